Source: an optimization exercise on an open RTL-to-GDS flow (aim: small area). Production flows keep margins and buffers that such runs may drop. At most, simulation tests tie the RTL to the original design; equivalence was not proved. Runs are listed by start time; runs that overlapped did not see each other's results, and the first one shown may already differ from the original design. Not every run is shown, and edits may drop behaviour that the tests do not exercise. For runs 5 and 6, only the layout was checked, not whether the RTL still works. The clock port is modelled as an ideal driver; clocking choices that lean on that would not hold on a real chip. Power figures rest on the tool's default switching activity, not on a simulated workload.

--- flow/design.v ---
module uart_top #(parameter clk_freq=1000000, baudrate=9600)
				(input clk,
				input reset,
				input newd,
				input [8-1:0] din,
				input rx,
				output tx,
				output done_tx,
				output done_rx,
				output [8-1:0] dout);
	uart_tx #(clk_freq, baudrate) DUT_TX (.clk(clk), .reset(reset), .newd(newd), .din(din), .tx(tx), .done_tx(done_tx));
	uart_rx #(clk_freq, baudrate) DUT_RX (.clk(clk), .reset(reset), .rx(rx), .done_rx(done_rx), .dout(dout));
endmodule
module uart_tx #(parameter clk_freq = 1000000, baudrate = 9600)
				(input clk, reset,
				input newd,
                input [8-1:0] din,
				output reg tx,	 
				output reg done_tx);
	localparam clk_count = (clk_freq/baudrate);	 
  	enum bit {idle=1'b0, send=1'b1} state;	 
	int count, countbit;
	reg [8-1:0] temp;
	reg uclk;	 
	wire utick = !(count < clk_count/2) && !uclk;
	always@(posedge clk) begin
		if(!reset) begin
			count <= 0;
			uclk  <= 1'b0;
		end
		else if(count < clk_count/2) begin
			count <= count+1;
		end
		else begin
			count <= 0;
			uclk <= !uclk;
		end	
	end
	always@(posedge clk) begin
		if(!reset) begin
			state 	<= idle;
			tx 		<= 1'b1;
			done_tx <= 1'b0;
		end
		else if(utick) begin
			case(state)
				idle: begin
					countbit <= 1'b0;
					tx 		 <= 1'b1;
					done_tx  <= 1'b0;
					if(newd) begin
						state 	<= send;
						tx 		<= 1'b0;	 
						temp	<= din;		 
					end
					else begin
						state 	<= idle;
						tx 		<= 1'b1;
						done_tx <= 1'b0;
					end
				end
				send: begin
					if(countbit<=8-1) begin
						tx 		 <= temp[countbit];
						done_tx  <= 1'b0; 	 
                      	state 	 <= send;	 
						countbit <= countbit + 1;
					end
					else begin
						tx		 <= 1'b1;	 
						done_tx  <= 1'b1;
						state	 <= idle;
						countbit <= 0;
					end
				end
				default: begin
					state 	 <= idle;
					tx 		 <= 1'b1;
					done_tx	 <= 1'b0;
					countbit <= 0;
				end
			endcase
		end
	end
endmodule
module uart_rx #(parameter clk_freq=1000000, baudrate=9600)
	(input clk, reset,
	input rx,
	output reg done_rx,
	output reg [8-1:0] dout);
	localparam clk_count = clk_freq/baudrate;
	integer count;
	integer countbit;	 
	reg uclk;
	wire utick = !(count < clk_count/2) && !uclk;
	enum bit {idle = 1'b0, receive = 1'b1} state;
	always@(posedge clk) begin
		if(!reset) begin
			count <= 0;
			uclk  <= 1'b0;
		end
        else if (count < clk_count/2) begin
			count <= count+1;
		end
		else begin
			count <= 0;
			uclk  <= !uclk;
		end
	end
	always@(posedge clk) begin
		if(!reset) begin
			state	 <= idle;
			done_rx  <= 1'b0;
			countbit <= 0;
			dout	 <= 0;
		end
		else if(utick) begin
			case(state)
				idle: begin
					countbit <= 0;
					dout	 <= 0;
					done_rx  <= 1'b0;
					if(rx==1'b0)	 
						state <= receive;
					else
						state <= idle;
				end
				receive: begin
					if (countbit <= 8-1) begin
						dout 	 <= {rx,dout[7:1]};			 
						 done_rx  <= 1'b0;
						 countbit <= countbit+1;
                      	 state	  <= receive;
					end
					else begin
						state  	 <= idle;
						done_rx  <= 1'b1;
						countbit <= 0;
					end
				end
				default: begin
					state 	 <= idle;
					done_rx  <= 1'b0;
					countbit <= 0;
					dout 	 <= 'b0;
				end
			 endcase
		end
	end
endmodule
--- flow/run.sh ---
#!/bin/bash
# synth_recipe.tcl (not shown) runs the flow's synth.tcl, then flattens the netlist and writes it again
# the make line also repeats each setting of config.mk as NAME=value (left out here)
make -C /OpenROAD-flow-scripts/flow DESIGN_CONFIG=/design/flow/config.mk WORK_HOME=/design/flow/orfs CLKGATE_MAP_FILE= SYNTH_SCRIPT=/design/flow/synth_recipe.tcl finish
--- flow/config.mk ---
export PLATFORM = sky130hd
export DESIGN_NAME = uart_top
export DESIGN_NICKNAME = uart_top
export VERILOG_FILES = /design/flow/design.v
export SDC_FILE = /design/flow/constraint.sdc
export NUM_CORES = 4
export LEC_CHECK = 0
export CAP_MARGIN = 20
export CORE_MARGIN = 2
export CORE_UTILIZATION = 40
export SLEW_MARGIN = 20
--- flow/constraint.sdc ---
create_clock -name core_clock -period 10.0 [get_ports {clk}]
set_input_delay 2.0000 -clock core_clock [delete_from_list [all_inputs] [get_ports {clk}]]
set_output_delay 2.0000 -clock core_clock [all_outputs]
set_load 0.01 [all_outputs]
==> results of run 1 <==
## per-stage QoR
stage	total power [mW]	instance area (um2)	utilization [%]	hold WS, ns	setup slack [ns]
floorplan	0.653	7510	-	0.430	4.83
global placement	0.661	7890	42.5	0.448	6.04
detailed placement	0.661	7890	42.5	0.458	6.00
CTS	1.36	8530	45.9	0.472	6.46
global route	1.39	8530	45.9	0.495	6.26
finish	1.34	8530	45.9	0.465	6.49
## routing by layer
metal  up-vias  part of all wire (%)
li1       3111                     -
met1      2881                    51
met2       102                    44
met3        19                   3.4
met4         0                   1.1
met5         -                     0
## state kept, by name, summed over array words and instances, names as in the netlist, 8 cells and up
name             cells
DUT_TX.count        32
DUT_TX.temp          8
DUT_RX.count        32
DUT_TX.countbit     32
DUT_RX.dout          8
DUT_RX.countbit     32
## critical path, stage by stage
cell	delay, ns
clkdlybuf4s50_1	0.46
buf_4	0.39
nand2_1	0.70
nor2_1	0.28
## power by group
part / switching (mW) / total, mW / internal [mW] / leakage, nW
sequential: 0.00227 / 0.629 / 0.626 / 1.26
combinational: 0.0118 / 0.0189 / 0.00709 / 1.15
clock: 0.255 / 0.694 / 0.439 / 0.314
total: 0.269 / 1.34 / 1.07 / 2.72
## cell families after synthesis
group	Yosys count	share of synthesized area (%)
AOI/OAI and AO/OA	90	7.58
xor gates and xnor gates	89	10.4
adders and majority gates	4	0.666
buffers and inverters	54	3.63
DFF	151	45.6
muxes	3	0.733
and+or+nand+nor	459	31.5
## final cells by class
| type | count | share of cell area [%] |
|---|---|---|
| Clock buffer | 21 | 5.53 |
| Sequential cell | 151 | 40.2 |
| Tap cell | 234 | 3.43 |
| Inverter | 16 | 0.704 |
| Timing Repair Buffer | 30 | 3.29 |
| Multi-Input combinational cell | 645 | 45.0 |
| Clock inverter | 11 | 1.94 |
## placed cells by master (no fill, tap or decap), types with 6 or more instances in the layout
master and count:
o21ai_0 8, xor2_1 36, clkbuf_16 18, nor4_1 38
clkdlybuf4s50_1 22, o22ai_1 17, nand4_1 47, and4_1 13
or4_1 6, nand2_1 77, or3_1 16, and3_1 22
edfxtp_1 40, a31oi_1 13, and2_1 7, inv_1 16
a21oi_1 29, nor3_1 21, dfxtp_1 111, nor2_1 124
buf_4 8, xnor2_1 53, nand3_1 61
## worst min-delay path by stage
stage | slack (ns) | from | end | cells after the start
2_1_floorplan | 0.43 | DUT_TX.count[0] | DUT_TX.count[0] | 1
3_3_place_gp | 0.45 | DUT_TX.count[0] | DUT_TX.count[0] | 1
4_1_cts | 0.47 | DUT_TX.count[0] | DUT_TX.count[0] | 1
3_5_place_dp | 0.46 | DUT_TX.count[0] | DUT_TX.count[0] | 1
5_1_grt | 0.50 | DUT_TX.count[31] | DUT_TX.count[31] | 1
6_report | 0.46 | DUT_TX.count[0] | DUT_TX.count[0] | 1
==> qor.csv, run 1 <==
stage;metric;value;unit
status;run status;timing/DRC/antenna clean;
clock_network;Hold Buf Count CTS;0;
power_and_ir_drop;power density over the cells;157;nW/um2
route;drt initial violations;431;
power_and_ir_drop;peak supply drop;0.0000790;V
sta;Final Slew Violations;0;
synth;most frequent cell after synthesis;nor2_1;
layout;register area;3420;um2
critical_path;CP endpoint kind;flip-flop;
sta;Fin Setup TNS;0;ns
critical_path;Startpoint Class;input pin;
floorplanning;Core Area;18600;um2
grt;largest net degree at the start of global routing;44;
clock_network;worst-skew pair later-pin latency;0.43;ns
floorplanning;Top Ports;23;
min_path;worst hold path type;flip-flop to flip-flop;
critical_path;Worst R2R Path Depth;5;
critical_path;Setup crit end;DUT_TX.count[26];
sta;Final period util;35.1;%
critical_path;Setup Crit Path Kind;input pin to flip-flop;
placed_design;dpl hpwl;10300;um
synth;register area share after synthesis;45.6;%
floorplanning;Die Span X;141;um
synth;syn_nets;866;
placed_design;placed insts;1076;
route;routed wire length;16300;um
synth;Synth top area share;29.6;%
sta;setup violators final;0;
run;maxcap violations;0;
synth;Yosys warning count;2;
floorplanning;Initial Utilization;40.4;%
route;Residual DRC;0;
clock_network;H-tree depth;4;
clock_network;total CTS buffers;17;
route;post-DR vias/cell;5.52;
sta;clk_skew;0.0106;ns
synth;number of synthesized flops with an enable pin;40;
grt;most used routing layer;met2;
floorplanning;row count;50;
clock_network;post-CTS sizing;0;
layout;fillcell total;1803;
clock_network;Reg clk slew, reported paths;0.06;ns
grt;first-pass GRT wire length;27500;um
sta;crit path time final;3.51;ns
synth;Top FF cell, synth;dfxtp_1;
critical_path;Critical Path Fanout Max;41;
sta;Slew HR;33.6;%
grt;Global Route Usage Sum;16.8;%
critical_path;r2r endpoint;DUT_TX.count[26];
grt;met3 Usage GRT;4.25;%
placed_design;Port Buf Inserts;22;
clock_network;clock sink total;151;
layout;final std cells w/o fill;1108;
clock_network;CTS max path bufs;2;
clock_network;CTS root buffer;clkbuf_16;
synth;Avg Inst Size Synth;8.84;um2
synth;Yosys reg bits;151;
grt;vias in the first global route;5700;
critical_path;FF-to-FF setup slack;7.21;ns
layout;# nets final;877;
sta;Worst Tran Pin Value;0.994;ns
grt;M2 GR Usage;26.6;%
route;drt wl/cell;14.7;um
synth;largest cells by area after synthesis;dfxtp_1 30%, edfxtp_1 16%, nor2_1 6.2%;
sta;Final Hold Fails;0;
layout;area of the multi-input gates;3830;um2
floorplanning;die area;19900;um2
layout;share of cells above drive strength 1;6.52;%
floorplanning;Die Y;141;um
grt;GR Overflow Total;0;
grt;met1 usage;22.8;%
clock_network;CTS tree;yes;
clock_network;post-CTS setup buffers;0;
synth;Synth area leader;dfxtp_1;
power_and_ir_drop;leak pwr;2.72;nW
critical_path;Worst EP arrival;3.86;ns
route;TritonRoute pass-1 iters;5;
layout;diodes inserted;0;
layout;Layout area overhead;13.5;%
critical_path;worst endpoint required time;10.35;ns
placed_design;routability cong.;0.754;
synth;synthesized area;7510;um2
synth;Post-Syn Instances;850;
critical_path;worst flop-to-flop path startpoint;DUT_TX.count[23];
synth;most frequent cells after synthesis;124 x nor2_1, 111 x dfxtp_1, 77 x nand2_1;
synth;Cell variety after synth;58;
route;Final ANT Viol Nets;0;
sta;fmax;0.285;GHz
sta;RSZ-0062 raised after global routing;no;
grt;initial antenna violation count;0;
route;DR vias;6113;
synth;ys async rst share;0;%
critical_path;crit path launch;reset;
==> inputs of run 2 (changes only) <==
==> flow/design.v (replaced) <==
module uart_top #(parameter clk_freq=1000000, baudrate=9600)
				(input clk,
				input reset,
				input newd,
				input [7:0] din,
				input rx,
				output tx,
				output done_tx,
				output done_rx,
				output [7:0] dout);
	localparam HALF = (clk_freq/baudrate)/2;	 
	localparam PER  = 2*(HALF+1);			 
	reg [5:0] c; reg u;
	wire tick = (c == 6'd52) && !u;
	always @(posedge clk)
		if (!reset) begin c <= 0; u <= 0; end
		else if (c == 6'd52) begin c <= 0; u <= !u; end
		else c <= c + 1'b1;
	reg [3:0] t;
	reg [7:0] temp;
	wire t_rdy = !t[3] && !t[0];
	always @(posedge clk) begin
		if (!reset) t <= 4'd6;
		else if (tick) begin
			if (t_rdy) t <= newd ? 4'd7 : 4'd6;
			else t <= t + 1'b1;
		end
		if (tick && t_rdy && newd) temp <= din;
	end
	assign tx = t[3] ? temp[t[2:0]] : !t[0];
	assign done_tx = !t[3] && !t[1];
	reg [3:0] r;
	reg [7:0] d;
	wire r_rdy = !r[3] && r[0];
	always @(posedge clk) begin
		if (!reset) begin
			r <= 4'd3;
			d <= 8'd0;
		end else if (tick) begin
			if (r_rdy) r <= rx ? 4'd3 : 4'd8;
			else r <= r + 1'b1;
			if (r_rdy) d <= 8'd0;
			else if (r[3]) d <= {rx, d[7:1]};
		end
	end
	assign dout = d;
	assign done_rx = !r[3] && r[0] && !r[1];
endmodule
==> run 2 against run 1 <==
  * Synthesized cell count decreased by 85%
  * Area after synthesis down 83%
  * Clock power fell by 87%
  * Worst setup slack worse by 0.53 ns
  * Via count shrank 83%
  * Sequential share of layout area grew 2.9 points
  * Hold slack improved by 0.010 ns
  * Final area down 81%
  * Die area down 81%
  * Sequential cell count is 120 lower
  * Critical path type is now flip-flop to output pin
  * Largest cell class is now sequential cells
==> qor.csv, run 2 <==
stage;metric;value;unit
status;run status;timing/DRC/antenna clean;
layout;biggest regs;d x8, temp x8, c x6;
clock_network;clock sink total;31;
critical_path;critical path's slowest cell;mux4_2;
placed_design;routability cong.;0.724;
synth;register area share after synthesis;54.1;%
sta;fmax;0.247;GHz
clock_network;Reg clk slew, reported paths;0.09;ns
floorplanning;Top Ports;23;
route;Residual DRC;0;
layout;final std cells w/o fill;199;
route;DR vias;1020;
synth;Yosys reg bits;31;
power_and_ir_drop;leak pwr;0.564;nW
critical_path;CP endpoint kind;output pin;
synth;most frequent cell after synthesis;dfxtp_1;
synth;Top FF cell, synth;dfxtp_1;
sta;RSZ-0062 raised after global routing;no;
clock_network;Hold Buf Count CTS;0;
critical_path;Setup Crit Path Kind;flip-flop to output pin;
sta;Slew HR;55.5;%
critical_path;CP bufs+invs;1;
layout;register area;701;um2
placed_design;placed insts;191;
sta;Worst Tran Pin Value;0.664;ns
placed_design;Port Buf Inserts;22;
power_and_ir_drop;power density over the cells;143;nW/um2
power_and_ir_drop;peak supply drop;0.000104;V
layout;share of cells above drive strength 1;6.45;%
layout;area of the multi-input gates;553;um2
layout;Layout area overhead;25.6;%
floorplanning;Initial Utilization;42.1;%
critical_path;worst endpoint required time;8.00;ns
synth;Cell variety after synth;34;
clock_network;CTS root buffer;clkbuf_4;
critical_path;crit path cell chain;mux4_2, nor3b_1, a21oi_1, clkdlybuf4s50_1;
sta;Final period util;40.5;%
placed_design;dpl hpwl;1780;um
sta;Final Slew Violations;0;
synth;most frequent cells after synthesis;23 x dfxtp_1, 15 x nand2_1, 11 x nor2_1;
synth;Yosys warning count;1;
clock_network;post-CTS setup buffers;0;
synth;mux cell area share after synthesis;3.47;%
layout;# nets final;170;
sta;Fin Setup TNS;0;ns
grt;first-pass GRT wire length;4230;um
route;drt initial violations;55;
grt;Global Route Usage Sum;15.4;%
floorplanning;Core Area;3080;um2
min_path;worst hold path type;flip-flop to flip-flop;
grt;initial antenna violation count;0;
grt;GR Overflow Total;0;
sta;clk_skew;0.00308;ns
clock_network;CTS max path bufs;2;
grt;vias in the first global route;951;
critical_path;Critical Path Fanout Max;6;
synth;Avg Inst Size Synth;10.1;um2
route;post-DR vias/cell;5.13;
layout;diodes inserted;0;
synth;syn_nets;144;
synth;Synth Area in XOR/XNOR;2.03;%
critical_path;max incr delay on CP;0.53;ns
synth;largest cells by area after synthesis;dfxtp_1 36%, edfxtp_1 19%, nand2_1 4.3%;
synth;Simple-Gate Fraction of Synth Area;19.3;%
layout;commonest cells after routing, fill and taps aside;23 x dfxtp_1, 22 x clkdlybuf4s50_1, 15 x nand2_1;
floorplanning;row count;20;
synth;synthesized area;1300;um2
critical_path;CP top delay family;multiplexers;
sta;crit path time final;4.05;ns
synth;ys async rst share;0;%
run;maxcap violations;0;
layout;commonest non-fill, non-tap cell in the layout;dfxtp_1;
critical_path;Startpoint Class;flip-flop;
clock_network;CTS tree;yes;
sta;setup violators final;0;
clock_network;worst-skew pair later-pin latency;0.32;ns
synth;Synth area leader;dfxtp_1;
synth;Synth top area share;35.5;%
layout;fillcell total;288;
synth;Post-Synth Adder-Cell Area;3.86;%
sta;Final Hold Fails;0;
synth;number of synthesized flops with an enable pin;8;
clock_network;post-CTS sizing;0;
route;TritonRoute pass-1 iters;4;
clock_network;total CTS buffers;5;
floorplanning;Die Y;60.9;um
clock_network;H-tree depth;2;
synth;Post-Syn Instances;128;
floorplanning;Die Span X;60.9;um
route;Final ANT Viol Nets;0;
synth;largest family of logic cells by synthesized area;simple AND/OR/NAND/NOR gates;
route;routed wire length;2430;um
synth;Compound-Gate Fraction of Synth Area;14.0;%
critical_path;Worst EP arrival;2.05;ns
route;drt wl/cell;12.2;um
floorplanning;die area;3710;um2
grt;largest net degree at the start of global routing;17;
==> run 2: changes by cell type in the layout (fill, tap and decap cells not counted), moves of 20 or more <==
cell      change
xnor2_1      -52
nand2_1      -62
edfxtp_1     -32
dfxtp_1      -88
nor3_1       -20
nand3_1      -56
xor2_1       -34
nor2_1      -113
and3_1       -22
nand4_1      -47
nor4_1       -36
==> run 2: worst reg2reg max path, cell delays in order (launching register included) <==
cell and delay (ns):
dfxtp_1 0.35, inv_1 0.06, ha_1 0.16, and4b_1 0.29, nand2_1 0.16, nor2_1 0.55
==> run 2: cells by family after synthesis <==
family	after synthesis
multiplexers	2
adder cells (fa/ha/maj)	4
XOR/XNOR	3
buffers and inverters	9
AO/OA/AOI/OAI	31
flip-flops	31
AND/OR/NAND/NOR	48
==> run 2: routing by layer <==
metal | vias up | track usage (%) | part of all wire (%)
met5 | - | 0 | 0
met4 | 0 | 7.45 | 1.6
met3 | 4 | 4.48 | 3.0
met2 | 12 | 21.4 | 44
met1 | 480 | 22.0 | 51
li1 | 524 | - | -
==> run 2: power breakdown <==
group          switching (mW)  internal, mW  leakage, nW
logic                 0.00382       0.00532        0.264
registers             0.00100         0.129        0.258
clock network          0.0417        0.0514       0.0426
==> run 2: layout make-up <==
type	instances	area share, %
Inverter	6	1.38
Multi-Input combinational cell	88	34.0
Tap cell	44	3.38
Sequential cell	31	43.0
Clock buffer	5	2.31
Clock inverter	3	2.38
Timing Repair Buffer	22	13.5
==> run 2: worst paths after layout <==
| path | from | endpoint | slack (ns) | depth (start not counted) |
|---|---|---|---|---|
| hold reg to reg | c[0] | c[0] | 0.48 | 1 |
| setup / recovery | t[1] | tx | 5.95 | 4 |
| setup reg to reg | c[0] | temp[6] | 8.07 | 5 |
| hold / removal | c[0] | c[0] | 0.48 | 1 |
==> run 2: through the flow <==
step / cell area, um2 / power [mW] / hold WS [ns] / util [%] / worst slack (ns)
after floorplan: 1300 / 0.137 / 0.430 / - / 6.81
after global placement: 1550 / 0.142 / 0.442 / 50.4 / 6.32
after detailed placement: 1550 / 0.142 / 0.459 / 50.4 / 6.30
after CTS: 1630 / 0.235 / 0.483 / 52.9 / 5.92
after global routing: 1630 / 0.244 / 0.520 / 52.9 / 5.72
final: 1630 / 0.233 / 0.475 / 52.9 / 5.95
==> inputs of run 3 (changes only) <==
==> flow/flow/run.sh (new file) <==
#!/bin/bash
set -euo pipefail
here=$(pwd)
export BUFFER_PORTS_ARGS="-buffer_cell sky130_fd_sc_hd__buf_1"
export PRE_CTS_TCL=$here/flow/clkbuf.tcl
export CTS_ARGS="-clk_nets clk"
export CLKBUF_CELL=${CLKBUF_CELL:-sky130_fd_sc_hd__clkbuf_4}
export CLKBUF_N=${CLKBUF_N:-3}
bash standard.sh > standard.log 2>&1
==> flow/flow/clkbuf.tcl (new file) <==
# PRE_CTS_TCL hook: replaces the TritonCTS tree (CTS_ARGS limits TritonCTS to the
# clk port net, which then has too few sinks to build anything).
# Drive the register clock pins through NBUF clock buffers fed by the clk port.
# Sinks are split into NBUF groups of nearby registers (sorted by x, then y).
set block [ord::get_db_block]
set master [[ord::get_db] findMaster $::env(CLKBUF_CELL)]
set nbuf $::env(CLKBUF_N)
set clknet [$block findNet clk]
set sinks {}
foreach it [$clknet getITerms] {
  set loc [[$it getInst] getLocation]
  lappend sinks [list [lindex $loc 0] [lindex $loc 1] $it]
}
set sinks [lsort -integer -index 0 $sinks]
set n [llength $sinks]
for {set b 0} {$b < $nbuf} {incr b} {
  set lo [expr {($b * $n) / $nbuf}]
  set hi [expr {(($b + 1) * $n) / $nbuf - 1}]
  set grp [lrange $sinks $lo $hi]
  set net [odb::dbNet_create $block clknet_$b]
  $net setSigType CLOCK
  set inst [odb::dbInst_create $block $master clkbuf_$b]
  set sx 0; set sy 0
  foreach s $grp {
    set sx [expr {$sx + [lindex $s 0]}]; set sy [expr {$sy + [lindex $s 1]}]
    set it [lindex $s 2]
    $it disconnect
    $it connect $net
  }
  [$inst findITerm A] connect $clknet
  [$inst findITerm X] connect $net
  $inst setLocation [expr {$sx / [llength $grp]}] [expr {$sy / [llength $grp]}]
  $inst setPlacementStatus PLACED
  puts "clock buffer clkbuf_$b ([$master getName]) drives [llength $grp] sinks"
}
==> flow/standard.sh (new file) <==
#!/bin/bash
# synth_recipe.tcl (not shown) runs the flow's synth.tcl, then flattens the netlist and writes it again
# the make line also repeats each setting of config.mk as NAME=value (left out here)
make -C /OpenROAD-flow-scripts/flow DESIGN_CONFIG=/design/flow/config.mk WORK_HOME=/design/flow/orfs CLKGATE_MAP_FILE= SYNTH_SCRIPT=/design/flow/synth_recipe.tcl "${@:-finish}"
--- a/flow/config.mk
+++ b/flow/config.mk
@@ -7,5 +7,6 @@
 export LEC_CHECK = 0
 export CAP_MARGIN = 20
 export CORE_MARGIN = 2
-export CORE_UTILIZATION = 40
+export CORE_UTILIZATION = 70
+export PLACE_DENSITY = 0.85
 export SLEW_MARGIN = 20
removed: flow/run.sh
==> run 3 against run 2 <==
  * Sequential share of layout area increased by 5.5 points
  * Via count increased by 4.8%
  * Sequential power about the same
  * Largest power group unchanged
  * Combinational power decreased by 31%
  * Critical path type unchanged
  * Worst setup slack improved by 0.24 ns
  * Critical path depth unchanged
  * Final cell count decreased by 10%
==> qor.csv, run 3 <==
stage;metric;value;unit
synth;Post-Syn Instances;128;
critical_path;worst flop-to-flop path startpoint;c[0];
synth;register area share after synthesis;54.1;%
sta;Final Hold Fails;0;
floorplanning;die area;2210;um2
synth;ys async rst share;0;%
synth;synthesized area;1300;um2
route;drt wl/cell;13.9;um
layout;Layout area overhead;11.3;%
route;DR vias;1069;
clock_network;post-CTS sizing;0;
sta;RSZ-0062 raised after global routing;no;
clock_network;Reg clk slew, reported paths;0.11;ns
sta;setup violators final;0;
sta;Worst Tran Pin Value;0.654;ns
layout;commonest cells after routing, fill and taps aside;23 x dfxtp_1, 22 x buf_1, 15 x nand2_1;
critical_path;r2r endpoint;d[2];
critical_path;CP endpoint kind;output pin;
sta;Hold WS;0.467;ns
critical_path;Worst R2R Path Depth;5;
synth;most frequent cell after synthesis;dfxtp_1;
route;routed wire length;2490;um
grt;Global Route Usage Sum;25.7;%
grt;vias in the first global route;960;
placed_design;Port Buf Inserts;22;
clock_network;post-CTS setup buffers;0;
layout;share of cells above drive strength 1;6.49;%
synth;most frequent cells after synthesis;23 x dfxtp_1, 15 x nand2_1, 11 x nor2_1;
layout;diodes inserted;0;
placed_design;routability cong.;0.735;
synth;syn_nets;144;
critical_path;FF-to-FF setup slack;8.04;ns
sta;Slew HR;56.2;%
layout;# nets final;171;
power_and_ir_drop;final total power;206;uW
synth;number of synthesized flops with an enable pin;8;
route;Final ANT Viol Nets;0;
route;post-DR vias/cell;5.97;
layout;commonest non-fill, non-tap cell in the layout;dfxtp_1;
status;run status;timing/DRC/antenna clean;
clock_network;total CTS buffers;3;
floorplanning;Die Span X;47.0;um
min_path;hold wc startpoint;c[0];
sta;crit path time final;3.81;ns
synth;Yosys reg bits;31;
critical_path;Critical Path Fanout Max;6;
floorplanning;Initial Utilization;75.1;%
critical_path;CP top delay family;multiplexers;
floorplanning;Core Area;1730;um2
grt;GR Overflow Total;0;
critical_path;worst endpoint required time;8.00;ns
critical_path;Setup Crit Path Kind;flip-flop to output pin;
critical_path;Startpoint Class;flip-flop;
sta;Final Slew Violations;0;
synth;largest cells by area after synthesis;dfxtp_1 36%, edfxtp_1 19%, nand2_1 4.3%;
grt;first-pass GRT wire length;3990;um
route;drt initial violations;6;
synth;Yosys warning count;1;
power_and_ir_drop;leak pwr;0.499;nW
synth;Synth area leader;dfxtp_1;
synth;Avg Inst Size Synth;10.1;um2
min_path;worst hold path type;flip-flop to flip-flop;
route;Residual DRC;0;
clock_network;worst-skew pair later-pin latency;0.43;ns
placed_design;dpl hpwl;1800;um
sta;fmax;0.262;GHz
critical_path;CP bufs+invs;1;
grt;initial antenna violation count;0;
sta;Fin Setup TNS;0;ns
layout;biggest regs;d x8, temp x8, c x6;
sta;Final period util;38.1;%
floorplanning;Top Ports;23;
synth;Cell variety after synth;34;
clock_network;Hold Buf Count CTS;0;
critical_path;crit path cell chain;mux4_2, nor3b_1, a21oi_1, buf_1;
floorplanning;row count;15;
run;maxcap violations;0;
sta;clk_skew;0.0201;ns
power_and_ir_drop;peak supply drop;0.000121;V
synth;Top FF cell, synth;dfxtp_1;
route;TritonRoute pass-1 iters;4;
min_path;hold path depth;1;
min_path;Hold EP;c[0];
critical_path;max incr delay on CP;0.53;ns
synth;Synth top area share;35.5;%
grt;largest net degree at the start of global routing;17;
critical_path;critical path's slowest cell;mux4_2;
power_and_ir_drop;power density over the cells;143;nW/um2
floorplanning;Die Y;47.0;um
critical_path;Worst EP arrival;1.81;ns
clock_network;CTS tree;yes;
run 3: cell count changes in the layout (fill, tap and decap cells not counted), sizes merged:
| cell | change |
|---|---|
| clkbuf | +2 |
| clkdlybuf4s50 | -22 |
| bufinv | -1 |
| buf | +22 |
| clkinv | -2 |
run 3: final cells by class, without the clock buffers:
| type | count | area (um2) |
|---|---|---|
| buffer | 3 | 22.5 |
| fill | 112 | 284 |
| inverter | 6 | 22.5 |
| multi-input combinational | 88 | 553 |
| sequential | 31 | 701 |
| tap | 25 | 31.3 |
| timing repair buffer | 22 | 82.6 |
run 3: per-stage QoR:
stage | instances | worst slack [ns] | util (%) | instance area (um2)
detailed placement | 172 | 6.66 | 80.5 | 1390
floorplan | 128 | 6.81 | - | 1300
global placement | 172 | 6.68 | 80.5 | 1390
CTS | 179 | 6.17 | 83.6 | 1440
finish | 179 | 6.19 | 83.6 | 1440
global route | 179 | 6.06 | 83.6 | 1440
run 3: how the worst max path moves through the flow:
stage               startpoint  endpoint  slack [ns]  depth (start not counted)
CTS                       t[1]        tx        6.17                          4
floorplan                 t[1]        tx        6.81                          3
finish                    t[1]        tx        6.19                          4
global route              t[1]        tx        6.06                          4
detailed placement        t[1]        tx        6.66                          4
global placement          t[1]        tx        6.68                          4
run 3: report_power, final:
part	switching, mW	internal, mW
combinational	0.00377	0.00254
sequential	0.000995	0.129
clock	0.0376	0.0320
run 3: cells by family (layout without fill, tap and decap cells):
kind of cell / Yosys count / after routing / share of synthesized area, %
adder cells (fa/ha/maj): 4 / 4 / 3.86
flip-flops: 31 / 31 / 54.1
XOR/XNOR: 3 / 3 / 2.03
multiplexers: 2 / 2 / 3.47
AO/OA/AOI/OAI: 31 / 31 / 14.0
buffers and inverters: 9 / 35 / 3.28
AND/OR/NAND/NOR: 48 / 48 / 19.3
run 3: worst reg2reg max path, cell delays in order (launching register included):
cell and delay, ns:
dfxtp_1 0.34, inv_1 0.06, ha_1 0.15, nand4b_1 0.50, nor3_2 0.64, o22ai_1 0.14
run 3: routing by layer:
layer / GRT usage [%] / vias to the layer above / part of all wire (%)
li1: - / 526 / -
met1: 30.6 / 521 / 42
met2: 46.0 / 18 / 53
met3: 7.31 / 4 / 3.7
met4: 6.11 / 0 / 1.0
met5: 0 / - / 0
==> inputs of run 4 (changes only) <==
==> flow/flow/run.sh (replaced) <==
#!/bin/bash
set -euo pipefail
here=$(pwd)
export BUFFER_PORTS_ARGS="-buffer_cell sky130_fd_sc_hd__buf_1"
export PRE_CTS_TCL=$here/flow/clkbuf.tcl
export CTS_ARGS="-clk_nets clk"
export CLKBUF_CELL=${CLKBUF_CELL:-sky130_fd_sc_hd__clkbuf_8}
export CLKBUF_N=${CLKBUF_N:-2}
bash standard.sh > standard.log 2>&1
--- a/flow/config.mk
+++ b/flow/config.mk
@@ -7,6 +7,5 @@
 export LEC_CHECK = 0
 export CAP_MARGIN = 20
 export CORE_MARGIN = 2
-export CORE_UTILIZATION = 70
-export PLACE_DENSITY = 0.85
+export CORE_UTILIZATION = 40
 export SLEW_MARGIN = 20
==> run 4 against run 3 <==
  * Still clean on timing, DRC and antenna
  * Final area up 1.5%
  * Sequential power about the same
  * Via count down 3.2%
  * Critical path depth unchanged
  * First-iteration DRC count rose to 11 times the previous value
  * Sequential share of layout area down 0.71 points
  * Maximum frequency up 0.17%
  * Critical path type unchanged
  * Largest cell class unchanged
  * Largest power group unchanged
==> qor.csv, run 4 <==
stage;metric;value;unit
status;run status;timing/DRC/antenna clean;
clock_network;Hold Buf Count CTS;0;
placed_design;pre-CTS WS;6.61;ns
sta;crit path time final;3.80;ns
clock_network;CTS tree;yes;
critical_path;max incr delay on CP;0.53;ns
sta;RSZ-0062 raised after global routing;no;
grt;initial antenna violation count;0;
synth;number of synthesized flops with an enable pin;8;
critical_path;Startpoint Class;flip-flop;
floorplanning;Core Area;3080;um2
critical_path;CP endpoint kind;output pin;
power_and_ir_drop;power density over the cells;141;nW/um2
sta;Final Hold Fails;0;
route;DR vias;1035;
sta;Final Slew Violations;0;
synth;register area share after synthesis;54.1;%
route;top sig layer;met4;
layout;# nets final;170;
run;maxcap violations;0;
critical_path;Setup Crit Path Kind;flip-flop to output pin;
grt;Global Route Usage Sum;15.2;%
placed_design;Port Buf Inserts;22;
grt;first-pass GRT wire length;4190;um
clock_network;post-CTS sizing;0;
clock_network;total CTS buffers;3;
sta;clk_skew;0.00998;ns
critical_path;Critical Path Fanout Max;6;
critical_path;Worst EP arrival;1.80;ns
route;routed wl met2;1210;um
sta;fmax;0.263;GHz
synth;synthesized area;1300;um2
synth;Cell variety after synth;34;
route;TritonRoute pass-1 iters;5;
route;drt wl/cell;12.5;um
sta;setup violators final;0;
critical_path;worst endpoint required time;8.00;ns
floorplanning;Top Ports;23;
grt;largest net degree at the start of global routing;17;
synth;Avg Inst Size Synth;10.1;um2
route;Residual DRC;0;
synth;syn_nets;144;
layout;Layout area overhead;12.9;%
synth;Post-Syn Instances;128;
layout;fillcell total;318;
synth;Synth area leader;dfxtp_1;
critical_path;critical path's slowest cell;mux4_2;
layout;diodes inserted;0;
min_path;worst hold path type;flip-flop to flip-flop;
synth;Yosys warning count;1;
sta;final setup margin;6.20;ns
route;Final ANT Viol Nets;0;
grt;GR Overflow Total;0;
layout;commonest non-fill, non-tap cell in the layout;dfxtp_1;
power_and_ir_drop;peak supply drop;0.0000835;V
grt;vias in the first global route;959;
route;M1 WL;1120;um
route;met3 routed wirelength;80;um
route;drt initial violations;63;
synth;Top FF cell, synth;dfxtp_1;
sta;Slew HR;56.2;%
synth;most frequent cells after synthesis;23 x dfxtp_1, 15 x nand2_1, 11 x nor2_1;
synth;largest cells by area after synthesis;dfxtp_1 36%, edfxtp_1 19%, nand2_1 4.3%;
placed_design;routability cong.;0.771;
floorplanning;row count;20;
route;routed wire length;2450;um
sta;Worst Tran Pin Value;0.655;ns
critical_path;crit path cell chain;mux4_2, nor3b_1, a21oi_1, buf_1;
sta;Fin Setup TNS;0;ns
layout;Post-Route Utilization;47.6;%
layout;share of cells above drive strength 1;5.26;%
layout;register area;701;um2
floorplanning;Die Y;60.9;um
sta;Final period util;38.0;%
synth;Yosys reg bits;31;
clock_network;worst-skew pair later-pin latency;0.41;ns
floorplanning;Die Span X;60.9;um
critical_path;CP bufs+invs;1;
synth;Synth top area share;35.5;%
clock_network;post-CTS setup buffers;0;
floorplanning;die area;3710;um2
layout;commonest cells after routing, fill and taps aside;23 x dfxtp_1, 22 x buf_1, 15 x nand2_1;
clock_network;Reg clk slew, reported paths;0.10;ns
layout;area of the multi-input gates;553;um2
critical_path;CP top delay family;multiplexers;
synth;most frequent cell after synthesis;dfxtp_1;
placed_design;dpl hpwl;1790;um
route;post-DR vias/cell;5.28;
layout;biggest regs;d x8, temp x8, c x6;
synth;ys async rst share;0;%
power_and_ir_drop;leak pwr;0.495;nW
floorplanning;Initial Utilization;42.1;%
run 4: worst register-to-register path, stage by stage, from the launching register on:
cell and delay (ns):
dfxtp_1 0.34, inv_1 0.06, ha_1 0.16, and4b_1 0.30, nand2_1 0.17, nor2_1 0.55
run 4: power breakdown:
| group | internal (mW) | switching (mW) |
|---|---|---|
| Clock | 0.0318 | 0.0377 |
| Sequential | 0.129 | 0.00100 |
| Combinational | 0.00261 | 0.00387 |
| Total | 0.164 | 0.0425 |
run 4: through the flow:
stage / area (um2) / total power [mW] / hold slack, ns / instances
final: 1460 / 0.206 / 0.473 / 196
after detailed placement: 1410 / 0.140 / 0.457 / 191
after CTS: 1460 / 0.211 / 0.478 / 196
after global placement: 1410 / 0.139 / 0.443 / 191
after global routing: 1460 / 0.216 / 0.504 / 196
after floorplan: 1300 / 0.137 / 0.430 / 128
run 4: cells by family after synthesis:
| group | Yosys count | synth area share [%] |
|---|---|---|
| adders and majority gates | 4 | 3.86 |
| and+or+nand+nor | 48 | 19.3 |
| buffers and inverters | 9 | 3.28 |
| AOI/OAI and AO/OA | 31 | 14.0 |
| xor gates and xnor gates | 3 | 2.03 |
| DFF | 31 | 54.1 |
| muxes | 2 | 3.47 |
run 4: final timing paths:
path                            startpoint      end  slack, ns  depth (start not counted)
worst max-delay path                  t[1]       tx       6.20                          4
worst min-delay path                  c[0]     c[0]       0.47                          1
worst max register to register        c[0]  temp[5]       8.05                          5
worst min register to register        c[0]     c[0]       0.47                          1
run 4: layer usage:
metal  vias to the layer above  track usage (%)
met5                         -                0
met4                         0             7.76
met3                         4             4.05
met2                        16             24.4
met1                       494             18.7
li1                        521                -
run 4: cell type report, without the clock buffers:
cell class	count	share of cell area (%)
tap	44	3.76
sequential	31	47.9
multi-input combinational	88	37.8
timing repair buffer	22	5.64
buffer	2	1.88
inverter	6	1.54
==> inputs of run 5 (changes only) <==
==> flow/design.v (replaced) <==
module uart_top #(parameter clk_freq=1000000, baudrate=9600)
				(input clk,
				input reset,
				input newd,
				input [7:0] din,
				input rx,
				output tx,
				output done_tx,
				output done_rx,
				output [7:0] dout);
	reg [6:0] s;
	wire fb = s[6] ^ (s[4] ? !(s[2] | s[0]) : (s[2] | !s[0]));
	wire tick = (s == 7'h50);
	always @(posedge clk)
		if (!reset) s <= 7'h40;
		else s <= {s[5:0], fb};
	reg [3:0] t;
	reg [7:0] temp;
	wire t_rdy = !t[3] && !t[0];
	wire [3:0] t_nx;
	assign t_nx[0] = t_rdy ? newd : !t[0];
	assign t_nx[1] = t_rdy | (t[1] ^ t[0]);
	assign t_nx[2] = t_rdy | (t[2] ^ (t[1] & t[0]));
	assign t_nx[3] = !(t_rdy | (t[3] & t[2] & t[1] & t[0]));
	always @(posedge clk) begin
		if (!reset) t <= 4'd6;
		else if (tick) begin
			t <= t_nx;
		end
		if (t_rdy) temp <= din;
	end
	assign tx = t[3] ? temp[t[2:0]] : !t[0];
	assign done_tx = !t[3] && !t[1];
	reg [3:0] r;
	reg [7:0] d;
	wire r_rdy = !r[3] && r[0];
	wire [3:0] r_nx;
	assign r_nx[0] = r_rdy ? rx : !r[0];
	assign r_nx[1] = r_rdy ? rx : r[1] ^ r[0];
	assign r_nx[2] = !r_rdy & (r[2] ^ (r[1] & r[0]));
	assign r_nx[3] = r_rdy ? !rx : r[3] & !(r[2] & r[1] & r[0]);
	always @(posedge clk) begin
		if (!reset) begin
			r <= 4'd3;
			d <= 8'd0;
		end else if (tick) begin
			r <= r_nx;
			if (r_rdy) d <= 8'd0;
			else if (r[3]) d <= {rx, d[7:1]};
		end
	end
	assign dout = d;
	assign done_rx = !r[3] && r[0] && !r[1];
endmodule
==> flow/flow/run.sh (replaced) <==
#!/bin/bash
set -euo pipefail
here=$(pwd)
export BUFFER_PORTS_ARGS="-buffer_cell sky130_fd_sc_hd__buf_1"
export PRE_CTS_TCL=$here/flow/pre_cts.tcl
export CTS_ARGS="-clk_nets clk"
export CLKBUF_CELL=${CLKBUF_CELL:-sky130_fd_sc_hd__clkbuf_16}
export CLKBUF_N=${CLKBUF_N:-1}
bash standard.sh > standard.log 2>&1
--- a/flow/flow/clkbuf.tcl
+++ b/flow/flow/clkbuf.tcl
@@ -1,5 +1,5 @@
-# PRE_CTS_TCL hook: replaces the TritonCTS tree (CTS_ARGS limits TritonCTS to the
-# clk port net, which then has too few sinks to build anything).
+# Clock tree: CTS_ARGS limits TritonCTS to the clk port net, which then
+# has too few sinks to build anything, so this is the whole tree.
 # Drive the register clock pins through NBUF clock buffers fed by the clk port.
 # Sinks are split into NBUF groups of nearby registers (sorted by x, then y).
 set block [ord::get_db_block]
==> flow/flow/downsize.tcl (new file) <==
set db [ord::get_db]
set block [ord::get_db_block]
set lib_masters {}
foreach lib [$db getLibs] {
  foreach m [$lib getMasters] { lappend lib_masters $m }
}
proc cell_area {m} { expr {[$m getWidth] * [$m getHeight]} }
set dont_use [split $::env(DONT_USE_CELLS)]
set saved 0
foreach inst [$block getInsts] {
  set m [$inst getMaster]
  set name [$m getName]
  if {![regexp {^(sky130_fd_sc_hd__[a-z0-9]+)_([0-9]+)$} $name -> base drive]} { continue }
  if {[regexp {df|edf|sdf|dl|clk|buf|tap|fill|decap|conb|ha$|fa$} $base]} { continue }
  set best $m
  foreach c $lib_masters {
    set cn [$c getName]
    if {![regexp "^${base}_\[0-9\]+\$" $cn]} { continue }
    if {[lsearch -exact $dont_use $cn] >= 0} { continue }
    if {[cell_area $c] < [cell_area $best]} { set best $c }
  }
  if {$best ne $m} {
    puts "downsize [$inst getName]: $name -> [$best getName]"
    replace_cell [$inst getName] [$best getName]
  }
}
==> flow/flow/pre_cts.tcl (new file) <==
# PRE_CTS hook: downsize logic, then build the clock tree by hand.
source [file dirname [info script]]/downsize.tcl
source [file dirname [info script]]/clkbuf.tcl
--- a/flow/config.mk
+++ b/flow/config.mk
@@ -7,5 +7,6 @@
 export LEC_CHECK = 0
 export CAP_MARGIN = 20
 export CORE_MARGIN = 2
-export CORE_UTILIZATION = 40
+export CORE_UTILIZATION = 70
+export PLACE_DENSITY = 0.85
 export SLEW_MARGIN = 20
==> run 5 against run 4 <==
  * Still clean
  * Utilization increased by 31 points
  * Routed wire length decreased by 8.5%
  * Clock skew decreased by 0.0069 ns
  * First-iteration DRC count decreased by 71%
  * Synthesized cell count decreased by 13%
  * Sequential share of layout area increased by 4.9 points
  * Area after synthesis decreased by 5.6%
  * Final area decreased by 9.2%
  * Sequential cell count unchanged
  * Clock power decreased by 31%
  * Power decreased by 7.1%
  * Via count decreased by 11%
  * Critical path type unchanged
  * Critical endpoint unchanged
==> qor.csv, run 5 <==
stage;metric;value;unit
critical_path;Worst EP arrival;1.48;ns
sta;Fin Setup TNS;0;ns
layout;share of cells above drive strength 1;3.08;%
sta;RSZ-0062 raised after global routing;no;
floorplanning;Initial Utilization;72.4;%
floorplanning;Die Y;45.8;um
synth;Yosys reg bits;31;
clock_network;worst-skew pair later-pin latency;0.17;ns
layout;fillcell total;128;
synth;most frequent cells after synthesis;23 x dfxtp_1, 11 x nand2_1, 8 x edfxtp_1;
critical_path;CP endpoint kind;output pin;
floorplanning;Die Span X;45.8;um
critical_path;Critical Path Fanout Max;6;
placed_design;dpl hpwl;1620;um
route;Residual DRC;0;
layout;# nets final;146;
synth;most frequent cell after synthesis;dfxtp_1;
sta;Final Hold Fails;0;
power_and_ir_drop;final total power;192;uW
sta;Final Slew Violations;0;
critical_path;critical path's slowest cell;mux4_2;
synth;synthesized area;1220;um2
grt;vias in the first global route;819;
synth;register area share after synthesis;57.3;%
clock_network;post-CTS setup buffers;0;
power_and_ir_drop;leak pwr;0.466;nW
sta;Final period util;34.8;%
synth;largest cells by area after synthesis;dfxtp_1 38%, edfxtp_1 20%, mux4_2 3.7%;
synth;Synth top area share;37.6;%
synth;Avg Inst Size Synth;11.0;um2
synth;number of synthesized flops with an enable pin;8;
route;TritonRoute pass-1 iters;4;
clock_network;Hold Buf Count CTS;0;
critical_path;max incr delay on CP;0.53;ns
route;Final ANT Viol Nets;0;
synth;Top FF cell, synth;dfxtp_1;
critical_path;Setup Crit Path Kind;flip-flop to output pin;
min_path;hold path depth;1;
grt;GR Overflow Total;0;
sta;Slew HR;44.0;%
critical_path;worst endpoint required time;8.00;ns
run;maxcap violations;0;
synth;Cell variety after synth;36;
status;run status;timing/DRC/antenna clean;
sta;fmax;0.288;GHz
route;routed wire length;2240;um
critical_path;CP bufs+invs;1;
floorplanning;die area;2100;um2
sta;crit path time final;3.48;ns
route;post-DR vias/cell;6.23;
sta;clk_skew;0.00307;ns
synth;ys async rst share;0;%
layout;diodes inserted;0;
placed_design;Port Buf Inserts;22;
synth;Synth area leader;dfxtp_1;
placed_design;routability cong.;0.777;
layout;biggest regs;d x8, temp x8, s x7;
critical_path;CP top delay family;multiplexers;
layout;Layout area overhead;8.59;%
grt;initial antenna violation count;0;
floorplanning;row count;15;
synth;Yosys warning count;1;
power_and_ir_drop;power density over the cells;144;nW/um2
route;DR vias;916;
grt;Global Route Usage Sum;23.1;%
critical_path;WP depth;4;
clock_network;post-CTS sizing;0;
floorplanning;Core Area;1690;um2
critical_path;Worst R2R Path Depth;3;
sta;setup violators final;0;
synth;Post-Syn Instances;111;
critical_path;crit path cell chain;mux4_2, nor2b_1, o21ai_1, buf_1;
grt;first-pass GRT wire length;3650;um
min_path;worst hold path type;flip-flop to flip-flop;
critical_path;Startpoint Class;flip-flop;
synth;syn_nets;125;
floorplanning;Top Ports;23;
clock_network;Reg clk slew, reported paths;0.11;ns
sta;Worst Tran Pin Value;0.834;ns
route;drt initial violations;18;
power_and_ir_drop;peak supply drop;0.000161;V
route;drt wl/cell;15.2;um
layout;commonest cells after routing, fill and taps aside;23 x dfxtp_1, 22 x buf_1, 11 x nand2_1;
grt;largest net degree at the start of global routing;32;
layout;commonest non-fill, non-tap cell in the layout;dfxtp_1;
run 5: changes by cell type in the layout (fill, tap and decap cells not counted), sizes merged, moves of 3 or more:
cell and delta:
a21oi -7, and2 +5, nor2 -5, clkbuf -4, nand2 -4, inv -3
o31ai -3
run 5: layout make-up:
| class | count | area [um2] | area share [%] |
|---|---|---|---|
| Buffer | 1 | 25.0 | 1.88 |
| Inverter | 3 | 11.3 | 0.847 |
| Multi-Input combinational cell | 72 | 480 | 36.2 |
| Sequential cell | 31 | 701 | 52.7 |
| Tap cell | 17 | 21.3 | 1.60 |
| Timing Repair Buffer | 23 | 90.1 | 6.78 |
run 5: cells by family (layout without fill, tap and decap cells):
kind of cell	count (synthesis)	count (layout)	share of synthesized area, %
buffers and inverters	8	27	2.66
multiplexers	4	4	5.32
adder cells (fa/ha/maj)	2	2	2.04
AND/OR/NAND/NOR	38	38	17.4
AO/OA/AOI/OAI	27	27	14.6
XOR/XNOR	1	1	0.716
flip-flops	31	31	57.3
run 5: stage by stage:
step | std cells | instance area (um2) | hold WS [ns] | setup WS [ns] | utilization [%]
5_1_grt | 147 | 1330 | 0.495 | 6.40 | 78.7
3_5_place_dp | 146 | 1310 | 0.449 | 6.67 | 77.8
2_1_floorplan | 111 | 1220 | 0.427 | 6.87 | -
4_1_cts | 147 | 1330 | 0.446 | 6.69 | 78.7
6_report | 147 | 1330 | 0.473 | 6.52 | 78.7
3_3_place_gp | 146 | 1310 | 0.443 | 6.71 | 77.8
run 5: path summary, 6_finish.rpt:
path,from,slack (ns),to
max,t[1],6.52,tx
min,s[5],0.47,s[6]
max reg2reg,s[0],8.09,d[6]
min reg2reg,s[5],0.47,s[6]
run 5: power by group:
| group | internal (mW) | switching (mW) | leakage (nW) |
|---|---|---|---|
| Clock | 0.0186 | 0.0295 | 0.0123 |
| Sequential | 0.132 | 0.00177 | 0.271 |
| Combinational | 0.00386 | 0.00638 | 0.183 |
| Total | 0.154 | 0.0377 | 0.466 |
run 5: layer usage:
layer | wire (um) | vias to the layer above | track usage [%]
li1 | - | 459 | -
met1 | 1060 | 434 | 35.1
met2 | 1070 | 21 | 38.6
met3 | 94 | 2 | 1.19
met4 | 16 | 0 | 1.14
met5 | 0 | - | 0
==> inputs of run 6 (changes only) <==
--- a/flow/config.mk
+++ b/flow/config.mk
@@ -6,7 +6,7 @@
 export NUM_CORES = 4
 export LEC_CHECK = 0
 export CAP_MARGIN = 20
-export CORE_MARGIN = 2
-export CORE_UTILIZATION = 70
+export CORE_AREA = 2.3 2.72 59.8 59.84
+export DIE_AREA = 0 0 62 62
 export PLACE_DENSITY = 0.85
 export SLEW_MARGIN = 20
==> run 6 against run 5 <==
  * Still clean on timing, DRC and antenna
  * First-iteration DRC count rose to 6.1 times the previous value
  * Final cell count up 20%
  * Power down 0.68%
  * Final area up 2.7%
  * Global-route usage down 12 points
  * Critical path depth unchanged
  * Clock skew up 0.0014 ns
  * Register-to-register slack better by 0.06 ns
  * Sequential share of layout area down 1.4 points
  * Utilization down 37 points
  * Combinational power about the same
==> qor.csv, run 6 <==
stage;metric;value;unit
status;run status;timing/DRC/antenna clean;
synth;Yosys reg bits;31;
critical_path;Setup Crit Path Kind;flip-flop to output pin;
synth;Post-Syn Instances;111;
floorplanning;Core Area;3280;um2
critical_path;CP top delay family;multiplexers;
run;maxcap violations;0;
sta;Fin Setup TNS;0;ns
layout;Layout area overhead;11.6;%
layout;fillcell total;316;
grt;initial antenna violation count;0;
critical_path;CP bufs+invs;1;
synth;Top FF cell, synth;dfxtp_1;
route;drt initial violations;110;
critical_path;max incr delay on CP;0.53;ns
floorplanning;Die Span X;62;um
power_and_ir_drop;leak pwr;0.466;nW
clock_network;Reg clk slew, reported paths;0.10;ns
critical_path;critical path's slowest cell;mux4_2;
synth;Synth top area share;37.6;%
synth;synthesized area;1220;um2
placed_design;dpl hpwl;1550;um
synth;largest cells by area after synthesis;dfxtp_1 38%, edfxtp_1 20%, mux4_2 3.7%;
synth;Cell variety after synth;36;
layout;final instance area;1370;um2
sta;crit path time final;3.47;ns
synth;Avg Inst Size Synth;11.0;um2
sta;Final period util;34.7;%
floorplanning;row count;21;
critical_path;Startpoint Class;flip-flop;
clock_network;Hold Buf Count CTS;0;
critical_path;crit path cell chain;mux4_2, nor2b_1, o21ai_1, buf_1;
sta;setup violators final;0;
critical_path;CP endpoint kind;output pin;
synth;register area share after synthesis;57.3;%
synth;most frequent cells after synthesis;23 x dfxtp_1, 11 x nand2_1, 8 x edfxtp_1;
clock_network;worst-skew pair later-pin latency;0.17;ns
critical_path;worst endpoint required time;8.00;ns
sta;RSZ-0062 raised after global routing;no;
placed_design;routability cong.;0.784;
floorplanning;die area;3840;um2
sta;Worst Tran Pin Value;0.784;ns
grt;largest net degree at the start of global routing;32;
route;post-DR vias/cell;5.12;
grt;GR Overflow Total;0;
sta;fmax;0.288;GHz
power_and_ir_drop;power density over the cells;139;nW/um2
synth;syn_nets;125;
route;routed wire length;2110;um
route;DR vias;901;
layout;diodes inserted;0;
floorplanning;Initial Utilization;37.3;%
grt;Global Route Usage Sum;10.9;%
clock_network;post-CTS sizing;0;
min_path;worst hold path type;flip-flop to flip-flop;
layout;# nets final;146;
layout;commonest cells after routing, fill and taps aside;23 x dfxtp_1, 22 x buf_1, 11 x nand2_1;
layout;share of cells above drive strength 1;3.08;%
route;drt wl/cell;12.0;um
power_and_ir_drop;peak supply drop;0.0000817;V
sta;Slew HR;47.4;%
floorplanning;Die Y;62;um
route;TritonRoute pass-1 iters;4;
layout;biggest regs;d x8, temp x8, s x7;
synth;Synth area leader;dfxtp_1;
clock_network;post-CTS setup buffers;0;
critical_path;FF-to-FF setup slack;8.15;ns
sta;clk_skew;0.00442;ns
critical_path;Critical Path Fanout Max;6;
floorplanning;Top Ports;23;
placed_design;DP Area;1350;um2
sta;Final Slew Violations;0;
synth;number of synthesized flops with an enable pin;8;
synth;ys async rst share;0;%
synth;Yosys warning count;1;
sta;Final Hold Fails;0;
synth;most frequent cell after synthesis;dfxtp_1;
layout;commonest non-fill, non-tap cell in the layout;dfxtp_1;
grt;vias in the first global route;772;
route;Final ANT Viol Nets;0;
critical_path;Worst EP arrival;1.47;ns
placed_design;Port Buf Inserts;22;
grt;first-pass GRT wire length;3300;um
route;Residual DRC;0;
-- run 6: cell counts after synthesis --
No cell type changed its count.
-- run 6: layout make-up --
class | instances | area, um2 | area share [%]
Tap cell | 46 | 57.6 | 4.22
Timing Repair Buffer | 23 | 90.1 | 6.60
Multi-Input combinational cell | 72 | 480 | 35.2
Buffer | 1 | 25.0 | 1.83
Sequential cell | 31 | 701 | 51.3
Inverter | 3 | 11.3 | 0.825
-- run 6: cells by family after synthesis --
logic type	share of synthesized area (%)
flops	57.3
mux	5.32
xor+xnor	0.716
buf+inv	2.66
compound gates	14.6
fa+ha+maj	2.04
simple gates	17.4
-- run 6: stage by stage --
step | utilization, % | total power [mW] | hold WS (ns) | std cells | setup slack (ns)
after floorplan | - | 0.143 | 0.427 | 111 | 6.87
after global placement | 41.1 | 0.146 | 0.443 | 175 | 6.73
after detailed placement | 41.1 | 0.147 | 0.461 | 175 | 6.62
after CTS | 41.6 | 0.183 | 0.461 | 176 | 6.59
after global routing | 41.6 | 0.200 | 0.512 | 176 | 6.38
final | 41.6 | 0.190 | 0.479 | 176 | 6.53
-- run 6: where the power goes --
group	switching (mW)	total [mW]	leakage, nW	internal, mW
combinational	0.00636	0.0102	0.183	0.00386
clock	0.0283	0.0469	0.0123	0.0186
sequential	0.00172	0.133	0.271	0.132
total	0.0364	0.190	0.466	0.154
-- run 6: worst min-delay path, stage by stage, from the launching register on --
cell and delay, ns:
dfxtp_1 0.33, nand2_1 0.06, o32ai_1 0.05
-- run 6: final timing paths --
check	from	endpoint	cells past startpoint
setup / recovery	t[1]	tx	4
setup reg to reg	s[0]	d[7]	3
hold reg to reg	r[2]	r[2]	2
hold / removal	r[2]	r[2]	2
-- run 6: metal layers --
| layer | vias to the layer above | part of all wire, % | track usage (%) |
|---|---|---|---|
| li1 | 461 | - | - |
| met1 | 419 | 46 | 14.5 |
| met2 | 19 | 50 | 20.2 |
| met3 | 2 | 2.5 | 0.414 |
| met4 | 0 | 0.90 | 0.912 |
| met5 | - | 0 | 0 |
==> inputs of run 7 (changes only) <==
--- a/flow/design.v
+++ b/flow/design.v
@@ -9,10 +9,28 @@
 				output done_rx,
 				output [7:0] dout);
 	reg [6:0] s;
-	wire fb = s[6] ^ (s[4] ? !(s[2] | s[0]) : (s[2] | !s[0]));
-	wire tick = (s == 7'h50);
+	reg fb;
+	always @* case ({s[6], s[5], s[3], s[1]})
+		4'd0: fb = 1'b0;
+		4'd1: fb = 1'b1;
+		4'd2: fb = 1'b1;
+		4'd3: fb = 1'b1;
+		4'd4: fb = 1'b0;
+		4'd5: fb = 1'b0;
+		4'd6: fb = 1'b0;
+		4'd7: fb = 1'b1;
+		4'd8: fb = 1'b1;
+		4'd9: fb = 1'b0;
+		4'd10: fb = 1'b0;
+		4'd11: fb = 1'b0;
+		4'd12: fb = 1'b1;
+		4'd13: fb = 1'b1;
+		4'd14: fb = 1'b1;
+		4'd15: fb = 1'b0;
+	endcase
+	wire tick = !s[0] & !s[1] & !s[2] & s[4] & s[5];
 	always @(posedge clk)
-		if (!reset) s <= 7'h40;
+		if (!reset) s <= 7'd34;
 		else s <= {s[5:0], fb};
 	reg [3:0] t;
 	reg [7:0] temp;
==> run 7 against run 6 <==
  * Critical endpoint unchanged
  * Combinational power shrank 22%
  * Routed wire length is 12% lower
  * Utilization fell by 1.6 points
  * Critical path depth is the same
  * Hold slack worse by 0.024 ns
  * First-iteration DRC count is 55% lower
  * Final area decreased by 3.8%
  * Synthesized cell count decreased by 1.8%
  * Sequential share of layout area grew 2.0 points
  * Global-route usage decreased by 0.48 points
==> qor.csv, run 7 <==
stage;metric;value;unit
sta;Slew HR;47.0;%
route;drt wl/cell;10.7;um
floorplanning;Top Ports;23;
min_path;hold wc startpoint;s[0];
critical_path;worst endpoint required time;8.00;ns
critical_path;Startpoint Class;flip-flop;
synth;ys async rst share;0;%
min_path;worst hold path type;flip-flop to flip-flop;
synth;Yosys reg bits;31;
layout;Layout area overhead;10.1;%
synth;Top FF cell, synth;dfxtp_1;
route;Final ANT Viol Nets;0;
sta;Fin Setup TNS;0;ns
power_and_ir_drop;peak supply drop;0.0000680;V
critical_path;FF-to-FF setup slack;8.27;ns
sta;Final period util;35.4;%
synth;Synth area leader;dfxtp_1;
grt;first-pass GRT wire length;3240;um
layout;commonest non-fill, non-tap cell in the layout;dfxtp_1;
sta;RSZ-0062 raised after global routing;no;
floorplanning;row count;21;
power_and_ir_drop;leak pwr;0.461;nW
clock_network;worst-skew pair later-pin latency;0.17;ns
layout;fillcell total;332;
synth;register area share after synthesis;58.7;%
floorplanning;Initial Utilization;36.3;%
critical_path;CP endpoint kind;output pin;
synth;Synth top area share;38.6;%
synth;Post-Syn Instances;109;
layout;biggest regs;d x8, temp x8, s x7;
sta;crit path time final;3.54;ns
sta;Final Slew Violations;0;
sta;Worst Tran Pin Value;0.792;ns
layout;diodes inserted;0;
clock_network;post-CTS setup buffers;0;
status;run status;timing/DRC/antenna clean;
sta;fmax;0.282;GHz
route;routed wire length;1870;um
power_and_ir_drop;final total power;190;uW
layout;register area;701;um2
critical_path;Setup Crit Path Kind;flip-flop to output pin;
route;TritonRoute pass-1 iters;2;
synth;Avg Inst Size Synth;11.0;um2
placed_design;dpl hpwl;1380;um
grt;initial antenna violation count;0;
sta;Final Hold Fails;0;
synth;most frequent cells after synthesis;23 x dfxtp_1, 12 x nand2_1, 12 x nor2_1;
route;Residual DRC;0;
synth;Cell variety after synth;33;
synth;synthesized area;1190;um2
grt;GR Overflow Total;0;
min_path;hold path depth;1;
sta;setup violators final;0;
placed_design;Port Buf Inserts;22;
synth;most frequent cell after synthesis;dfxtp_1;
grt;largest net degree at the start of global routing;32;
power_and_ir_drop;power density over the cells;144;nW/um2
min_path;Hold EP;s[1];
route;DR vias;815;
critical_path;Worst R2R Path Depth;4;
clock_network;Hold Buf Count CTS;0;
synth;number of synthesized flops with an enable pin;8;
floorplanning;Die Span X;62;um
critical_path;Critical Path Fanout Max;6;
route;drt initial violations;50;
clock_network;post-CTS sizing;0;
floorplanning;Core Area;3280;um2
synth;largest cells by area after synthesis;dfxtp_1 39%, edfxtp_1 20%, mux4_2 3.8%;
layout;share of cells above drive strength 1;3.10;%
synth;Yosys warning count;1;
grt;vias in the first global route;735;
placed_design;routability cong.;0.721;
floorplanning;die area;3840;um2
run;maxcap violations;0;
route;post-DR vias/cell;4.66;
sta;clk_skew;0.00461;ns
layout;commonest cells after routing, fill and taps aside;23 x dfxtp_1, 22 x buf_1, 14 x nand2_1;
critical_path;Worst EP arrival;1.54;ns
critical_path;worst flop-to-flop path startpoint;s[1];
layout;area of the multi-input gates;437;um2
synth;syn_nets;123;
clock_network;Reg clk slew, reported paths;0.11;ns
grt;Global Route Usage Sum;10.4;%
floorplanning;Die Y;62;um
critical_path;r2r endpoint;d[5];
layout;# nets final;145;
## run 7: cell types whose count changed in the layout (fill, tap and decap cells not counted), moves of 2 or more
cell | before | now
nand2_1 | 11 | 14
nor4_1 | 2 | 0
nand3_1 | 3 | 0
a21oi_1 | 3 | 5
and2_1 | 5 | 3
o21ai_1 | 4 | 0
o21ai_0 | 2 | 6
nor2_1 | 6 | 12
## run 7: worst max-delay path by stage
stage	startpoint	end	slack, ns
6_report	t[1]	tx	6.46
5_1_grt	t[1]	tx	6.36
4_1_cts	t[1]	tx	6.66
3_5_place_dp	t[1]	tx	6.66
3_3_place_gp	t[1]	tx	6.70
2_1_floorplan	t[1]	tx	6.82
## run 7: cell type report
type / instances / area share [%]
sequential: 31 / 53.3
multi-input combinational: 72 / 33.2
timing repair buffer: 22 / 6.29
tap: 46 / 4.38
buffer: 1 / 1.90
inverter: 3 / 0.857
## run 7: critical path: stages (launching register included)
cell and delay (ns):
dfxtp_1 0.47, mux4_2 0.53, nor3b_1 0.19, a21oi_1 0.06, buf_1 0.13
## run 7: kinds of logic after synthesis
kind of cell               share of synthesized area [%]
and+or+nand+nor                                     19.6
DFF                                                 58.7
AOI/OAI and AO/OA                                   10.9
buffers and inverters                               2.52
muxes                                               4.61
adders and majority gates                           2.93
xor gates and xnor gates                           0.734
## run 7: metal layers
metal  part of all wire (%)  vias to the layer above  global-route usage, %
met5                      0                        -                      0
met4                   0.86                        0                  0.608
met1                     49                      374                   15.0
li1                       -                      430                      -
met2                     48                        9                   18.2
met3                    2.1                        2                  0.621
## run 7: through the flow
stage | std cells | setup WS, ns | utilization [%] | instance area, um2 | hold slack, ns
floorplan | 109 | 6.82 | - | 1190 | 0.432
global placement | 174 | 6.70 | 40.0 | 1320 | 0.454
detailed placement | 174 | 6.66 | 40.0 | 1320 | 0.457
CTS | 175 | 6.66 | 40.0 | 1310 | 0.431
global route | 175 | 6.36 | 40.0 | 1310 | 0.499
finish | 175 | 6.46 | 40.0 | 1310 | 0.456
## run 7: power breakdown
part | leakage (nW) | switching, mW | internal (mW)
logic | 0.177 | 0.00400 | 0.00392
registers | 0.272 | 0.00159 | 0.132
clock network | 0.0123 | 0.0290 | 0.0186
==> inputs of run 8 (changes only) <==
--- a/flow/design.v
+++ b/flow/design.v
@@ -32,23 +32,13 @@
 	always @(posedge clk)
 		if (!reset) s <= 7'd34;
 		else s <= {s[5:0], fb};
-	reg [3:0] t;
-	reg [7:0] temp;
-	wire t_rdy = !t[3] && !t[0];
-	wire [3:0] t_nx;
-	assign t_nx[0] = t_rdy ? newd : !t[0];
-	assign t_nx[1] = t_rdy | (t[1] ^ t[0]);
-	assign t_nx[2] = t_rdy | (t[2] ^ (t[1] & t[0]));
-	assign t_nx[3] = !(t_rdy | (t[3] & t[2] & t[1] & t[0]));
-	always @(posedge clk) begin
-		if (!reset) t <= 4'd6;
-		else if (tick) begin
-			t <= t_nx;
-		end
-		if (t_rdy) temp <= din;
-	end
-	assign tx = t[3] ? temp[t[2:0]] : !t[0];
-	assign done_tx = !t[3] && !t[1];
+	reg [9:0] sr;
+	wire t_rdy = ~|sr[9:1];
+	always @(posedge clk)
+		if (!reset) sr <= 10'd0;
+		else if (tick) sr <= (t_rdy && newd) ? {1'b1, din, 1'b0} : {1'b0, sr[9:1]};
+	assign tx = sr[0] | t_rdy;
+	assign done_tx = sr[0] & t_rdy;
 	reg [3:0] r;
 	reg [7:0] d;
 	wire r_rdy = !r[3] && r[0];
==> run 8 against run 7 <==
  * Power decreased by 8.1%
  * Clock power decreased by 3%
  * Clock skew decreased by 0.0023 ns
  * Critical path depth unchanged
  * First-iteration DRC count increased by 110%
  * Sequential share of layout area decreased by 8.2 points
==> qor.csv, run 8 <==
stage;metric;value;unit
status;run status;timing/DRC/antenna clean;
layout;share of cells above drive strength 1;9.85;%
synth;synthesized area;1160;um2
placed_design;DP Area;1270;um2
floorplanning;row count;21;
run;maxcap violations;0;
sta;Final period util;36.4;%
layout;Post-Route Utilization;39.2;%
min_path;worst hold path type;flip-flop to flip-flop;
route;drt wl/cell;10.6;um
route;post-DR vias/cell;4.81;
placed_design;pre-CTS WS;6.39;ns
placed_design;Port Buf Inserts;22;
route;Residual DRC;0;
synth;register area share after synthesis;49.8;%
critical_path;CP top delay family;simple AND/OR/NAND/NOR gates;
critical_path;max incr delay on CP;0.56;ns
critical_path;Setup Crit Path Kind;flip-flop to output pin;
grt;first-pass GRT wire length;2950;um
sta;Final Slew Violations;0;
layout;# nets final;147;
clock_network;Reg clk slew, reported paths;0.10;ns
synth;Avg Inst Size Synth;10.2;um2
sta;Final Hold Fails;0;
floorplanning;Die Y;62;um
grt;vias in the first global route;685;
grt;Global Route Usage Sum;9.59;%
critical_path;CP bufs+invs;1;
layout;final instance area;1290;um2
sta;final setup margin;6.36;ns
clock_network;worst-skew pair later-pin latency;0.16;ns
synth;most frequent cell after synthesis;dfxtp_1;
layout;Largest Register;sr;
critical_path;worst endpoint required time;8.00;ns
synth;ys async rst share;0;%
layout;final std cells w/o fill;178;
sta;clk_skew;0.00230;ns
critical_path;Startpoint Class;flip-flop;
layout;biggest regs;sr x10, d x8, s x7;
synth;syn_nets;127;
floorplanning;die area;3840;um2
placed_design;dpl hpwl;1360;um
placed_design;routability cong.;0.767;
route;Final ANT Viol Nets;0;
power_and_ir_drop;leak pwr;0.486;nW
floorplanning;Top Ports;23;
clock_network;post-CTS sizing;0;
sta;Hold WS;0.437;ns
critical_path;crit path cell chain;or4_1, nor3_1, and2_0, buf_1;
power_and_ir_drop;final total power;174;uW
route;DR vias;857;
synth;largest cells by area after synthesis;dfxtp_1 50%, mux2_2 5.8%, a22o_2 5.2%;
floorplanning;Core Area;3280;um2
floorplanning;Initial Utilization;35.5;%
clock_network;post-CTS setup buffers;0;
route;drt initial violations;103;
layout;commonest non-fill, non-tap cell in the layout;dfxtp_1;
critical_path;Worst EP arrival;1.64;ns
route;TritonRoute pass-1 iters;4;
synth;Synth area leader;dfxtp_1;
synth;most frequent cells after synthesis;29 x dfxtp_1, 13 x nand2_1, 8 x o22ai_1;
grt;initial antenna violation count;0;
route;routed wire length;1890;um
clock_network;Hold Buf Count CTS;0;
power_and_ir_drop;peak supply drop;0.0000792;V
critical_path;CP endpoint kind;output pin;
sta;Slew HR;65.6;%
layout;diodes inserted;0;
sta;Fin Setup TNS;0;ns
synth;number of synthesized flops with an enable pin;0;
synth;Synth top area share;49.8;%
sta;Worst Tran Pin Value;0.517;ns
sta;setup violators final;0;
sta;fmax;0.274;GHz
synth;Post-Syn Instances;114;
synth;Yosys warning count;1;
layout;commonest cells after routing, fill and taps aside;29 x dfxtp_1, 21 x buf_1, 14 x nand2_1;
grt;GR Overflow Total;0;
layout;Layout area overhead;10.4;%
sta;crit path time final;3.64;ns
layout;Largest register FFs;10;
grt;largest net degree at the start of global routing;32;
critical_path;Critical Path Fanout Max;3;
synth;Cell variety after synth;38;
synth;Top FF cell, synth;dfxtp_1;
critical_path;critical path's slowest cell;or4_1;
floorplanning;Die Span X;62;um
placed_design;placed insts;176;
sta;RSZ-0062 raised after global routing;no;
synth;Yosys reg bits;29;
power_and_ir_drop;power density over the cells;135;nW/um2
## run 8: cell types whose count changed after synthesis, sizes merged, moves of 2 or more
| cell | before | now |
|---|---|---|
| a21boi | 0 | 2 |
| and2 | 4 | 6 |
| mux2 | 0 | 7 |
| dfxtp | 23 | 29 |
| nor2 | 12 | 4 |
| or4 | 0 | 2 |
| a22o | 0 | 7 |
| edfxtp | 8 | 0 |
| o21ai | 6 | 3 |
| a21oi | 5 | 1 |
| clkbuf | 2 | 4 |
| mux4 | 2 | 0 |
| nand2b | 3 | 5 |
## run 8: metal layers
layer	vias up	GRT usage (%)	share of wire [%]
met5	-	0	0
met4	0	1.22	1.2
met3	2	0.414	3.9
met2	14	16.2	44
met1	394	13.9	51
li1	447	-	-
## run 8: path summary, 6_finish.rpt
check | start | slack, ns | cells past startpoint | endpoint
worst min-delay path | s[0] | 0.44 | 1 | s[1]
worst max-delay path | sr[5] | 6.36 | 4 | done_tx
worst min register to register | s[0] | 0.44 | 1 | s[1]
worst max register to register | sr[5] | 8.18 | 4 | sr[6]
## run 8: power breakdown
| part | switching, mW | internal [mW] | leakage [nW] |
|---|---|---|---|
| Combinational | 0.00475 | 0.00417 | 0.238 |
| Clock | 0.0276 | 0.0185 | 0.0123 |
| Sequential | 0.00138 | 0.118 | 0.236 |
| Total | 0.0337 | 0.140 | 0.486 |
## run 8: area by class of cell
type | instances | area (um2)
buffer | 1 | 25.0
multi-input combinational | 77 | 524
tap | 46 | 57.6
inverter | 2 | 7.51
fill | 330 | 2000
sequential | 29 | 581
timing repair buffer | 23 | 91.3
## run 8: logic make-up after synthesis
group,synth area share (%)
and+or+nand+nor,19.4
DFF,49.8
AOI/OAI and AO/OA,16.1
muxes,8.49
buffers and inverters,3.44
adders and majority gates,1.93
xor gates and xnor gates,0.752
==> inputs of run 9 (changes only) <==
--- a/flow/flow/downsize.tcl
+++ b/flow/flow/downsize.tcl
@@ -1,3 +1,10 @@
+# Swap each logic cell for the smallest-area cell of the same family
+# (sky130_fd_sc_hd__<func>_<drive>); timing slack is several ns, so the
+# drive strengths ABC chose for speed are not needed. A swap is undone if
+# the cell's output slew would exceed MAX_SLEW_NS (placement parasitics),
+# so that repair_design does not have to buffer the net afterwards.
+# Flip-flops and buffers are left alone.
+set max_slew 0.5
 set db [ord::get_db]
 set block [ord::get_db_block]
 set lib_masters {}
@@ -5,8 +12,16 @@
   foreach m [$lib getMasters] { lappend lib_masters $m }
 }
 proc cell_area {m} { expr {[$m getWidth] * [$m getHeight]} }
+proc out_slew {iname} {
+  set worst 0
+  foreach p [get_pins -of_objects [get_cells $iname] -filter "direction==output"] {
+    set s [get_property $p slew_max]
+    if {$s > $worst} { set worst $s }
+  }
+  return $worst
+}
 set dont_use [split $::env(DONT_USE_CELLS)]
-set saved 0
+estimate_parasitics -placement
 foreach inst [$block getInsts] {
   set m [$inst getMaster]
   set name [$m getName]
@@ -19,8 +34,16 @@
     if {[lsearch -exact $dont_use $cn] >= 0} { continue }
     if {[cell_area $c] < [cell_area $best]} { set best $c }
   }
-  if {$best ne $m} {
-    puts "downsize [$inst getName]: $name -> [$best getName]"
-    replace_cell [$inst getName] [$best getName]
+  if {$best eq $m} { continue }
+  set iname [$inst getName]
+  replace_cell $iname [$best getName]
+  estimate_parasitics -placement
+  set s [out_slew $iname]
+  if {$s > $max_slew} {
+    replace_cell $iname $name
+    estimate_parasitics -placement
+    puts "keep $iname: $name (slew [format %.3f $s] ns as [$best getName])"
+  } else {
+    puts "downsize $iname: $name -> [$best getName] (slew [format %.3f $s] ns)"
   }
 }
==> run 9 against run 8 <==
  * Still clean on timing, DRC and antenna
  * Die area unchanged
  * Register-to-register slack worse by 0.18 ns
  * Via count is 0.23% lower
  * Clock power hardly changed
  * Clock skew hardly changed
  * Combinational power shrank 0.6%
  * Largest cell class unchanged
  * Largest power group unchanged
  * Worst setup slack better by 0.0040 ns
==> qor.csv, run 9 <==
stage;metric;value;unit
critical_path;Worst R2R Path Depth;4;
placed_design;pre-CTS WS;6.39;ns
synth;Cell variety after synth;38;
synth;Yosys reg bits;29;
critical_path;crit path launch;sr[5];
synth;Synth top area share;49.8;%
synth;Post-Syn Instances;114;
grt;initial antenna violation count;0;
sta;clk_skew;0.00230;ns
run;maxcap violations;0;
grt;first-pass GRT wire length;2950;um
synth;Synth area leader;dfxtp_1;
synth;Avg Inst Size Synth;10.2;um2
layout;Largest register FFs;10;
layout;Layout area overhead;9.77;%
grt;largest net degree at the start of global routing;32;
route;DR vias;855;
placed_design;routability cong.;0.767;
synth;most frequent cells after synthesis;29 x dfxtp_1, 13 x nand2_1, 8 x o22ai_1;
route;drt wl/cell;10.6;um
critical_path;Setup Crit Path Kind;flip-flop to output pin;
critical_path;Critical Path Fanout Max;3;
sta;Slew HR;41.3;%
sta;Worst Tran Pin Value;0.876;ns
power_and_ir_drop;final total power;174;uW
route;TritonRoute pass-1 iters;4;
layout;share of cells above drive strength 1;9.16;%
clock_network;worst-skew pair later-pin latency;0.16;ns
route;routed wire length;1890;um
synth;synthesized area;1160;um2
sta;setup violators final;0;
layout;diodes inserted;0;
synth;register area share after synthesis;49.8;%
floorplanning;Top Ports;23;
sta;final setup margin;6.36;ns
route;drt initial violations;85;
synth;largest cells by area after synthesis;dfxtp_1 50%, mux2_2 5.8%, a22o_2 5.2%;
synth;Yosys warning count;1;
status;run status;timing/DRC/antenna clean;
critical_path;r2r endpoint;r[3];
synth;most frequent cell after synthesis;dfxtp_1;
synth;Top FF cell, synth;dfxtp_1;
layout;# nets final;146;
critical_path;Worst EP arrival;1.64;ns
floorplanning;Core Area;3280;um2
critical_path;Startpoint Class;flip-flop;
layout;fillcell total;329;
critical_path;Setup crit end;done_tx;
power_and_ir_drop;power density over the cells;136;nW/um2
floorplanning;row count;21;
clock_network;Reg clk slew, reported paths;0.10;ns
synth;number of synthesized flops with an enable pin;0;
sta;crit path time final;3.64;ns
layout;Post-Route Utilization;38.9;%
floorplanning;Initial Utilization;35.5;%
floorplanning;Die Y;62;um
sta;RSZ-0062 raised after global routing;no;
sta;Final period util;36.4;%
synth;syn_nets;127;
grt;GR Overflow Total;0;
critical_path;worst flop-to-flop path startpoint;s[2];
sta;Final Hold Fails;0;
clock_network;post-CTS setup buffers;0;
synth;ys async rst share;0;%
grt;Global Route Usage Sum;9.59;%
route;Residual DRC;0;
layout;biggest regs;sr x10, d x8, s x7;
power_and_ir_drop;leak pwr;0.480;nW
layout;commonest cells after routing, fill and taps aside;29 x dfxtp_1, 21 x buf_1, 14 x nand2_1;
min_path;worst hold path type;flip-flop to flip-flop;
grt;vias in the first global route;681;
placed_design;dpl hpwl;1360;um
route;Final ANT Viol Nets;0;
power_and_ir_drop;peak supply drop;0.0000793;V
clock_network;post-CTS sizing;0;
critical_path;CP endpoint kind;output pin;
clock_network;Hold Buf Count CTS;0;
layout;commonest non-fill, non-tap cell in the layout;dfxtp_1;
sta;Final Slew Violations;0;
route;post-DR vias/cell;4.83;
sta;fmax;0.275;GHz
sta;Fin Setup TNS;0;ns
critical_path;FF-to-FF setup slack;8.00;ns
placed_design;Port Buf Inserts;22;
floorplanning;Die Span X;62;um
critical_path;worst endpoint required time;8.00;ns
floorplanning;die area;3840;um2
layout;Largest Register;sr;
## run 9: cell counts after synthesis
Identical to the previous run, type by type.
## run 9: through the flow
stage	instances	area [um2]	hold WS [ns]
after floorplan	114	1160	0.401
after global placement	176	1270	0.415
after detailed placement	176	1270	0.413
after CTS	177	1280	0.414
after global routing	177	1280	0.450
final	177	1280	0.437
## run 9: how the worst min path moves through the flow
stage / start / endpoint / slack, ns / cells past startpoint
floorplan: s[0] / s[1] / 0.40 / 1
global placement: s[0] / s[1] / 0.41 / 1
detailed placement: s[0] / s[1] / 0.41 / 1
CTS: s[0] / s[1] / 0.41 / 1
global route: s[0] / s[1] / 0.45 / 1
finish: s[0] / s[1] / 0.44 / 1
## run 9: kinds of logic after synthesis
kind of cell | count (synthesis) | synth area share, %
simple gates | 40 | 19.4
flops | 29 | 49.8
compound gates | 25 | 16.1
mux | 9 | 8.49
buf+inv | 8 | 3.44
fa+ha+maj | 2 | 1.93
xor+xnor | 1 | 0.752
## run 9: area by class of cell
cell class	instances	area [um2]	area share, %
inverter	2	7.51	0.587
multi-input combinational	77	524	41.0
tap	46	57.6	4.50
timing repair buffer	22	83.8	6.56
buffer	1	25.0	1.96
sequential	29	581	45.4
## run 9: routing by layer
metal	global-route usage, %	vias up	wire length [um]
met2	16.1	14	832
met1	14.0	393	955
met4	1.22	0	23
met5	0	-	0
met3	0.414	2	73
li1	-	446	-
## run 9: where the power goes
part           internal [mW]  total, mW  leakage, nW  switching (mW)
clock                 0.0185     0.0462       0.0123          0.0276
sequential             0.118      0.119        0.236         0.00138
combinational        0.00413    0.00887        0.232         0.00474
## run 9: worst max-delay path: stages (launching register included)
cell and delay, ns:
dfxtp_1 0.33, or4_1 0.56, nor3_1 0.27, and2_0 0.17, buf_1 0.15
==> inputs of run 10 (changes only) <==
==> flow/flow/run.sh (replaced) <==
#!/bin/bash
set -euo pipefail
here=$(pwd)
export BUFFER_PORTS_ARGS="-buffer_cell sky130_fd_sc_hd__buf_1"
export PRE_CTS_TCL=$here/flow/pre_cts.tcl
export CTS_ARGS="-clk_nets clk"
export CLKBUF_CELL=${CLKBUF_CELL:-sky130_fd_sc_hd__buf_12}
export CLKBUF_N=${CLKBUF_N:-1}
bash standard.sh > standard.log 2>&1
==> run 10 against run 9 <==
  * Still clean on timing, DRC and antenna
  * Maximum frequency up 0.79%
  * Clock skew up 0.0012 ns
  * Combinational power about the same
  * Area after synthesis unchanged
==> qor.csv, run 10 <==
stage;metric;value;unit
grt;most used routing layer;met2;
floorplanning;Die Y;62;um
route;drt wl/cell;10.6;um
grt;Global Route Usage Sum;9.51;%
min_path;hold wc startpoint;s[0];
floorplanning;Top Ports;23;
layout;final instance area;1270;um2
critical_path;Worst R2R Path Depth;4;
layout;Layout area overhead;9.34;%
critical_path;crit path cell chain;or4_1, nor3_1, and2_0, buf_1;
critical_path;CP endpoint kind;output pin;
synth;most frequent cells after synthesis;29 x dfxtp_1, 13 x nand2_1, 8 x o22ai_1;
critical_path;Worst EP arrival;1.61;ns
synth;Cell variety after synth;38;
placed_design;DP Area;1270;um2
critical_path;worst endpoint required time;8.00;ns
critical_path;max incr delay on CP;0.56;ns
layout;Post-Route Utilization;38.8;%
floorplanning;Die Span X;62;um
power_and_ir_drop;switch share;19.5;%
route;Residual DRC;0;
grt;vias in the first global route;688;
min_path;hold path depth;1;
grt;largest net degree at the start of global routing;32;
critical_path;Startpoint Class;flip-flop;
sta;crit path time final;3.61;ns
synth;most frequent cell after synthesis;dfxtp_1;
placed_design;pre-CTS WS;6.39;ns
placed_design;dpl hpwl;1360;um
status;run status;timing/DRC/antenna clean;
floorplanning;Initial Utilization;35.5;%
layout;# nets final;146;
sta;setup violators final;0;
layout;share of cells above drive strength 1;9.16;%
power_and_ir_drop;Sw Pwr;33.6;uW
synth;Yosys reg bits;29;
route;post-DR vias/cell;4.90;
critical_path;CP top delay family;simple AND/OR/NAND/NOR gates;
route;drt initial violations;80;
synth;Synth top area share;49.8;%
sta;Worst Tran Pin Value;0.890;ns
layout;commonest non-fill, non-tap cell in the layout;dfxtp_1;
critical_path;worst flop-to-flop path startpoint;s[2];
synth;number of synthesized flops with an enable pin;0;
critical_path;critical path's slowest cell;or4_1;
min_path;Hold EP;s[1];
grt;M2 GR Usage;16.5;%
layout;diodes inserted;0;
placed_design;routability cong.;0.767;
grt;first-pass GRT wire length;2930;um
route;Final ANT Viol Nets;0;
power_and_ir_drop;peak supply drop;0.0000791;V
grt;met3 Usage GRT;0.414;%
route;DR vias;868;
route;routed wire length;1870;um
clock_network;Reg clk slew, reported paths;0.11;ns
synth;largest cells by area after synthesis;dfxtp_1 50%, mux2_2 5.8%, a22o_2 5.2%;
synth;ys async rst share;0;%
power_and_ir_drop;Sequential Power Share;69.3;%
route;TritonRoute pass-1 iters;4;
critical_path;CP bufs+invs;1;
clock_network;post-CTS setup buffers;0;
sta;final setup margin;6.39;ns
power_and_ir_drop;final total power;172;uW
sta;fmax;0.277;GHz
synth;Synth area leader;dfxtp_1;
sta;Slew HR;40.4;%
power_and_ir_drop;Clk network pwr share;25.5;%
power_and_ir_drop;Int Power;138;uW
synth;Top FF cell, synth;dfxtp_1;
grt;initial antenna violation count;0;
layout;final std cells w/o fill;177;
critical_path;Critical Path Fanout Max;3;
layout;commonest cells after routing, fill and taps aside;29 x dfxtp_1, 21 x buf_1, 14 x nand2_1;
layout;Largest Register;sr;
floorplanning;row count;21;
layout;Largest register FFs;10;
synth;syn_nets;127;
critical_path;FF-to-FF setup slack;8.00;ns
synth;Post-Syn Instances;114;
synth;synthesized area;1160;um2
sta;clk_skew;0.00352;ns
floorplanning;die area;3840;um2
power_and_ir_drop;leak pwr;0.477;nW
synth;register area share after synthesis;49.8;%
placed_design;Port Buf Inserts;22;
power_and_ir_drop;power density over the cells;135;nW/um2
clock_network;Hold Buf Count CTS;0;
grt;met1 usage;13.4;%
critical_path;r2r endpoint;r[3];
floorplanning;Core Area;3280;um2
synth;Yosys warning count;1;
synth;Avg Inst Size Synth;10.2;um2
sta;Final Hold Fails;0;
sta;Final period util;36.1;%
min_path;worst hold path type;flip-flop to flip-flop;
power_and_ir_drop;combinational power share;5.2;%
sta;RSZ-0062 raised after global routing;no;
placed_design;placed insts;176;
sta;Final Slew Violations;0;
clock_network;post-CTS sizing;0;
sta;Fin Setup TNS;0;ns
sta;Hold WS;0.438;ns
critical_path;Setup Crit Path Kind;flip-flop to output pin;
grt;GR Overflow Total;0;
run;maxcap violations;0;
clock_network;worst-skew pair later-pin latency;0.14;ns
layout;biggest regs;sr x10, d x8, s x7;
==> run 10: logic make-up after synthesis <==
| logic type | synth area share, % |
|---|---|
| buffers and inverters | 3.44 |
| DFF | 49.8 |
| AOI/OAI and AO/OA | 16.1 |
| muxes | 8.49 |
| and+or+nand+nor | 19.4 |
| xor gates and xnor gates | 0.752 |
| adders and majority gates | 1.93 |
==> run 10: cell type report <==
cell class,count,area [um2]
repair buffers,22,83.8
inverters,2,7.51
flip-flops and latches,29,581
well taps,46,57.6
plain buffers,1,20.0
fillers,329,2010
multi-input cells,77,524
==> run 10: worst max-delay path by stage <==
stage               startpoint       to  slack (ns)  cells after the start
CTS                      reset    sr[8]        6.39                      3
detailed placement       reset    sr[5]        6.39                      3
global placement         reset    sr[2]        6.40                      3
floorplan                sr[5]  done_tx        6.82                      3
global route             sr[5]  done_tx        6.22                      4
finish                   sr[5]  done_tx        6.39                      4
==> run 10: worst register-to-register path, stage by stage, from the launching register on <==
cell and delay [ns]:
dfxtp_1 0.32, nand2b_1 0.16, nor3_2 0.72, nand2_1 0.38
o221a_2 0.33
==> run 10: power groups by stage <==
stage	Sequential (mW)	Clock, mW	Combinational [mW]
2_1_floorplan	0.121	0	0.00633
3_3_place_gp	0.122	0	0.00887
3_5_place_dp	0.122	0	0.00907
4_1_cts	0.122	0.0339	0.00901
5_1_grt	0.119	0.0494	0.0101
6_report	0.119	0.0438	0.00886
==> run 10: per-layer routing <==
metal  up-vias  share of wire (%)
met4         0                1.2
met2        16                 44
met5         -                  0
met1       403                 50
met3         2                4.0
li1        447                  -
==> inputs of run 11 (changes only) <==
--- a/flow/design.v
+++ b/flow/design.v
@@ -34,9 +34,13 @@
 		else s <= {s[5:0], fb};
 	reg [9:0] sr;
 	wire t_rdy = ~|sr[9:1];
+	wire ld = tick & t_rdy & newd;
 	always @(posedge clk)
 		if (!reset) sr <= 10'd0;
-		else if (tick) sr <= (t_rdy && newd) ? {1'b1, din, 1'b0} : {1'b0, sr[9:1]};
+		else begin
+			if (tick) sr <= {1'b0, sr[9:1]};
+			if (ld) sr <= {1'b1, din, 1'b0};
+		end
 	assign tx = sr[0] | t_rdy;
 	assign done_tx = sr[0] & t_rdy;
 	reg [3:0] r;
--- a/flow/flow/run.sh
+++ b/flow/flow/run.sh
@@ -6,4 +6,24 @@
 export CTS_ARGS="-clk_nets clk"
 export CLKBUF_CELL=${CLKBUF_CELL:-sky130_fd_sc_hd__buf_12}
 export CLKBUF_N=${CLKBUF_N:-1}
+
+bash standard.sh synth > synth.log 2>&1
+
+res=$here/orfs/results/${FLOW_PLATFORM}/uart_top/base
+cp $res/1_2_yosys.v $here/standard_1_2_yosys.v
+export REOPT_LIB=$FLOW_HOME/platforms/sky130hd/lib/sky130_fd_sc_hd__tt_025C_1v80.lib
+export REOPT_TOP=$FLOW_TOP
+export REOPT_IN=$here/standard_1_2_yosys.v
+export REOPT_OUT=$here/reopt_1_2_yosys.v
+export REOPT_STAT=$here/reopt_stat.txt
+export REOPT_SECONDS=${REOPT_SECONDS:-20}
+export EQ_GOLD=$REOPT_IN
+export EQ_GATE=$REOPT_OUT
+if yosys -c flow/reopt.tcl > reopt.log 2>&1 && yosys -c flow/equiv.tcl > equiv.log 2>&1; then
+  echo "using the re-optimised netlist" > reopt_used.txt
+  cp $REOPT_OUT $res/1_2_yosys.v
+else
+  echo "re-optimisation failed or not proved equivalent: standard netlist kept" > reopt_used.txt
+fi
+
 bash standard.sh > standard.log 2>&1
==> flow/flow/equiv.tcl (new file) <==
# Check that two netlists with the same flip-flops (by instance name) are
# equivalent: the flip-flop outputs are matched by name and the logic
# between them is proved equal (equiv_simple, then induction).
yosys -import
set lib $::env(REOPT_LIB)
foreach {f tag} [list $::env(EQ_GOLD) gold $::env(EQ_GATE) gate] {
  design -reset
  read_liberty -ignore_miss_func $lib
  read_verilog $f
  hierarchy -top $::env(REOPT_TOP)
  flatten
  delete t:\$scopeinfo
  opt_clean
  yosys rename -hide w:_*_ w:*.*
  yosys rename $::env(REOPT_TOP) $tag
  design -stash $tag
}
design -reset
design -copy-from gold -as gold gold
design -copy-from gate -as gate gate
equiv_make gold gate equiv
hierarchy -top equiv
async2sync
equiv_simple -seq 2
equiv_induct -seq 2
equiv_status -assert
==> flow/flow/reopt.tcl (new file) <==
# Re-optimise the combinational logic of the standard synthesis netlist.
# The flip-flops stay as they are (same instances, names and cell types):
# they are made black boxes, every other cell is flattened into gates, and
# ABC maps those gates again for area with a much longer search than the
# standard synthesis uses. Reads REOPT_IN, writes REOPT_OUT.
yosys -import
set lib $::env(REOPT_LIB)
read_liberty -ignore_miss_func $lib
read_verilog $::env(REOPT_IN)
hierarchy -top $::env(REOPT_TOP)
blackbox sky130_fd_sc_hd__df* sky130_fd_sc_hd__edf* sky130_fd_sc_hd__sdf*
flatten
yosys rename -hide w:*.*
delete t:\$scopeinfo
opt_clean
opt
set script "+strash;&get,-n;&deepsyn,-T,$::env(REOPT_SECONDS);&put;dch,-f;&get,-n;&nf,-R,1000;&put;topo;dnsize"
abc -liberty $lib -dont_use *probe* -dont_use *lpflow* -script $script
# cell interfaces again (hierarchy dropped the unused ones), for the checks
read_liberty -lib -overwrite -ignore_miss_func $lib
opt_clean -purge
hilomap -singleton -hicell sky130_fd_sc_hd__conb_1 HI -locell sky130_fd_sc_hd__conb_1 LO
splitnets
opt_clean -purge
insbuf -buf sky130_fd_sc_hd__buf_1 A X
check -assert
tee -o $::env(REOPT_STAT) stat -liberty $lib
write_verilog -noattr -nohex -nodec $::env(REOPT_OUT)
==> run 11 against run 10 <==
  * Still clean on timing, DRC and antenna
  * Power shrank 1.0%
  * First-iteration DRC count is 46% lower
  * Sequential share of layout area is 4.7 points higher
  * Sequential cell count unchanged
  * Die area unchanged
  * Worst setup slack lost 0.36 ns
  * Area after synthesis decreased by 15%
  * Routed wire length decreased by 2.5%
  * Critical endpoint is now r[3]
==> qor.csv, run 11 <==
stage;metric;value;unit
sta;Fin Setup TNS;0;ns
route;Final ANT Viol Nets;0;
critical_path;crit path cell chain;buf_1, nand2b_1, nor2_1, nand2_1, o21ai_0, nor3_1, or2_0, a21o_1;
placed_design;dpl hpwl;1370;um
critical_path;CP top delay family;simple AND/OR/NAND/NOR gates;
floorplanning;row count;21;
sta;Slew HR;37.9;%
sta;setup violators final;0;
power_and_ir_drop;leak pwr;0.438;nW
sta;crit path time final;3.97;ns
grt;initial antenna violation count;0;
sta;Final Slew Violations;0;
critical_path;CP endpoint kind;flip-flop;
sta;Final Hold Fails;0;
layout;final std cells w/o fill;165;
sta;Final period util;39.7;%
clock_network;Reg clk slew, reported paths;0.11;ns
route;Residual DRC;0;
layout;Largest register FFs;10;
status;run status;timing/DRC/antenna clean;
sta;fmax;0.252;GHz
placed_design;routability cong.;0.776;
clock_network;post-CTS setup buffers;0;
layout;Post-Route Utilization;35.1;%
synth;Post-Syn Instances;96;
floorplanning;Top Ports;23;
layout;# nets final;133;
critical_path;critical path's slowest cell;nor2_1;
layout;Layout area overhead;16.1;%
clock_network;Hold Buf Count CTS;0;
route;TritonRoute pass-1 iters;4;
sta;clk_skew;0.00326;ns
floorplanning;Die Span X;62;um
floorplanning;Core Area;3280;um2
grt;GR Overflow Total;0;
layout;commonest cells after routing, fill and taps aside;29 x dfxtp_1, 22 x buf_1, 11 x clkinv_1;
layout;final instance area;1150;um2
layout;Largest Register;sr;
route;drt wl/cell;11.0;um
synth;syn_nets;108;
layout;diodes inserted;0;
layout;area of the multi-input gates;372;um2
layout;register area;581;um2
critical_path;Startpoint Class;input pin;
placed_design;Port Buf Inserts;22;
grt;vias in the first global route;646;
placed_design;placed insts;164;
placed_design;DP Area;1130;um2
clock_network;worst-skew pair later-pin latency;0.14;ns
run;maxcap violations;0;
layout;fillcell total;339;
layout;biggest regs;sr x10, d x8, s x7;
grt;first-pass GRT wire length;2840;um
critical_path;Setup Crit Path Kind;input pin to flip-flop;
clock_network;post-CTS sizing;0;
sta;Worst Tran Pin Value;0.924;ns
sta;RSZ-0062 raised after global routing;no;
synth;Yosys warning count;1;
critical_path;worst endpoint required time;10.05;ns
power_and_ir_drop;peak supply drop;0.0000769;V
critical_path;Worst EP arrival;4.01;ns
synth;synthesized area;993;um2
critical_path;CP bufs+invs;1;
floorplanning;die area;3840;um2
min_path;worst hold path type;flip-flop to flip-flop;
power_and_ir_drop;power density over the cells;147;nW/um2
route;DR vias;784;
route;post-DR vias/cell;4.75;
critical_path;max incr delay on CP;0.60;ns
floorplanning;Die Y;62;um
grt;largest net degree at the start of global routing;30;
synth;Avg Inst Size Synth;10.3;um2
grt;Global Route Usage Sum;9.29;%
sta;final setup margin;6.03;ns
layout;commonest non-fill, non-tap cell in the layout;dfxtp_1;
critical_path;Critical Path Fanout Max;13;
floorplanning;Initial Utilization;30.2;%
route;routed wire length;1820;um
placed_design;pre-CTS WS;5.85;ns
route;drt initial violations;43;
layout;share of cells above drive strength 1;0.840;%
## run 11: layout make-up
type | instances | share of cell area (%)
Sequential cell | 29 | 50.3
Timing Repair Buffer | 22 | 7.16
Multi-Input combinational cell | 56 | 32.2
Tap cell | 46 | 4.99
Inverter | 11 | 3.58
Buffer | 1 | 1.74
## run 11: path summary, 6_finish.rpt
check | from | end | slack (ns) | depth (start not counted)
hold reg to reg | s[4] | s[5] | 0.45 | 1
hold / removal | s[4] | s[5] | 0.45 | 1
setup reg to reg | s[5] | r[3] | 7.33 | 8
setup / recovery | reset | r[3] | 6.03 | 8
## run 11: through the flow
stage	total power, mW	hold WS, ns
floorplan	0.125	0.401
global placement	0.128	0.430
detailed placement	0.128	0.431
CTS	0.162	0.436
global route	0.176	0.507
finish	0.170	0.455
## run 11: per-layer routing
metal,share of wire (%),vias to the layer above,global-route usage [%],wire length [um]
met1,46,368,13.3,845
met5,0,-,0,0
met3,3.8,2,0.828,70
met2,48,16,15.8,881
li1,-,398,-,-
met4,1.4,0,0.912,26
## run 11: where the power goes
part           switching [mW]  leakage (nW)  total (mW)  internal, mW
clock network          0.0281       0.00940      0.0444        0.0163
registers             0.00101         0.236       0.118         0.117
logic                 0.00421         0.193     0.00707       0.00285
==> inputs of run 12 (changes only) <==
--- a/flow/design.v
+++ b/flow/design.v
@@ -8,7 +8,8 @@
 				output done_tx,
 				output done_rx,
 				output [7:0] dout);
-	reg [6:0] s;
+	reg [6:0] q;
+	wire [6:0] s = q ^ 7'd21;
 	reg fb;
 	always @* case ({s[6], s[5], s[3], s[1]})
 		4'd0: fb = 1'b0;
@@ -30,8 +31,8 @@
 	endcase
 	wire tick = !s[0] & !s[1] & !s[2] & s[4] & s[5];
 	always @(posedge clk)
-		if (!reset) s <= 7'd34;
-		else s <= {s[5:0], fb};
+		if (!reset) q <= 7'd55;	 
+		else q <= {s[5:0], fb} ^ 7'd21;
 	reg [9:0] sr;
 	wire t_rdy = ~|sr[9:1];
 	wire ld = tick & t_rdy & newd;
==> run 12 against run 11 <==
  * Still clean on timing, DRC and antenna
  * Routed wire length shrank 6.6%
  * Sequential power hardly changed
  * Maximum frequency is 4.8% higher
  * Combinational power down about 10%
  * Critical path type unchanged
  * Highest routed layer is now met3
==> qor.csv, run 12 <==
stage;metric;value;unit
grt;M2 GR Usage;14.1;%
route;Residual DRC;0;
clock_network;post-CTS setup buffers;0;
power_and_ir_drop;Sequential Power Share;70.2;%
critical_path;Setup crit end;d[6];
placed_design;dpl hpwl;1280;um
critical_path;max incr delay on CP;0.39;ns
grt;most used routing layer;met1;
critical_path;r2r endpoint;d[6];
layout;register area;581;um2
sta;RSZ-0062 raised after global routing;no;
layout;area of the multi-input gates;364;um2
clock_network;Reg clk slew, reported paths;0.11;ns
floorplanning;Top Ports;23;
sta;fmax;0.264;GHz
layout;final instance area;1140;um2
synth;syn_nets;103;
critical_path;Worst EP arrival;3.83;ns
grt;first-pass GRT wire length;2870;um
layout;fillcell total;341;
critical_path;CP endpoint kind;flip-flop;
status;run status;timing/DRC/antenna clean;
placed_design;Port Buf Inserts;22;
grt;GR Overflow Total;0;
layout;# nets final;129;
route;routed wire length;1700;um
grt;vias in the first global route;651;
grt;largest net degree at the start of global routing;30;
critical_path;critical path's slowest cell;and2_0;
floorplanning;row count;21;
placed_design;routability cong.;0.729;
synth;Avg Inst Size Synth;10.7;um2
route;Final ANT Viol Nets;0;
layout;share of cells above drive strength 1;1.74;%
power_and_ir_drop;Int Power;136;uW
critical_path;Worst R2R Path Depth;6;
power_and_ir_drop;peak supply drop;0.0000587;V
layout;Largest Register;sr;
route;TritonRoute pass-1 iters;6;
layout;commonest cells after routing, fill and taps aside;29 x dfxtp_1, 22 x buf_1, 9 x nand2_1, 9 x a22o_1;
critical_path;worst flop-to-flop path startpoint;q[2];
critical_path;FF-to-FF setup slack;7.96;ns
critical_path;Setup Crit Path Kind;input pin to flip-flop;
power_and_ir_drop;power density over the cells;148;nW/um2
critical_path;crit path launch;reset;
floorplanning;Core Area;3280;um2
grt;Global Route Usage Sum;9.32;%
sta;setup violators final;0;
power_and_ir_drop;combinational power share;3.8;%
route;post-DR vias/cell;4.69;
sta;crit path time final;3.79;ns
layout;biggest regs;sr x10, d x8, q x6;
route;drt initial violations;61;
clock_network;Hold Buf Count CTS;0;
route;DR vias;755;
critical_path;crit path cell chain;buf_1, nand2_1, nor4bb_1, buf_4, and2_0, nor2_1, a22o_1;
power_and_ir_drop;switch share;19.2;%
floorplanning;die area;3840;um2
power_and_ir_drop;leak pwr;0.431;nW
clock_network;worst-skew pair later-pin latency;0.14;ns
grt;met1 usage;15.0;%
sta;Final period util;37.9;%
power_and_ir_drop;Sw Pwr;32.4;uW
sta;Slew HR;53.8;%
grt;met3 Usage GRT;0.828;%
sta;clk_skew;0.00233;ns
synth;Yosys warning count;1;
critical_path;Critical Path Fanout Max;15;
critical_path;worst endpoint required time;10.04;ns
route;drt wl/cell;10.6;um
sta;Final Slew Violations;0;
power_and_ir_drop;Clk network pwr share;26.0;%
critical_path;Startpoint Class;input pin;
sta;Final Hold Fails;0;
synth;Post-Syn Instances;91;
min_path;worst hold path type;flip-flop to flip-flop;
layout;commonest non-fill, non-tap cell in the layout;dfxtp_1;
clock_network;post-CTS sizing;0;
sta;Worst Tran Pin Value;0.691;ns
floorplanning;Initial Utilization;29.7;%
run;maxcap violations;0;
synth;synthesized area;975;um2
sta;Fin Setup TNS;0;ns
grt;initial antenna violation count;0;
layout;diodes inserted;0;
floorplanning;Die Y;62;um
floorplanning;Die Span X;62;um
placed_design;DP Area;1130;um2
layout;Layout area overhead;17.2;%
layout;Largest register FFs;10;
run 12: cell type report:
cell class | count | area share [%]
flip-flops and latches | 29 | 50.8
inverters | 8 | 2.63
multi-input cells | 54 | 31.9
well taps | 46 | 5.04
plain buffers | 1 | 1.75
repair buffers | 23 | 7.89
run 12: worst min-delay path by stage:
stage | start | end | slack (ns) | cells past startpoint
after global placement | fb | q[0] | 0.35 | 1
final | q[3] | q[4] | 0.38 | 1
after CTS | q[3] | q[4] | 0.36 | 1
after detailed placement | q[3] | q[4] | 0.36 | 1
after floorplan | fb | q[0] | 0.35 | 1
after global routing | fb | q[0] | 0.41 | 1
run 12: through the flow:
stage	power (mW)	setup slack, ns	cells	utilization, %	hold WS, ns
3_5_place_dp	0.128	6.08	160	34.4	0.360
6_report	0.169	6.21	161	34.8	0.383
5_1_grt	0.175	6.00	161	34.8	0.406
4_1_cts	0.161	6.06	161	34.8	0.361
3_3_place_gp	0.128	6.16	160	34.4	0.353
2_1_floorplan	0.124	5.93	91	-	0.350
run 12: power groups by stage:
stage               logic (mW)  clock network, mW  registers, mW
floorplan              0.00338                  0          0.121
finish                 0.00636             0.0438          0.118
global route           0.00734             0.0486          0.119
detailed placement     0.00651                  0          0.121
global placement       0.00637                  0          0.121
CTS                    0.00641             0.0339          0.121
run 12: worst max-delay path, delay by kind of cell:
family / cells / cell delay, ns
AND/OR/NAND/NOR: 4 / 1.05
buffers and inverters: 2 / 0.54
AO/OA/AOI/OAI: 1 / 0.23
run 12: routing by layer:
layer	share of wire, %	up-vias
met1	52	346
met3	6.1	0
li1	-	390
met4	0	0
met5	0	-
met2	42	19
==> inputs of run 13 (changes only) <==
==> flow/flow/run.sh (replaced) <==
#!/bin/bash
set -euo pipefail
here=$(pwd)
export BUFFER_PORTS_ARGS="-buffer_cell sky130_fd_sc_hd__buf_1"
export PRE_CTS_TCL=$here/flow/pre_cts.tcl
export CTS_ARGS="-clk_nets clk"
export CLKBUF_CELL=${CLKBUF_CELL:-sky130_fd_sc_hd__buf_12}
export CLKBUF_N=${CLKBUF_N:-1}

bash standard.sh synth > synth.log 2>&1

res=$here/orfs/results/${FLOW_PLATFORM}/uart_top/base
cp $res/1_2_yosys.v $here/standard_1_2_yosys.v
export REOPT_LIB=$FLOW_HOME/platforms/sky130hd/lib/sky130_fd_sc_hd__tt_025C_1v80.lib
export REOPT_TOP=$FLOW_TOP
export REOPT_IN=$here/standard_1_2_yosys.v
export REOPT_SECONDS=${REOPT_SECONDS:-30}
# four seeds in parallel; keep the smallest result that is proved equivalent
best=""; best_area=""
for seed in 1 2 3 4; do
  ( export REOPT_SEED=$seed REOPT_OUT=$here/reopt_$seed.v REOPT_STAT=$here/reopt_stat_$seed.txt
    yosys -c flow/reopt.tcl > reopt_$seed.log 2>&1 ) &
done
wait || true
for seed in 1 2 3 4; do
  [[ -s reopt_stat_$seed.txt && -s reopt_$seed.v ]] || continue
  if EQ_GOLD=$REOPT_IN EQ_GATE=$here/reopt_$seed.v yosys -c flow/equiv.tcl > equiv_$seed.log 2>&1; then
    area=$(awk '/Chip area/ {print $NF}' reopt_stat_$seed.txt)
    if [[ -z "$best" ]] || awk -v a="$area" -v b="$best_area" 'BEGIN {exit !(a < b)}'; then
      best=$seed; best_area=$area
    fi
  fi
done
if [[ -n "$best" ]]; then
  echo "using the re-optimised netlist of seed $best (area $best_area)" > reopt_used.txt
  cp $here/reopt_$best.v $res/1_2_yosys.v
else
  echo "re-optimisation failed or not proved equivalent: standard netlist kept" > reopt_used.txt
fi

bash standard.sh > standard.log 2>&1
--- a/flow/flow/reopt.tcl
+++ b/flow/flow/reopt.tcl
@@ -2,7 +2,8 @@
 # The flip-flops stay as they are (same instances, names and cell types):
 # they are made black boxes, every other cell is flattened into gates, and
 # ABC maps those gates again for area with a much longer search than the
-# standard synthesis uses. Reads REOPT_IN, writes REOPT_OUT.
+# standard synthesis uses (ABC's &deepsyn, seeded by REOPT_SEED).
+# Reads REOPT_IN, writes REOPT_OUT.
 yosys -import
 set lib $::env(REOPT_LIB)
 read_liberty -ignore_miss_func $lib
@@ -14,7 +15,7 @@
 delete t:\$scopeinfo
 opt_clean
 opt
-set script "+strash;&get,-n;&deepsyn,-T,$::env(REOPT_SECONDS);&put;dch,-f;&get,-n;&nf,-R,1000;&put;topo;dnsize"
+set script "+strash;&get,-n;&deepsyn,-T,$::env(REOPT_SECONDS),-S,$::env(REOPT_SEED);&put;dch,-f;&get,-n;&nf,-R,1000;&put;topo;dnsize"
 abc -liberty $lib -dont_use *probe* -dont_use *lpflow* -script $script
 # cell interfaces again (hierarchy dropped the unused ones), for the checks
 read_liberty -lib -overwrite -ignore_miss_func $lib
==> run 13 against run 12 <==
  * Sequential cell count unchanged
  * Routed wire length down 4.5%
  * Utilization up 0.076 points
  * Critical endpoint is now d[0]
  * Critical path depth unchanged
  * First-iteration DRC count up 13%
  * Global-route usage down 1.0 points
  * Clock power down 3%
  * Still clean
  * Combinational power up 7.4%
==> qor.csv, run 13 <==
stage;metric;value;unit
status;run status;timing/DRC/antenna clean;
critical_path;Startpoint Class;input pin;
placed_design;Port Buf Inserts;22;
grt;initial antenna violation count;0;
run;maxcap violations;0;
clock_network;Reg clk slew, reported paths;0.10;ns
sta;Worst Tran Pin Value;0.703;ns
power_and_ir_drop;Clk network pwr share;25.4;%
power_and_ir_drop;Sequential Power Share;70.5;%
sta;crit path time final;3.75;ns
power_and_ir_drop;Sw Pwr;31.5;uW
layout;# nets final;132;
layout;Largest Register;sr;
clock_network;post-CTS setup buffers;0;
grt;largest net degree at the start of global routing;30;
route;post-DR vias/cell;4.67;
critical_path;Worst EP arrival;3.78;ns
layout;biggest regs;sr x10, d x8, q x6;
layout;share of cells above drive strength 1;1.69;%
placed_design;routability cong.;0.763;
layout;Largest register FFs;10;
power_and_ir_drop;switch share;18.8;%
grt;first-pass GRT wire length;2560;um
floorplanning;die area;3840;um2
clock_network;worst-skew pair later-pin latency;0.14;ns
power_and_ir_drop;Int Power;137;uW
power_and_ir_drop;peak supply drop;0.0000679;V
synth;Yosys warning count;1;
power_and_ir_drop;final total power;168;uW
floorplanning;Core Area;3280;um2
grt;Global Route Usage Sum;8.30;%
sta;setup violators final;0;
route;Residual DRC;0;
placed_design;placed insts;163;
route;drt initial violations;69;
min_path;worst hold path type;flip-flop to flip-flop;
clock_network;post-CTS sizing;0;
synth;Avg Inst Size Synth;10.4;um2
floorplanning;Top Ports;23;
synth;syn_nets;106;
sta;Final Hold Fails;0;
route;Final ANT Viol Nets;0;
layout;commonest cells after routing, fill and taps aside;29 x dfxtp_1, 22 x buf_1, 10 x nand2_1, 10 x clkinv_1, 9 x a22o_1;
critical_path;Setup Crit Path Kind;input pin to flip-flop;
floorplanning;Initial Utilization;29.8;%
critical_path;Critical Path Fanout Max;16;
layout;final std cells w/o fill;164;
sta;clk_skew;0.00396;ns
sta;Final Slew Violations;0;
route;DR vias;766;
layout;commonest non-fill, non-tap cell in the layout;dfxtp_1;
critical_path;critical path's slowest cell;and2_0;
power_and_ir_drop;leak pwr;0.432;nW
grt;vias in the first global route;658;
critical_path;worst endpoint required time;10.04;ns
sta;fmax;0.267;GHz
clock_network;Hold Buf Count CTS;0;
critical_path;CP endpoint kind;flip-flop;
floorplanning;Die Span X;62;um
synth;synthesized area;977;um2
power_and_ir_drop;combinational power share;4.1;%
sta;Slew HR;53.1;%
route;drt wl/cell;9.91;um
floorplanning;row count;21;
layout;diodes inserted;0;
sta;RSZ-0062 raised after global routing;no;
layout;fillcell total;343;
floorplanning;Die Y;62;um
sta;Final period util;37.5;%
critical_path;max incr delay on CP;0.38;ns
grt;GR Overflow Total;0;
layout;Layout area overhead;17.2;%
synth;Post-Syn Instances;94;
route;routed wire length;1630;um
route;TritonRoute pass-1 iters;4;
critical_path;crit path cell chain;buf_1, nand2_1, nor4bb_1, buf_4, and2_0, nor2_1, a22o_1;
sta;Fin Setup TNS;0;ns
power_and_ir_drop;power density over the cells;147;nW/um2
[run 13: per-layer routing]
metal  global-route usage (%)  vias to the layer above  routed length (um)
met5                        0                        -                   0
met4                    0.608                        0                   6
met3                     1.24                        2                 142
met2                     14.7                       25                 661
met1                     11.1                      346                 817
li1                         -                      393                   -
[run 13: worst paths after layout]
check | cells past startpoint | startpoint | end | slack, ns
worst min-delay path | 1 | fb | q[0] | 0.39
worst max register to register | 6 | q[2] | d[0] | 8.01
worst min register to register | 1 | fb | q[0] | 0.39
worst max-delay path | 7 | reset | d[0] | 6.25
[run 13: through the flow]
| stage | cell area, um2 | setup WS [ns] | util (%) | hold WS [ns] |
|---|---|---|---|---|
| after floorplan | 977 | 5.82 | - | 0.350 |
| after global placement | 1130 | 6.18 | 34.4 | 0.358 |
| after detailed placement | 1130 | 6.11 | 34.4 | 0.366 |
| after CTS | 1140 | 6.10 | 34.9 | 0.366 |
| after global routing | 1140 | 6.02 | 34.9 | 0.399 |
| final | 1140 | 6.25 | 34.9 | 0.387 |
[run 13: worst max-delay path: cells and delay by family]
family | cells | cell delay (ns)
simple gates | 4 | 1.00
compound gates | 1 | 0.22
buf+inv | 2 | 0.56
[run 13: final cells by class]
| cell class | instances | area, um2 | area share [%] |
|---|---|---|---|
| inverter | 10 | 37.5 | 3.28 |
| buffer | 1 | 20.0 | 1.75 |
| sequential | 29 | 581 | 50.7 |
| tap | 46 | 57.6 | 5.03 |
| timing repair buffer | 23 | 90.1 | 7.87 |
| multi-input combinational | 55 | 359 | 31.4 |
[run 13: power by group through the flow]
stage                     registers, mW  logic (mW)  clock network, mW
final                             0.119     0.00683             0.0427
after global routing              0.119     0.00772             0.0491
after CTS                         0.121     0.00692             0.0339
after detailed placement          0.121     0.00705                  0
after global placement            0.121     0.00687                  0
after floorplan                   0.121     0.00379                  0

re-timing with driven ports:
No port has a modelled driver above. Below, the same layouts with a new extraction and two added sets of constraints.
Step 1, drivers: a clkbuf_16 drives clk and a buf_2 each remaining input, both assumed.
Step 2 adds t to the input delays and takes it off the output delays; t is the mean of the earliest and latest rising clock arrival at the registers after step 1. Input paths then give back, and output paths get back, about the clock's delay inside the block.
Slacks: ideal / step 1 / step 2; pairs: ideal / step 1.
| run | shift t [ns] | setup WS [ns] | worst setup path after step 2 | slew at the worst register clock pin (ns) |
|---|---|---|---|---|
| run 1 | 0.465 | 6.486 / 6.507 / 6.042 | input to register | 0.06 / 0.06 |
| run 2 | 0.344 | 5.953 / 5.931 / 6.274 | register to output | 0.09 / 0.09 |
| run 3 | 0.440 | 6.190 / 6.169 / 6.609 | register to output | 0.11 / 0.11 |
| run 4 | 0.423 | 6.196 / 6.175 / 6.598 | register to output | 0.10 / 0.10 |
| run 5 | 0.193 | 6.524 / 6.497 / 6.656 | input to register | 0.11 / 0.11 |
| run 6 | 0.191 | 6.526 / 6.498 / 6.590 | input to register | 0.10 / 0.10 |
| run 7 | 0.193 | 6.458 / 6.430 / 6.623 | register to output | 0.11 / 0.11 |
| run 8 | 0.192 | 6.357 / 6.326 / 6.518 | register to output | 0.10 / 0.10 |
| run 9 | 0.192 | 6.361 / 6.330 / 6.522 | register to output | 0.10 / 0.10 |
| run 10 | 0.169 | 6.389 / 6.357 / 6.526 | register to output | 0.11 / 0.11 |
| run 11 | 0.169 | 6.033 / 6.034 / 5.865 | input to register | 0.11 / 0.11 |
| run 12 | 0.165 | 6.214 / 6.214 / 6.049 | input to register | 0.11 / 0.11 |
| run 13 | 0.163 | 6.253 / 6.259 / 6.096 | input to register | 0.10 / 0.10 |
After both steps every run listed still meets setup and hold. The setup slack of run 1, which loses most, moves by +0.021 ns with the drivers and by -0.444 ns with both steps.
